This design comes from an exercise in tuning for small area and a short achievable clock period on the open sky130 flow, not from production work.
In this exercise RTL edits were held to simulation tests only and were not proved equivalent to the original.
Order is by start time. A run may have started before the one above it ended, and the first run may already hold edits.
Some runs may be left out. An edit can pass the tests and still lose a function that they never use.
Power figures rest on the tool's default switching activity, not on a simulated workload.

File: flow/design.v
package cep_define;
typedef enum logic [11:0] {
    CSR_PMPCFG0   = 12'h3A0,
    CSR_PMPCFG1   = 12'h3A1,
    CSR_PMPCFG2   = 12'h3A2,
    CSR_PMPCFG3   = 12'h3A3,
    CSR_PMPADDR0  = 12'h3B0,
    CSR_PMPADDR1  = 12'h3B1,
    CSR_PMPADDR2  = 12'h3B2,
    CSR_PMPADDR3  = 12'h3B3,
    CSR_PMPADDR4  = 12'h3B4,
    CSR_PMPADDR5  = 12'h3B5,
    CSR_PMPADDR6  = 12'h3B6,
    CSR_PMPADDR7  = 12'h3B7,
    CSR_PMPADDR8  = 12'h3B8,
    CSR_PMPADDR9  = 12'h3B9,
    CSR_PMPADDR10 = 12'h3BA,
    CSR_PMPADDR11 = 12'h3BB,
    CSR_PMPADDR12 = 12'h3BC,
    CSR_PMPADDR13 = 12'h3BD,
    CSR_PMPADDR14 = 12'h3BE,
    CSR_PMPADDR15 = 12'h3BF
} pmp_csr_e;
typedef enum logic[1:0] { 
    OFF,
    TOR,
    NA4,
    NAPOT
 } mode;
typedef struct packed {
    logic        L;       
    logic [1:0]  reserved;  
    mode         A;       
    logic        X;       
    logic        W;       
    logic        R;       
} pmpcfg;
typedef enum logic[1:0] { 
   READ,
   WRITE,
   EXECUTE,
   NOTHING
} operations;
endpackage
module tor (
    input logic unsigned [31:0] addr,addr_n_1,addr_n,
    input logic [1:0]size,
    output logic tor_out
    );
always_comb begin
    if ((addr + size) < addr) begin
        tor_out = 1'b0;
    end 
    else begin
        tor_out = (addr>=addr_n_1) && ((addr+size)< (addr_n));
    end
end
endmodule
module na4 (
    input logic unsigned [31:0] addr,addr_n,
    input logic [1:0]size,
    output logic na4_out
    );
always_comb begin
    if ((addr + size) < addr) begin
        na4_out = 1'b0;
    end 
    else begin
        na4_out=(addr>=(addr_n))  && ((addr+size) <= (addr_n+3));
    end
end
endmodule
module napot (
    input logic unsigned [31:0] addr,addr_n,
    input logic [1:0]size,
    output logic napot_out
);
logic [5:0]position;
logic [31:0]ones,base,offset;
assign ones=(~(32'b0) << position+1);
assign base=(addr_n & (ones));
assign offset=(32'h8<<position);
always_comb begin
    if ((addr + size) < addr) begin
        napot_out = 1'b0;
    end 
    else begin
        napot_out = ((((base) + offset-1) >= (addr+size)) && (addr >= (base)));
    end
end
always_comb begin :priority_circuit
    casez (addr_n)   
        32'b???????????????????????????????0: position = 6'd0;
        32'b??????????????????????????????01: position = 6'd1;
        32'b?????????????????????????????011: position = 6'd2;
        32'b????????????????????????????0111: position = 6'd3;
        32'b???????????????????????????01111: position = 6'd4;
        32'b??????????????????????????011111: position = 6'd5;
        32'b?????????????????????????0111111: position = 6'd6;
        32'b????????????????????????01111111: position = 6'd7;
        32'b???????????????????????011111111: position = 6'd8;
        32'b??????????????????????0111111111: position = 6'd9;
        32'b?????????????????????01111111111: position = 6'd10;
        32'b????????????????????011111111111: position = 6'd11;
        32'b???????????????????0111111111111: position = 6'd12;
        32'b??????????????????01111111111111: position = 6'd13;
        32'b?????????????????011111111111111: position = 6'd14;
        32'b????????????????0111111111111111: position = 6'd15;
        32'b???????????????01111111111111111: position = 6'd16;
        32'b??????????????011111111111111111: position = 6'd17;
        32'b?????????????0111111111111111111: position = 6'd18;
        32'b????????????01111111111111111111: position = 6'd19;
        32'b???????????011111111111111111111: position = 6'd20;
        32'b??????????0111111111111111111111: position = 6'd21;
        32'b?????????01111111111111111111111: position = 6'd22;
        32'b????????011111111111111111111111: position = 6'd23;
        32'b???????0111111111111111111111111: position = 6'd24;
        32'b??????01111111111111111111111111: position = 6'd25;
        32'b?????011111111111111111111111111: position = 6'd26;
        32'b????0111111111111111111111111111: position = 6'd27;
        32'b???01111111111111111111111111111: position = 6'd28;
        32'b??011111111111111111111111111111: position = 6'd29;
        32'b?0111111111111111111111111111111: position = 6'd30;
        32'b01111111111111111111111111111111: position = 6'd31;
        32'b11111111111111111111111111111111: position = 6'd32;
        default: position = 6'd0;   
    endcase
end
endmodule
import cep_define ::*;
module addr_check_n (
    input logic unsigned [31:0]addr,addr_n,addr_n_1,
    input logic [1:0]size,
    input logic [1:0]a_n,
    output logic out
);
logic na4_out,napot_out,tor_out;
tor TOR(.*);
na4 NA4(.*);
napot NAPOT(.*);
always_comb begin
    case (a_n)
       2'b00:out = 1'b0;
       2'b01:out = tor_out;
       2'b10:out = na4_out;
       2'b11:out = napot_out;
       default: out= 1'b0;
    endcase
end
endmodule
module pmp_check (
    input logic unsigned [31:0] pmpaddr0_data,  pmpaddr1_data,   pmpaddr2_data,  pmpaddr3_data,  pmpaddr4_data,  pmpaddr5_data,
                                pmpaddr6_data,  pmpaddr7_data,   pmpaddr8_data,  pmpaddr9_data,  pmpaddr10_data, pmpaddr11_data,
                                pmpaddr12_data, pmpaddr13_data,  pmpaddr14_data, pmpaddr15_data,
    input logic          [31:0] pmpcfg0_data, pmpcfg1_data, pmpcfg2_data, pmpcfg3_data,
    input logic          [1:0]  size,
    input logic          [1:0]  priv_mode,oper,
    input logic unsigned [31:0] addr,
    output logic         [1:0]  permission
);
    logic        out0, out1, out2, out3, out4, out5, out6, out7, out8, out9, out10, out11, out12, out13, out14, out15; 
    logic [1:0]  pre_permission;
    logic [15:0] pri;
    logic [4:0]  entry_num;
    logic [31:0] pmpcfg_reg_selected;
    logic        oper_permission, pre_lock;
    cep_define::pmpcfg       pmp0cfg, pmp1cfg,  pmp2cfg,  pmp3cfg,  pmp4cfg,  pmp5cfg,  pmp6cfg,  pmp7cfg, 
                 pmp8cfg, pmp9cfg,  pmp10cfg, pmp11cfg, pmp12cfg, pmp13cfg, pmp14cfg, pmp15cfg;
    cep_define::pmpcfg       pmpcfg_selected;
    assign {pmp3cfg,  pmp2cfg,  pmp1cfg,  pmp0cfg}   = pmpcfg0_data;
    assign {pmp7cfg,  pmp6cfg,  pmp5cfg,  pmp4cfg}   = pmpcfg1_data;
    assign {pmp11cfg, pmp10cfg, pmp9cfg,  pmp8cfg}   = pmpcfg2_data;
    assign {pmp15cfg, pmp14cfg, pmp13cfg, pmp12cfg}  = pmpcfg3_data;
    addr_check_n Addr_Check_0 (.addr, .a_n(pmp0cfg.A),  .addr_n_1(32'b0),          .addr_n(pmpaddr0_data),  .size, .out(out0));
    addr_check_n Addr_Check_1 (.addr, .a_n(pmp1cfg.A),  .addr_n_1(pmpaddr0_data),  .addr_n(pmpaddr1_data),  .size, .out(out1));
    addr_check_n Addr_Check_2 (.addr, .a_n(pmp2cfg.A),  .addr_n_1(pmpaddr1_data),  .addr_n(pmpaddr2_data),  .size, .out(out2));
    addr_check_n Addr_Check_3 (.addr, .a_n(pmp3cfg.A),  .addr_n_1(pmpaddr2_data),  .addr_n(pmpaddr3_data),  .size, .out(out3));
    addr_check_n Addr_Check_4 (.addr, .a_n(pmp4cfg.A),  .addr_n_1(pmpaddr3_data),  .addr_n(pmpaddr4_data),  .size, .out(out4));
    addr_check_n Addr_Check_5 (.addr, .a_n(pmp5cfg.A),  .addr_n_1(pmpaddr4_data),  .addr_n(pmpaddr5_data),  .size, .out(out5));
    addr_check_n Addr_Check_6 (.addr, .a_n(pmp6cfg.A),  .addr_n_1(pmpaddr5_data),  .addr_n(pmpaddr6_data),  .size, .out(out6));
    addr_check_n Addr_Check_7 (.addr, .a_n(pmp7cfg.A),  .addr_n_1(pmpaddr6_data),  .addr_n(pmpaddr7_data),  .size, .out(out7));
    addr_check_n Addr_Check_8 (.addr, .a_n(pmp8cfg.A),  .addr_n_1(pmpaddr7_data),  .addr_n(pmpaddr8_data),  .size, .out(out8));
    addr_check_n Addr_Check_9 (.addr, .a_n(pmp9cfg.A),  .addr_n_1(pmpaddr8_data),  .addr_n(pmpaddr9_data),  .size, .out(out9));
    addr_check_n Addr_Check_10(.addr, .a_n(pmp10cfg.A), .addr_n_1(pmpaddr9_data),  .addr_n(pmpaddr10_data), .size, .out(out10));
    addr_check_n Addr_Check_11(.addr, .a_n(pmp11cfg.A), .addr_n_1(pmpaddr10_data), .addr_n(pmpaddr11_data), .size, .out(out11));
    addr_check_n Addr_Check_12(.addr, .a_n(pmp12cfg.A), .addr_n_1(pmpaddr11_data), .addr_n(pmpaddr12_data), .size, .out(out12));
    addr_check_n Addr_Check_13(.addr, .a_n(pmp13cfg.A), .addr_n_1(pmpaddr12_data), .addr_n(pmpaddr13_data), .size, .out(out13));
    addr_check_n Addr_Check_14(.addr, .a_n(pmp14cfg.A), .addr_n_1(pmpaddr13_data), .addr_n(pmpaddr14_data), .size, .out(out14));
    addr_check_n Addr_Check_15(.addr, .a_n(pmp15cfg.A), .addr_n_1(pmpaddr14_data), .addr_n(pmpaddr15_data), .size, .out(out15));
always_comb begin : priority_circuit
    pri = {out15, out14, out13, out12, out11, out10, out9, out8,
           out7,  out6,  out5,  out4,  out3,  out2,  out1, out0};
    casez (pri)   
        16'b???????????????1: entry_num = 5'd0;
        16'b??????????????10: entry_num = 5'd1;
        16'b?????????????100: entry_num = 5'd2;
        16'b????????????1000: entry_num = 5'd3;
        16'b???????????10000: entry_num = 5'd4;
        16'b??????????100000: entry_num = 5'd5;
        16'b?????????1000000: entry_num = 5'd6;
        16'b????????10000000: entry_num = 5'd7;
        16'b???????100000000: entry_num = 5'd8;
        16'b??????1000000000: entry_num = 5'd9;
        16'b?????10000000000: entry_num = 5'd10;
        16'b????100000000000: entry_num = 5'd11;
        16'b???1000000000000: entry_num = 5'd12;
        16'b??10000000000000: entry_num = 5'd13;
        16'b?100000000000000: entry_num = 5'd14;
        16'b1000000000000000: entry_num = 5'd15;
        default:entry_num=5'd16;
    endcase
end
always_comb begin : selction_of_pmpcfg_reg_and_entry
    case (entry_num[3:2])
        4'd0: pmpcfg_reg_selected = pmpcfg0_data;
        4'd1: pmpcfg_reg_selected = pmpcfg1_data;
        4'd2: pmpcfg_reg_selected = pmpcfg2_data;
        4'd3: pmpcfg_reg_selected = pmpcfg3_data;
        default: pmpcfg_reg_selected = 32'b0;
    endcase
    case (entry_num[1:0])
        4'd0: pmpcfg_selected = pmpcfg_reg_selected[7:0];
        4'd1: pmpcfg_selected = pmpcfg_reg_selected[15:8];
        4'd2: pmpcfg_selected = pmpcfg_reg_selected[23:16];
        4'd3: pmpcfg_selected = pmpcfg_reg_selected[31:24];
        default: pmpcfg_selected = 8'b0;
    endcase
    if (entry_num != 5'd16) begin
    case (oper)
        2'b00: oper_permission = pmpcfg_selected.R;
        2'b01: oper_permission = pmpcfg_selected.W;
        2'b10: oper_permission = pmpcfg_selected.X;
        default: oper_permission = 1'b0; 
    endcase
    end
    else 
        oper_permission = 1'b1;
    end
assign pre_permission = (oper_permission) ? 2'b11 : oper; 
assign pre_lock = (~pmpcfg_selected.L) && (priv_mode==2'b0);
assign permission = (pre_lock) ? {1'b1, pre_lock} : pre_permission;
endmodule
module pmp_registers (
    input  logic                 clock, reset, wr_en,
    input  logic          [1:0]  priv_mode,
    input  logic          [31:0] wdata,
    input  logic unsigned [31:0] rw_addr,
    output logic          [31:0] rdata,
    output logic unsigned [31:0] pmpaddr0_data,  pmpaddr1_data,  pmpaddr2_data,  pmpaddr3_data,  pmpaddr4_data,   pmpaddr5_data,
                                 pmpaddr6_data,  pmpaddr7_data,  pmpaddr8_data,  pmpaddr9_data,  pmpaddr10_data,  pmpaddr11_data,
                                 pmpaddr12_data, pmpaddr13_data, pmpaddr14_data, pmpaddr15_data,
    output logic          [31:0] pmpcfg0_data,   pmpcfg1_data,   pmpcfg2_data,   pmpcfg3_data
);
    logic unsigned [31:0] pmpaddr0, pmpaddr1, pmpaddr2,  pmpaddr3,  pmpaddr4,  pmpaddr5,  pmpaddr6,  pmpaddr7,
                          pmpaddr8, pmpaddr9, pmpaddr10, pmpaddr11, pmpaddr12, pmpaddr13, pmpaddr14, pmpaddr15;
    logic          [31:0] pmpcfg0, pmpcfg1, pmpcfg2, pmpcfg3;
    always_ff @(posedge clock) begin
        if (reset)begin
            pmpcfg0   <= 32'b0;
            pmpcfg1   <= 32'b0;
            pmpcfg2   <= 32'b0;
            pmpcfg3   <= 32'b0;
            pmpaddr0  <= 32'b0;
            pmpaddr1  <= 32'b0;
            pmpaddr2  <= 32'b0;
            pmpaddr3  <= 32'b0;
            pmpaddr4  <= 32'b0;
            pmpaddr5  <= 32'b0;
            pmpaddr6  <= 32'b0;
            pmpaddr7  <= 32'b0;
            pmpaddr8  <= 32'b0;
            pmpaddr9  <= 32'b0;
            pmpaddr10 <= 32'b0;
            pmpaddr11 <= 32'b0;
            pmpaddr12 <= 32'b0;
            pmpaddr13 <= 32'b0;
            pmpaddr14 <= 32'b0;
            pmpaddr15 <= 32'b0;
        end
        else if (wr_en && (priv_mode == 2'b0)) begin
            case (rw_addr)
                cep_define::CSR_PMPCFG0:
                    if (~(pmpcfg0[7]  || pmpcfg0[15] || pmpcfg0[23] || pmpcfg0[31]))
                        pmpcfg0 <= wdata;
                cep_define::CSR_PMPCFG1:
                    if (~(pmpcfg1[7]  || pmpcfg1[15] || pmpcfg1[23] || pmpcfg1[31]))
                        pmpcfg1 <= wdata;
                cep_define::CSR_PMPCFG2:
                    if (~(pmpcfg2[7]  || pmpcfg2[15] || pmpcfg2[23] || pmpcfg2[31]))
                        pmpcfg2 <= wdata;
                cep_define::CSR_PMPCFG3:
                    if (~(pmpcfg3[7]  || pmpcfg3[15] || pmpcfg3[23] || pmpcfg3[31]))
                        pmpcfg3 <= wdata;
                cep_define::CSR_PMPADDR0:
                    if (~pmpcfg0[7])        
                        pmpaddr0  <= wdata;
                cep_define::CSR_PMPADDR1:
                    if (~pmpcfg0[15])       
                        pmpaddr1  <= wdata;
                cep_define::CSR_PMPADDR2:
                    if (~pmpcfg0[23])       
                        pmpaddr2  <= wdata;
                cep_define::CSR_PMPADDR3:
                    if (~pmpcfg0[31])       
                        pmpaddr3  <= wdata;
                cep_define::CSR_PMPADDR4:
                    if (~pmpcfg1[7])        
                        pmpaddr4  <= wdata;
                cep_define::CSR_PMPADDR5:
                    if (~pmpcfg1[15])       
                        pmpaddr5  <= wdata;
                cep_define::CSR_PMPADDR6:
                    if (~pmpcfg1[23])       
                        pmpaddr6  <= wdata;
                cep_define::CSR_PMPADDR7:
                    if (~pmpcfg1[31])       
                        pmpaddr7  <= wdata;
                cep_define::CSR_PMPADDR8:
                    if (~pmpcfg2[7])        
                        pmpaddr8  <= wdata;
                cep_define::CSR_PMPADDR9:
                    if (~pmpcfg2[15])       
                        pmpaddr9  <= wdata;
                cep_define::CSR_PMPADDR10:
                    if (~pmpcfg2[23])       
                        pmpaddr10 <= wdata;
                cep_define::CSR_PMPADDR11:
                    if (~pmpcfg2[31])       
                        pmpaddr11 <= wdata;
                cep_define::CSR_PMPADDR12:
                    if (~pmpcfg3[7])        
                        pmpaddr12 <= wdata;
                cep_define::CSR_PMPADDR13:
                    if (~pmpcfg3[15])       
                        pmpaddr13 <= wdata;
                cep_define::CSR_PMPADDR14:
                    if (~pmpcfg3[23])       
                        pmpaddr14 <= wdata;
                cep_define::CSR_PMPADDR15:
                    if (~pmpcfg3[31])       
                        pmpaddr15 <= wdata;
                default:  ;
            endcase
        end
    end
    always_comb begin
        if (priv_mode==2'b0 && !(wr_en)) begin
            case (rw_addr)
                cep_define::CSR_PMPCFG0:   rdata = pmpcfg0;
                cep_define::CSR_PMPCFG1:   rdata = pmpcfg1;
                cep_define::CSR_PMPCFG2:   rdata = pmpcfg2;
                cep_define::CSR_PMPCFG3:   rdata = pmpcfg3;
                cep_define::CSR_PMPADDR0:  rdata = pmpaddr0;
                cep_define::CSR_PMPADDR1:  rdata = pmpaddr1;
                cep_define::CSR_PMPADDR2:  rdata = pmpaddr2;
                cep_define::CSR_PMPADDR3:  rdata = pmpaddr3;
                cep_define::CSR_PMPADDR4:  rdata = pmpaddr4;
                cep_define::CSR_PMPADDR5:  rdata = pmpaddr5;
                cep_define::CSR_PMPADDR6:  rdata = pmpaddr6;
                cep_define::CSR_PMPADDR7:  rdata = pmpaddr7;
                cep_define::CSR_PMPADDR8:  rdata = pmpaddr8;
                cep_define::CSR_PMPADDR9:  rdata = pmpaddr9;
                cep_define::CSR_PMPADDR10: rdata = pmpaddr10;
                cep_define::CSR_PMPADDR11: rdata = pmpaddr11;
                cep_define::CSR_PMPADDR12: rdata = pmpaddr12;
                cep_define::CSR_PMPADDR13: rdata = pmpaddr13;
                cep_define::CSR_PMPADDR14: rdata = pmpaddr14;
                cep_define::CSR_PMPADDR15: rdata = pmpaddr15;
                default:       rdata = 32'b0;
            endcase
        end 
        else rdata = 32'b0;
    end
    assign pmpcfg0_data   = pmpcfg0;
    assign pmpcfg1_data   = pmpcfg1;
    assign pmpcfg2_data   = pmpcfg2;
    assign pmpcfg3_data   = pmpcfg3;
    assign pmpaddr0_data  = pmpaddr0;
    assign pmpaddr1_data  = pmpaddr1;
    assign pmpaddr2_data  = pmpaddr2;
    assign pmpaddr3_data  = pmpaddr3;
    assign pmpaddr4_data  = pmpaddr4;
    assign pmpaddr5_data  = pmpaddr5;
    assign pmpaddr6_data  = pmpaddr6;
    assign pmpaddr7_data  = pmpaddr7;
    assign pmpaddr8_data  = pmpaddr8;
    assign pmpaddr9_data  = pmpaddr9;
    assign pmpaddr10_data = pmpaddr10;
    assign pmpaddr11_data = pmpaddr11;
    assign pmpaddr12_data = pmpaddr12;
    assign pmpaddr13_data = pmpaddr13;
    assign pmpaddr14_data = pmpaddr14;
    assign pmpaddr15_data = pmpaddr15;
endmodule
module pmp (
    input  logic                 clock, reset, wr_en,
    input  logic          [1:0]  oper, size, priv_mode,
    input  logic unsigned [31:0] addr, rw_addr,
    input  logic          [31:0] wdata,
    output logic          [31:0] rdata,
    output logic          [1:0]  permission
);
    logic unsigned [31:0] pmpaddr0_data,  pmpaddr1_data,  pmpaddr2_data,  pmpaddr3_data,  pmpaddr4_data,   pmpaddr5_data,
                          pmpaddr6_data,  pmpaddr7_data,  pmpaddr8_data,  pmpaddr9_data,  pmpaddr10_data,  pmpaddr11_data,
                          pmpaddr12_data, pmpaddr13_data, pmpaddr14_data, pmpaddr15_data;
    logic          [31:0] pmpcfg0_data, pmpcfg1_data, pmpcfg2_data, pmpcfg3_data;
    pmp_registers PMP_REG(.*);
    pmp_check PMP_CHECK(.*);
endmodule
File: flow/constraint.sdc
create_clock -name core_clock -period 18.0 [get_ports {clock}]
set_input_delay 3.6000 -clock core_clock [delete_from_list [all_inputs] [get_ports {clock}]]
set_output_delay 3.6000 -clock core_clock [all_outputs]
set_load 0.01 [all_outputs]
File: flow/run.sh
#!/bin/bash
# synth_recipe.tcl (not shown) runs the flow's synth.tcl, then flattens the netlist and writes it again
# the make line also repeats each setting of config.mk as NAME=value (left out here)
make -C /OpenROAD-flow-scripts/flow DESIGN_CONFIG=/design/flow/config.mk WORK_HOME=/design/flow/orfs CLKGATE_MAP_FILE= SYNTH_SCRIPT=/design/flow/synth_recipe.tcl finish
File: flow/config.mk
export PLATFORM = sky130hd
export DESIGN_NAME = pmp
export DESIGN_NICKNAME = pmp
export VERILOG_FILES = /design/flow/design.v
export SDC_FILE = /design/flow/constraint.sdc
export NUM_CORES = 4
export LEC_CHECK = 0
export CAP_MARGIN = 20
export CORE_MARGIN = 2
export CORE_UTILIZATION = 25
export PLACE_DENSITY = 0.35
export SLEW_MARGIN = 20
==> metrics.yaml, run 1 <==
synth_top_area_cell: "ha_1"
p_per_area_nw_per_um2: 32.7
cp_max_fo: 8
firstDrtPassIters: 8
place.gp.congestion: 1.01
synth_nets: 23000
async_reset_ff_frac: 0
setup_tns_ns: 0
rsz0062_at_grt: "false"
ant_nets: 0
hp-class: "reg -> reg"
finalHoldViolations: 0
routedWlPerCell_um: 35.0
synth-seq-cells: 640
drive_gt1_frac: 0.0628
numCtsBuffers: 97
synth_warnings: 6
synth_ff_type: "dfxtp_1"
p_leak_nw: 63.3
p_total_mw: 5.10
cp.arrival_ns: 13.83
post-route-period-util: 0.968
initial_core_util: 0.251
grt_pass1_wl_um: 1250000
startpoint_type: "register"
grt_pass1_vias: 143000
final-setup-viol-count: 0
cp-end-kind: "output port"
cts_buffer_depth: 4
cts_tree: "yes"
synth_area_per_cell_um2: 7.20
io_pins: 139
via_per_inst: 5.72
use_met1: 0.429
finClkSkew_ns: 0.0972
ctsHoldBuffers: 0
dr_total_vias: 153000
wl_um: 937000
status: "timing/DRC/antenna clean"
crit_type: "reg -> out"
synth_top_area_share: 0.330
fin_crit_ns: 17.43
dp_worst_setup_slack_ns: 0.202
finalNetCount: 23100
synth_area_um2: 138000
area_growth_pct: 12.7
slew_headroom: 0.0281
layout_setup_ws_ns: 0.568
grt_max_degree: 169
n_fill_cell: 60700
vdd.ir_drop.worst_v: 0.0000745
die_w_um: 748
drc: 0
required_ns: 14.40
clkSlewWorstSetupHoldPaths_ns: 0.06
place_inst: 26500
drt-initial-drc-count: 17900
ys_top_cells_by_area: "ha_1 (33%), dfxtp_1 (9.3%), nand2_1 (7.8%)"
worst_path_max_delay_cell: "a311oi_1"
die-area_um2: 559000
met3_usage: 0.0561
root_buffer: "clkbuf_16"
yosysSeqAreaShare: 0.0927
slowest_delay_ns: 0.86
yosysMostFrequentCell: "ha_1"
gr-total-overflow: 0
fin_util: 0.282
drv_slew: 0
fin_cells: 26800
num_rows: 273
synth_edf_count: 0
synth.distinct_cells: 104
grt_antenna_before_repair: 155
clock_latency_ns: 0.91
max_cap_viol_count: 0
dieHeight_um: 748
busiest_layer: "met2"
clock.fmax_mhz: 57.4
synth_cells: 19200
grt_util_met2: 0.486
clock_sinks: 640
netlist_top_cells_count: "ha_1 (3649), nand2_1 (2870), inv_1 (1747)"
portBuffers: 138
core_um2: 552000
grt_usage: 0.321
h-tree-depth: 3
tightest_slew_ns: 1.44
dp_hpwl_um: 732000
-- routing by layer --
metal  up-vias  share of wire
met5         -        0.00019
met4        26          0.065
met3      1593          0.080
met2      7245           0.42
met1     74700           0.43
li1      69800              -
-- repair_timing --
| action | CTS | global route |
|---|---|---|
| setup endpoints to repair | 2 | 2 |
| buffers inserted | 1 | 5 |
| hold endpoints to repair | 0 | 0 |
| cloned | 0 | 0 |
| pin swaps | 1 | 8 |
| gates resized for setup | 11 | 117 |
-- final cells by class --
type / instances / area (um2) / area share
Tap cell: 7287 / 9120 / 0.0585
Antenna cell: 67 / 168 / 0.00108
Clock buffer: 124 / 2730 / 0.0175
Timing Repair Buffer: 802 / 6450 / 0.0414
Clock inverter: 49 / 588 / 0.00378
Sequential cell: 640 / 12800 / 0.0825
Inverter: 1748 / 6630 / 0.0426
Multi-Input combinational cell: 16100 / 117000 / 0.753
-- flip-flops by register name (all words and copies together), names as in the netlist --
| name | flops |
|---|---|
| PMP_REG.pmpaddr0 | 32 |
| PMP_REG.pmpaddr1 | 32 |
| PMP_REG.pmpaddr10 | 32 |
| PMP_REG.pmpaddr11 | 32 |
| PMP_REG.pmpaddr12 | 32 |
| PMP_REG.pmpaddr13 | 32 |
| PMP_REG.pmpaddr14 | 32 |
| PMP_REG.pmpaddr15 | 32 |
| PMP_REG.pmpaddr2 | 32 |
| PMP_REG.pmpaddr3 | 32 |
| PMP_REG.pmpaddr4 | 32 |
| PMP_REG.pmpaddr5 | 32 |
| PMP_REG.pmpaddr6 | 32 |
| PMP_REG.pmpaddr7 | 32 |
| PMP_REG.pmpaddr8 | 32 |
| PMP_REG.pmpaddr9 | 32 |
| PMP_REG.pmpcfg0 | 32 |
| PMP_REG.pmpcfg1 | 32 |
| PMP_REG.pmpcfg2 | 32 |
| PMP_REG.pmpcfg3 | 32 |
-- stage by stage --
| stage | hold WS [ns] | instance area (um2) |
|---|---|---|
| global placement | 0.443 | 152000 |
| CTS | 0.455 | 155000 |
| detailed placement | 0.447 | 152000 |
| global route | 0.472 | 156000 |
| floorplan | 0.436 | 138000 |
| finish | 0.455 | 156000 |
-- power by group --
part           total (mW)   switching, mW  internal (mW)
registers            1.42  0.000000000165           1.42
logic                1.55            1.14          0.417
clock network        2.13           0.905           1.23
-- placed cells by master, fill, tap and decap left out, drive strengths merged, types with 101 or more instances in the layout --
| cell type | instances |
|---|---|
| nand3 | 833 |
| o211ai | 322 |
| nor3 | 387 |
| o21a | 113 |
| and2 | 101 |
| xor2 | 130 |
| a221oi | 125 |
| nor2 | 958 |
| clkbuf | 124 |
| inv | 1739 |
| nand4 | 497 |
| xnor2 | 829 |
| buf | 730 |
| nor4 | 123 |
| o21ai | 797 |
| nand2 | 2870 |
| a31oi | 160 |
| a22oi | 135 |
| a21o | 507 |
| nor2b | 215 |
| ha | 3649 |
| nand2b | 128 |
| a211oi | 215 |
| and3 | 161 |
| a21oi | 1727 |
| dfxtp | 640 |
-- critical path: cells and delay by family (launching register included) --
kind                     cells  cell delay [ns]
AO/OA/AOI/OAI               22             6.18
adder cells (fa/ha/maj)      5             1.58
XOR/XNOR                     1             0.12
AND/OR/NAND/NOR             12             3.24
buffers and inverters        4             1.10
flip-flops                   1             0.71
-- worst paths after layout --
check                        endpoint  cells past startpoint                  from  slack [ns]
setup / recovery        permission[0]                     44  PMP_REG.pmpaddr14[5]        0.57
setup reg to reg  PMP_REG.pmpcfg1[19]                      5    PMP_REG.pmpcfg1[7]       15.37
hold / removal    PMP_REG.pmpcfg1[28]                      2   PMP_REG.pmpcfg1[28]        0.46
hold reg to reg   PMP_REG.pmpcfg1[28]                      2   PMP_REG.pmpcfg1[28]        0.46
-- kinds of logic (layout without fill, tap and decap cells) --
family,Yosys count,in the layout,share of synthesized area
AND/OR/NAND/NOR,6571,6571,0.220
XOR/XNOR,959,959,0.0608
multiplexers,27,27,0.00196
AO/OA/AOI/OAI,4852,4852,0.224
adder cells (fa/ha/maj),3666,3666,0.333
flip-flops,640,640,0.0927
buffers and inverters,2486,2723,0.0677
other,0,67,0
==> inputs of run 2 (changes only) <==
==> flow/design.v (replaced) <==
package cep_define;
typedef enum logic [11:0] {
    CSR_PMPCFG0   = 12'h3A0,
    CSR_PMPCFG1   = 12'h3A1,
    CSR_PMPCFG2   = 12'h3A2,
    CSR_PMPCFG3   = 12'h3A3,
    CSR_PMPADDR0  = 12'h3B0,
    CSR_PMPADDR1  = 12'h3B1,
    CSR_PMPADDR2  = 12'h3B2,
    CSR_PMPADDR3  = 12'h3B3,
    CSR_PMPADDR4  = 12'h3B4,
    CSR_PMPADDR5  = 12'h3B5,
    CSR_PMPADDR6  = 12'h3B6,
    CSR_PMPADDR7  = 12'h3B7,
    CSR_PMPADDR8  = 12'h3B8,
    CSR_PMPADDR9  = 12'h3B9,
    CSR_PMPADDR10 = 12'h3BA,
    CSR_PMPADDR11 = 12'h3BB,
    CSR_PMPADDR12 = 12'h3BC,
    CSR_PMPADDR13 = 12'h3BD,
    CSR_PMPADDR14 = 12'h3BE,
    CSR_PMPADDR15 = 12'h3BF
} pmp_csr_e;
typedef enum logic[1:0] { 
    OFF,
    TOR,
    NA4,
    NAPOT
 } mode;
typedef struct packed {
    logic        L;       
    logic [1:0]  reserved;  
    mode         A;       
    logic        X;       
    logic        W;       
    logic        R;       
} pmpcfg;
typedef enum logic[1:0] { 
   READ,
   WRITE,
   EXECUTE,
   NOTHING
} operations;
endpackage
module lt32 (
    input  logic [31:0] x, y,
    output logic        lt
);
    logic [31:0] g, p;
    logic [15:0] g1, p1;
    logic [7:0]  g2, p2;
    logic [3:0]  g3, p3;
    logic [1:0]  g4, p4;
    always_comb begin
        g = y & ~x;
        p = y | ~x;
        for (int b = 0; b < 16; b++) begin
            g1[b] = g[2*b+1] | (p[2*b+1] & g[2*b]);
            p1[b] = p[2*b+1] & p[2*b];
        end
        for (int b = 0; b < 8; b++) begin
            g2[b] = g1[2*b+1] | (p1[2*b+1] & g1[2*b]);
            p2[b] = p1[2*b+1] & p1[2*b];
        end
        for (int b = 0; b < 4; b++) begin
            g3[b] = g2[2*b+1] | (p2[2*b+1] & g2[2*b]);
            p3[b] = p2[2*b+1] & p2[2*b];
        end
        for (int b = 0; b < 2; b++) begin
            g4[b] = g3[2*b+1] | (p3[2*b+1] & g3[2*b]);
            p4[b] = p3[2*b+1] & p3[2*b];
        end
        lt = g4[1] | (p4[1] & g4[0]);
    end
endmodule
module entry_cmp (
    input  logic [31:0] addr, e,
    input  logic [31:0] lob,         
    input  logic [31:0] u,           
    output logic        lower, below
);
    logic lt_lo;
    lt32 c_lo (.x(addr), .y(lob), .lt(lt_lo));
    lt32 c_hi (.x(e),    .y(u),   .lt(below));
    assign lower = ~lt_lo;
endmodule
module entry_reg (
    input  logic [31:0] a,
    input  logic [1:0]  mode,
    output logic [31:0] lob, u,
    output logic        valid,       
    output logic        up_all       
);
    logic [31:0] am;
    logic [32:0] pre, c;
    logic        na4, napot, big, cout, base_zero;
    assign na4   = (mode == 2'd2);
    assign napot = (mode == 2'd3);
    assign pre[0] = 1'b1;
    for (genvar b = 0; b < 32; b++) begin : g_pre
        assign pre[b+1] = pre[b] & a[b];
        assign am[b] = a[b] & ~(napot & pre[b]);
    end
    assign c[0] = 1'b0;
    for (genvar b = 1; b <= 32; b++) begin : g_inc
        logic st;
        if (b == 2) begin : g_s2
            assign st = na4;
        end else if (b >= 3 && b < 32) begin : g_sn
            assign st = napot & pre[b-3] & ~a[b-3];
        end else begin : g_s0
            assign st = 1'b0;
        end
        assign c[b] = st | (c[b-1] & a[b-1]);
    end
    for (genvar b = 0; b < 32; b++) begin : g_u
        assign u[b] = am[b] ^ c[b];
    end
    assign cout      = c[32];
    assign big       = napot & pre[29];             
    assign base_zero = ~(am[31] | am[30]);
    assign valid     = big ? base_zero : (~cout | (u == 32'b0));
    assign up_all    = cout | big;
    for (genvar b = 0; b < 32; b++) begin : g_lob
        assign lob[b] = a[b] & ~(napot & valid & pre[b]);
    end
endmodule
module pmp_match (
    input  logic [511:0] pmpaddr,      
    input  logic [127:0] pmpcfg,       
    input  logic [31:0]  addr,
    input  logic [1:0]   size, oper, priv_mode,
    output logic [1:0]   permission
);
    logic [31:0] e;
    logic        wrap;
    pmp_end u_end (.addr, .size, .e, .wrap);
    logic [15:0] match, grant, lower, below, valid, up_all;
    genvar i;
    generate
        for (i = 0; i < 16; i++) begin : g_entry
            logic [31:0] lob, u;
            logic [7:0]  cfg;
            logic        tor, lsel;
            assign cfg = pmpcfg[8*i +: 8];
            entry_reg u_reg (.a(pmpaddr[32*i +: 32]), .mode(cfg[4:3]), .lob, .u,
                             .valid(valid[i]), .up_all(up_all[i]));
            entry_cmp u_cmp (.addr, .e, .lob, .u, .lower(lower[i]), .below(below[i]));
            assign tor = (cfg[4:3] == 2'd1);
            if (i == 0) begin : g_l0
                assign lsel = tor | lower[0];
            end else begin : g_ln
                assign lsel = tor ? lower[i-1] : lower[i];
            end
            assign match[i] = (cfg[4:3] != 2'd0) && !wrap && valid[i] && lsel &&
                              (up_all[i] || below[i]);
            assign grant[i] = ((priv_mode == 2'b00) && !cfg[7]) ||
                              (oper == 2'd0 && cfg[0]) ||
                              (oper == 2'd1 && cfg[1]) ||
                              (oper == 2'd2 && cfg[2]);
        end
    endgenerate
    logic granted;
    always_comb begin
        granted = 1'b1;       
        for (int k = 15; k >= 0; k--)
            if (match[k]) granted = grant[k];
    end
    assign permission = granted ? 2'b11 : oper;
endmodule
module pmp_end (
    input  logic [31:0] addr,
    input  logic [1:0]  size,
    output logic [31:0] e,
    output logic        wrap
);
    logic [32:2] cy;           
    assign e[0]  = addr[0] ^ size[0];
    assign e[1]  = addr[1] ^ size[1] ^ (addr[0] & size[0]);
    assign cy[2] = (addr[1] & size[1]) | ((addr[1] | size[1]) & addr[0] & size[0]);
    for (genvar b = 3; b <= 32; b++) begin : g_cy
        assign cy[b] = cy[2] & (&addr[b-1:2]);
    end
    for (genvar b = 2; b < 32; b++) begin : g_e
        assign e[b] = addr[b] ^ cy[b];
    end
    assign wrap = cy[32];
endmodule
module pmp (
    input  logic                 clock, reset, wr_en,
    input  logic          [1:0]  oper, size, priv_mode,
    input  logic unsigned [31:0] addr, rw_addr,
    input  logic          [31:0] wdata,
    output logic          [31:0] rdata,
    output logic          [1:0]  permission
);
    logic [3:0][31:0]  pmpcfg;
    logic [15:0][31:0] pmpaddr;
    logic        csr_hi, is_cfg, is_addr, m0, wr_ok, rd_ok;
    logic [31:0] wd;
    assign csr_hi  = (rw_addr[31:6] == 26'hE);                                
    assign is_addr = csr_hi && (rw_addr[5:4] == 2'b11);                       
    assign is_cfg  = csr_hi && (rw_addr[5:4] == 2'b10) && (rw_addr[3:2] == 2'b00);  
    assign m0      = (priv_mode == 2'b00);
    assign wr_ok   = wr_en && m0;
    assign rd_ok   = !wr_en && m0;
    assign wd      = reset ? 32'b0 : wdata;
    always_ff @(posedge clock) begin
        for (int k = 0; k < 4; k++)
            if (reset || (wr_ok && is_cfg && rw_addr[1:0] == k &&
                          !(pmpcfg[k][7] || pmpcfg[k][15] || pmpcfg[k][23] || pmpcfg[k][31])))
                pmpcfg[k] <= wd;
        for (int k = 0; k < 16; k++)
            if (reset || (wr_ok && is_addr && rw_addr[3:0] == k && !pmpcfg[k/4][8*(k%4)+7]))
                pmpaddr[k] <= wd;
    end
    logic [31:0] ra, rc;
    assign ra    = pmpaddr[rw_addr[3:0]];
    assign rc    = pmpcfg[rw_addr[1:0]];
    assign rdata = (rd_ok && is_addr) ? ra : (rd_ok && is_cfg) ? rc : 32'b0;
    pmp_match u_match (.pmpaddr(pmpaddr), .pmpcfg(pmpcfg), .addr, .size, .oper, .priv_mode,
                       .permission);
endmodule
--- a/flow/config.mk
+++ b/flow/config.mk
@@ -5,8 +5,11 @@
 export SDC_FILE = /design/flow/constraint.sdc
 export NUM_CORES = 4
 export LEC_CHECK = 0
+export ABC_AREA = 1
 export CAP_MARGIN = 20
 export CORE_MARGIN = 2
 export CORE_UTILIZATION = 25
 export PLACE_DENSITY = 0.35
 export SLEW_MARGIN = 20
+export SYNTH_HIERARCHICAL = 1
+export SYNTH_MINIMUM_KEEP_SIZE = 0
==> run 2 against run 1 <==
Effect of this change:
- cell area decreased by 40%
- fmax is 16% higher
- power increased by 21%
- critical endpoint is now permission[1]
- largest cell class unchanged
- largest power group unchanged
- highest routed layer unchanged
==> metrics.yaml, run 2 <==
required_ns: 14.40  # about the same
final_common_cell: "nand2_1"
whs_path_depth: 3  # +1
setup_tns_ns: 0  # unchanged
cp_max_fo: 29  # +21
reg2reg_slack_ns: 15.39  # +0.02 ns
cts_buffer_depth: 4  # unchanged
hp-class: "reg -> reg"
rsz0062_at_grt: "false"
finalNetCount: 14900  # -36%
cpLargestDelayFamily: "simple AND/OR/NAND/NOR gates"
synth_warnings: 9  # +3
num_rows: 211  # -23%
worst_path_max_delay_cell: "nand3_2"
slew_headroom: 0.202  # +0.174
dp_hpwl_um: 391000  # -47%
yosysMostFrequentCell: "nand2_1"
worst-path-buf-inv: 5  # +1
worstReg2RegStart: "pmpcfg[127]"
netlist_top_cells_count: "nand2_1 (5435), inv_1 (2222), nor2_1 (1749)"
synth_area_um2: 82600  # -40%
regMostFlops: "pmpaddr"
clock_latency_ns: 0.89  # -0.02 ns
numCtsBuffers: 100  # +3.1%
io_pins: 139  # unchanged
dr_total_vias: 93700  # -39%
crit_type: "reg -> out"
synth_top_area_cell: "nand2_1"
drt-initial-drc-count: 9023  # -50%
portBuffers: 138  # unchanged
synth_top_area_share: 0.247  # -0.0835
finClkSkew_ns: 0.0687  # -0.0284 ns
final_cell_mix: "nand2_1 (5402), inv_1 (2222), nor2_1 (1710)"
cts.repair.resized: 0  # -11
synth_nets: 14700  # -36%
die-area_um2: 335000  # -40%
p_leak_nw: 46.6  # -26%
h-tree-depth: 3  # unchanged
r2r_end: "pmpaddr[509]"
place.gp.congestion: 1.01  # +0.13%
ys_top_cells_by_area: "nand2_1 (25%), edfxtp_1 (23%), inv_1 (10%)"
grt_antenna_before_repair: 61  # -61%
initial_core_util: 0.251  # about the same
core_um2: 330000  # -40%
hold_path.startpoint: "pmpcfg[7]"
dieHeight_um: 579  # -23%
clock_sinks: 640  # unchanged
tightest_slew_ns: 1.19  # -0.250 ns
fin_crit_ns: 14.99  # -2.44 ns
startpoint_type: "register"
grt_usage: 0.305  # -0.0161
reg_top3: "pmpaddr (512), pmpcfg (128)"
dp_worst_setup_slack_ns: 3.94  # +3.73 ns
root_buffer: "clkbuf_16"
drv_slew: 0  # unchanged
ff2ff_path_depth: 4  # -1
area_growth_pct: 12.8  # about the same
cts_setup_buffers: 0  # -1
wl_um: 524000  # -44%
synth_ff_type: "edfxtp_1"
firstDrtPassIters: 6  # -2
synth_edf_count: 640  # +640
synth_area_per_cell_um2: 5.68  # -21%
p_per_area_nw_per_um2: 66.2  # +100%
cp.arrival_ns: 11.39  # -2.44 ns
cpMostUsedCell: "nand2_1"
slowest_delay_ns: 0.77  # -0.09 ns
max_cap_viol_count: 0  # unchanged
grt_max_degree: 108  # -36%
cp-end-kind: "output port"
ant_nets: 0  # unchanged
final-setup-viol-count: 0  # unchanged
synth_cells: 14600  # -24%
yosysSeqAreaShare: 0.233  # +0.140
clock.fmax_mhz: 66.7  # +16%
drc: 0  # unchanged
via_per_inst: 4.86  # -15%
ctsHoldBuffers: 0  # unchanged
post-route-period-util: 0.833  # -0.136
layout_setup_ws_ns: 3.01  # +2.44 ns
hold_end: "pmpcfg[4]"
status: "timing/DRC/antenna clean"
synth-seq-cells: 640  # unchanged
largest_reg_flops: 512
routedWlPerCell_um: 27.2  # -22%
cts_tree: "yes"
gr-total-overflow: 0  # unchanged
synth.distinct_cells: 61  # -41%
drive_gt1_frac: 0.116  # +0.0532
grt_pass1_wl_um: 708000  # -43%
vdd.ir_drop.worst_v: 0.0000675  # -9.4%
grt_pass1_vias: 87500  # -39%
clkSlewWorstSetupHoldPaths_ns: 0.06  # about the same
finalHoldViolations: 0  # unchanged
async_reset_ff_frac: 0  # unchanged
die_w_um: 579  # -23%
==> run 2: cell types whose count changed in the layout (fill, tap and decap cells not counted), moves of 340 or more <==
cell,before,now
ha_1,3633,2
nand2_1,2865,5402
a21oi_1,1718,777
nor2_1,937,1710
xnor2_1,818,80
nand2_2,5,653
edfxtp_1,0,640
dfxtp_1,617,0
inv_1,1714,2222
a21o_1,506,1
buf_4,660,215
o21ai_0,775,418
nand4_1,494,154
==> run 2: worst max-delay path by stage <==
stage                           start            end  depth (start not counted)
final                     pmpcfg[108]  permission[1]                         97
after global routing      pmpcfg[108]  permission[1]                         97
after floorplan               size[1]  permission[0]                         36
after detailed placement  pmpcfg[108]  permission[1]                         91
after CTS                 pmpcfg[108]  permission[1]                         93
after global placement    pmpcfg[108]  permission[1]                         91
==> run 2: layout make-up <==
cell class,count,area (um2)
timing repair buffer,330,2800
sequential,640,19200
inverter,2394,9000
multi-input combinational,11300,53200
tap,4366,5460
clock inverter,68,763
fill,38300,237000
clock buffer,115,2560
antenna,55,138
==> run 2: per-module statistics from Yosys (local to each module, per instance) <==
module,flops+latches,cell area (um2)
pmp,640,27100
entry_reg,0,1970
pmp_match,0,1030
pmp_end,0,946
lt32,0,688
entry_cmp,0,3.75
==> run 2: stage by stage <==
step	power [mW]	hold WS (ns)	cell area (um2)	cells	util
2_1_floorplan	3.07	1.33	82600	14600	-
3_3_place_gp	4.07	1.09	89700	19000	0.272
3_5_place_dp	4.04	1.08	89700	19000	0.272
4_1_cts	6.19	1.08	93000	19200	0.282
5_1_grt	6.42	1.13	93000	19200	0.282
6_report	6.16	1.06	93200	19300	0.283
==> run 2: routing by layer <==
| metal | track usage | share of wire |
|---|---|---|
| met5 | 0 | 0.000063 |
| met4 | 0.203 | 0.072 |
| met3 | 0.0318 | 0.053 |
| met2 | 0.509 | 0.47 |
| met1 | 0.370 | 0.41 |
==> run 2: cells by family after synthesis <==
kind of cell             Yosys count  share of synthesized area
flip-flops                       640                      0.233
AND/OR/NAND/NOR                 9382                      0.489
adder cells (fa/ha/maj)            4                   0.000606
AO/OA/AOI/OAI                   1746                      0.131
XOR/XNOR                         167                     0.0177
buffers and inverters           2620                      0.130
==> run 2: report_power, final <==
| part | internal, mW | switching (mW) |
|---|---|---|
| logic | 0.510 | 1.52 |
| clock network | 1.22 | 0.902 |
| registers | 1.78 | 0.223 |
==> run 2: worst register-to-register path: stages (launching register included) <==
cell      delay [ns]
edfxtp_1        0.42
or2_2           0.34
nor2_1          0.18
nand2_1         0.27
nand2_2         0.89
==> inputs of run 3 (changes only) <==
--- a/flow/design.v
+++ b/flow/design.v
@@ -73,6 +73,23 @@
         lt = g4[1] | (p4[1] & g4[0]);
     end
 endmodule
+module pre_and32 (
+    input  logic [31:0] x,
+    output logic [32:0] pre
+);
+    logic [7:0] blk;
+    logic [8:0] bp;
+    assign bp[0] = 1'b1;
+    for (genvar m = 0; m < 8; m++) begin : g_blk
+        assign blk[m]  = &x[4*m +: 4];
+        assign bp[m+1] = bp[m] & blk[m];
+        assign pre[4*m]     = bp[m];
+        assign pre[4*m + 1] = bp[m] & x[4*m];
+        assign pre[4*m + 2] = bp[m] & x[4*m] & x[4*m+1];
+        assign pre[4*m + 3] = bp[m] & x[4*m] & x[4*m+1] & x[4*m+2];
+    end
+    assign pre[32] = bp[8];
+endmodule
 module entry_cmp (
     input  logic [31:0] addr, e,
     input  logic [31:0] lob,         
@@ -91,36 +108,37 @@
     output logic        valid,       
     output logic        up_all       
 );
-    logic [31:0] am;
-    logic [32:0] pre, c;
-    logic        na4, napot, big, cout, base_zero;
+    logic [32:0] pre, pres;
+    logic [31:0] am, as, ms, v2;
+    logic        tor, na4, napot, inc, big, base_zero, cout;
+    assign tor   = (mode == 2'd1);
     assign na4   = (mode == 2'd2);
     assign napot = (mode == 2'd3);
-    assign pre[0] = 1'b1;
-    for (genvar b = 0; b < 32; b++) begin : g_pre
-        assign pre[b+1] = pre[b] & a[b];
+    assign inc   = na4 | napot;
+    pre_and32 u_pre (.x(a), .pre);
+    assign ms[0] = 1'b1;
+    assign ms[1] = 1'b1;
+    for (genvar b = 2; b < 32; b++) begin : g_ms
+        assign ms[b] = napot & pre[b-2];
+    end
+    for (genvar b = 0; b < 32; b++) begin : g_am
         assign am[b] = a[b] & ~(napot & pre[b]);
     end
-    assign c[0] = 1'b0;
-    for (genvar b = 1; b <= 32; b++) begin : g_inc
-        logic st;
-        if (b == 2) begin : g_s2
-            assign st = na4;
-        end else if (b >= 3 && b < 32) begin : g_sn
-            assign st = napot & pre[b-3] & ~a[b-3];
-        end else begin : g_s0
-            assign st = 1'b0;
-        end
-        assign c[b] = st | (c[b-1] & a[b-1]);
-    end
+    assign as = a | ms;
+    pre_and32 u_pres (.x(as), .pre(pres));
     for (genvar b = 0; b < 32; b++) begin : g_u
-        assign u[b] = am[b] ^ c[b];
-    end
-    assign cout      = c[32];
+        assign u[b] = am[b] ^ (inc & ~ms[b] & pres[b]);
+    end
+    assign cout = inc & pres[32];
+    assign v2[0] = a[0] & ~napot;
+    assign v2[1] = a[1] & (~napot | ~pre[1]);
+    for (genvar b = 2; b < 32; b++) begin : g_v2
+        assign v2[b] = a[b] & napot & pre[b-2] & ~pre[b];
+    end
     assign big       = napot & pre[29];             
-    assign base_zero = ~(am[31] | am[30]);
-    assign valid     = big ? base_zero : (~cout | (u == 32'b0));
-    assign up_all    = cout | big;
+    assign base_zero = ~(a[31] & ~pre[31]) & ~(a[30] & ~pre[30]);
+    assign valid     = tor | (big ? base_zero : ~(cout & (|v2)));
+    assign up_all    = big | cout;
     for (genvar b = 0; b < 32; b++) begin : g_lob
         assign lob[b] = a[b] & ~(napot & valid & pre[b]);
     end
@@ -160,12 +178,30 @@
                               (oper == 2'd2 && cfg[2]);
         end
     endgenerate
+    logic [15:0] m1, g1;
+    logic [7:0]  m2, g2;
+    logic [3:0]  m3, g3;
+    logic [1:0]  m4, g4;
+    always_comb begin
+        for (int k = 0; k < 16; k++) begin
+            m1[k] = match[k];
+            g1[k] = grant[k];
+        end
+        for (int k = 0; k < 8; k++) begin
+            m2[k] = m1[2*k] | m1[2*k+1];
+            g2[k] = m1[2*k] ? g1[2*k] : g1[2*k+1];
+        end
+        for (int k = 0; k < 4; k++) begin
+            m3[k] = m2[2*k] | m2[2*k+1];
+            g3[k] = m2[2*k] ? g2[2*k] : g2[2*k+1];
+        end
+        for (int k = 0; k < 2; k++) begin
+            m4[k] = m3[2*k] | m3[2*k+1];
+            g4[k] = m3[2*k] ? g3[2*k] : g3[2*k+1];
+        end
+    end
     logic granted;
-    always_comb begin
-        granted = 1'b1;       
-        for (int k = 15; k >= 0; k--)
-            if (match[k]) granted = grant[k];
-    end
+    assign granted    = m4[0] ? g4[0] : (m4[1] ? g4[1] : 1'b1);
     assign permission = granted ? 2'b11 : oper;
 endmodule
 module pmp_end (
@@ -174,17 +210,16 @@
     output logic [31:0] e,
     output logic        wrap
 );
-    logic [32:2] cy;           
-    assign e[0]  = addr[0] ^ size[0];
-    assign e[1]  = addr[1] ^ size[1] ^ (addr[0] & size[0]);
-    assign cy[2] = (addr[1] & size[1]) | ((addr[1] | size[1]) & addr[0] & size[0]);
-    for (genvar b = 3; b <= 32; b++) begin : g_cy
-        assign cy[b] = cy[2] & (&addr[b-1:2]);
-    end
+    logic [32:0] pre;          
+    logic        c2;           
+    pre_and32 u_pre (.x({2'b11, addr[31:2]}), .pre);
+    assign e[0] = addr[0] ^ size[0];
+    assign e[1] = addr[1] ^ size[1] ^ (addr[0] & size[0]);
+    assign c2   = (addr[1] & size[1]) | ((addr[1] | size[1]) & addr[0] & size[0]);
     for (genvar b = 2; b < 32; b++) begin : g_e
-        assign e[b] = addr[b] ^ cy[b];
-    end
-    assign wrap = cy[32];
+        assign e[b] = addr[b] ^ (c2 & pre[b-2]);
+    end
+    assign wrap = c2 & pre[30];
 endmodule
 module pmp (
     input  logic                 clock, reset, wr_en,
==> flow/flow/run.sh (new file) <==
#!/bin/bash
# Own flow: the standard layout (standard.sh), with one change to synthesis:
# ABC maps for area ("map -a", keeping the balanced structure the RTL describes) instead of
# the delay script, and adders are left to ABC instead of being extracted into
# half/full-adder cells. Everything else (floorplan, power grid, placement,
# CTS, routing) is the standard flow.
set -euo pipefail
W=$PWD
S=$W/scripts_area
rm -rf "$S"
cp -r "$FLOW_HOME/scripts" "$S"
cp "$W/flow/abc_area_map.script" "$S/abc_speed.script"
sed -i 's/^  extract_fa {\*}\[dont_use_extract_fa_args\]$/  # extract_fa skipped by this flow/' "$S/synth.tcl"
grep -q "extract_fa skipped by this flow" "$S/synth.tcl"
bash standard.sh finish SCRIPTS_DIR="$S" > "$W/standard_flow.log" 2>&1
==> flow/flow/abc_area_map.script (new file) <==
strash
map -a
topo
==> flow/standard.sh (new file) <==
#!/bin/bash
# synth_recipe.tcl (not shown) runs the flow's synth.tcl, then flattens the netlist and writes it again
# the make line also repeats each setting of config.mk as NAME=value (left out here)
make -C /OpenROAD-flow-scripts/flow DESIGN_CONFIG=/design/flow/config.mk WORK_HOME=/design/flow/orfs CLKGATE_MAP_FILE= SYNTH_SCRIPT=/design/flow/synth_recipe.tcl "${@:-finish}"
==> flow/config.mk (replaced) <==
export PLATFORM = sky130hd
export DESIGN_NAME = pmp
export DESIGN_NICKNAME = pmp
export VERILOG_FILES = /design/flow/design.v
export SDC_FILE = /design/flow/constraint.sdc
export NUM_CORES = 4
export LEC_CHECK = 0
export CAP_MARGIN = 20
export CORE_MARGIN = 2
export CORE_UTILIZATION = 40
export PLACE_DENSITY = 0.55
export SETUP_SLACK_MARGIN = 5
export SLEW_MARGIN = 20
removed: flow/run.sh
==> run 3 against run 2 <==
Effect of this change:
- still clean on timing, DRC and antenna
- global-route usage is 17 points higher
- core utilization grew 19 points
- critical path depth shrank 76
- count of clock-buffer cells in the layout is 11 lower
- via count fell by 2.8%
- worst setup slack improved by 2.2 ns
- wire length is 15% lower
- cell count decreased by 29%
- largest power group is now combinational cells
==> metrics.yaml, run 3 <==
status: "timing/DRC/antenna clean"
p_leak_nw: 27.8  # -40%
slowest_delay_ns: 0.64  # -0.13 ns
netlist_top_cells_count: "nor2_1 (2040), clkinv_1 (1502), nand2_1 (1482)"
synth_ff_type: "edfxtp_1"
slew_headroom: 0.110  # -0.0916
layout_setup_ws_ns: 5.21  # +2.20 ns
synth_area_um2: 69900  # -15%
synth.distinct_cells: 41  # -33%
grt_antenna_before_repair: 53  # -13%
core_um2: 174000  # -47%
final_common_cell: "nor2_1"
cts_tree: "yes"
h-tree-depth: 3  # unchanged
synth_top_area_share: 0.275  # +0.0280
root_buffer: "clkbuf_16"
synthXorXnorAreaFrac: 0.0638  # +0.0461
cp-end-kind: "output port"
synth_simple_gate_area_share: 0.325  # -0.164
synth_top_area_cell: "edfxtp_1"
final_cell_mix: "nor2_1 (1895), nand2_1 (1470), clkinv_1 (1462)"
dp_hpwl_um: 325000  # -17%
die_w_um: 422  # -27%
initial_core_util: 0.402  # +0.152
grt_max_degree: 131  # +21%
wl_um: 447000  # -15%
busiest_layer: "met2"
post-route-period-util: 0.710  # -0.122
num_rows: 153  # -27%
reg_top3: "pmpaddr (512), pmpcfg (128)"
routedWlPerCell_um: 32.9  # +21%
p_total_mw: 5.94  # -3.7%
synth_nets: 10700  # -27%
crit_type: "in -> out"
muxShareOfSynthArea: 0.0332  # +0.0332
portBuffers: 138  # unchanged
numCtsBuffers: 88  # -12%
ant_nets: 0  # unchanged
worst_path_max_delay_cell: "buf_2"
multi_input_area_um2: 47500  # -11%
whs_path_depth: 2  # -1
met3_usage: 0.178  # +0.147
cts_buffer_depth: 3  # -1
setup_tns_ns: 0  # unchanged
cp.arrival_ns: 9.19  # -2.20 ns
synth-seq-cells: 640  # unchanged
reg2reg_slack_ns: 15.38  # about the same
startpoint_type: "primary input"
drive_gt1_frac: 0.0869  # -0.0291
area_growth_pct: 18.2
placed_area_um2: 76700  # -14%
yosysSeqAreaShare: 0.275  # +0.0423
fin_crit_ns: 12.79  # -2.20 ns
synth_top_family_by_area: "simple AND/OR/NAND/NOR gates"
clock.fmax_mhz: 78.2  # +17%
die-area_um2: 178000  # -47%
cp_max_fo: 20  # -31%
place_inst: 13300  # -30%
dp_worst_setup_slack_ns: 2.47  # -1.47 ns
synth_adder_area_share: 0.00172  # +0.00111
synth-compound-area-share: 0.221  # +0.0903
required_ns: 14.40  # about the same
hold_path.startpoint: "pmpcfg[15]"
hp-class: "reg -> reg"
gr-total-overflow: 0  # unchanged
drc: 0  # unchanged
clock_sinks: 640  # unchanged
grt_pass1_vias: 79500  # -9.1%
synth_cells: 10600  # -27%
async_reset_ff_frac: 0  # unchanged
clock_latency_ns: 0.78  # -0.11 ns
pwr-share-seq: 0.324  # -0.002
finalNetCount: 11300  # -24%
grt_pass1_wl_um: 604000  # -15%
switchingPower_mw: 2.53  # -4.5%
fin_cells: 13600  # -29%
grt_util_met2: 0.658  # +0.149
grt_usage: 0.477  # +0.173
dieHeight_um: 422  # -27%
final-setup-viol-count: 0  # unchanged
drt-initial-drc-count: 14400  # +60%
synth_area_per_cell_um2: 6.60  # +16%
ff2ff_path_depth: 4  # unchanged
io_pins: 139  # unchanged
r2r_end: "pmpcfg[75]"
dr_total_vias: 91000  # -2.8%
finClkSkew_ns: 0.0343  # -0.0345 ns
hold_end: "pmpcfg[30]"
regMostFlops: "pmpaddr"
place.gp.congestion: 1.11  # +10%
fin_area_um2: 82600  # -11%
largest_reg_flops: 512  # unchanged
drv_slew: 0  # unchanged
p_per_area_nw_per_um2: 71.9  # +8.6%
max_cap_viol_count: 0  # unchanged
ys_top_cells_by_area: "edfxtp_1 (27%), nor2_1 (11%), clkinv_1 (8.1%)"
use_met1: 0.593  # +0.222
synth_warnings: 3  # -6
firstDrtPassIters: 9  # +3
via_per_inst: 6.69  # +38%
synth_edf_count: 640  # unchanged
worstReg2RegStart: "pmpcfg[71]"
combPwrFrac: 0.353  # +0.023
rsz0062_at_grt: "false"
ctsHoldBuffers: 0  # unchanged
yosysMostFrequentCell: "nor2_1"
finalHoldViolations: 0  # unchanged
path_cells: "buf_2 > buf_4 > clkinv_1 > nor4_1 > a31oi_1 > nor2_4 > clkinv_2 > a21oi_1 > o211a_1 > nor3b_2 > o21ai_0 > nand3_1 > a31oi_1 > a311o_2 > nand2_1 > nor2_1 > o22ai_2 > nand3_4 > a21oi_4 > nand2_1 > dlymetal6s2s_1"
tightest_slew_ns: 1.33  # +0.142 ns
netSwitchingFraction: 0.426  # -0.00353
p_int_mw: 3.41  # -3.1%
clkSlewWorstSetupHoldPaths_ns: 0.06  # about the same
n_fill_cell: 18000  # -53%
vdd.ir_drop.worst_v: 0.0000825  # +22%
area.sequential_um2: 19200  # unchanged
clockPowerShare: 0.322  # -0.022
[run 3: cell types whose count changed after synthesis, moves of 291 or more]
cell	before	now
nand2_2	634	0
inv_1	2222	0
o21ai_0	420	773
nand2_1	5435	1482
nand4_1	154	464
clkinv_1	16	1502
nor2_1	1749	2040
[run 3: worst max path at each step]
| stage | startpoint | end | slack (ns) | cells past startpoint |
|---|---|---|---|---|
| detailed placement | addr[0] | permission[1] | 2.47 | 23 |
| global route | pmpaddr[480] | permission[0] | 5.06 | 42 |
| floorplan | addr[4] | permission[0] | 5.27 | 25 |
| finish | addr[28] | permission[0] | 5.21 | 21 |
| CTS | addr[2] | permission[1] | 5.00 | 32 |
| global placement | addr[0] | permission[1] | 2.48 | 23 |
[run 3: power by group through the flow]
stage / registers [mW] / logic, mW / clock network (mW)
final: 1.93 / 2.10 / 1.91
after CTS: 1.91 / 1.92 / 1.91
after global placement: 1.95 / 1.86 / 0
after detailed placement: 1.94 / 1.87 / 0
after global routing: 1.93 / 2.16 / 1.96
after floorplan: 1.89 / 1.00 / 0
[run 3: kinds of logic after synthesis]
logic type,count (synthesis)
and+or+nand+nor,5179
AOI/OAI and AO/OA,2520
buffers and inverters,1502
DFF,640
xor gates and xnor gates,509
muxes,232
adders and majority gates,12
[run 3: timing repair]
action	4_1_cts	5_1_grt
pin swaps	26	49
resized for setup	168	264
endpoints found under the setup margin	2	2
gates cloned	8	4
setup buffers	49	62
hold endpoints to repair	0	0
[run 3: stage by stage]
| step | utilization | hold slack, ns |
|---|---|---|
| 3_5_place_dp | 0.441 | 0.830 |
| 3_3_place_gp | 0.441 | 0.824 |
| 4_1_cts | 0.466 | 0.838 |
| 6_report | 0.475 | 0.870 |
| 5_1_grt | 0.474 | 0.871 |
| 2_1_floorplan | - | 1.35 |
[run 3: area by class of cell]
type | instances | area share
multi-input combinational | 8458 | 0.575
inverter | 1502 | 0.0697
antenna | 56 | 0.00170
sequential | 640 | 0.233
tap | 2325 | 0.0352
timing repair inverter | 3 | 0.000227
clock inverter | 58 | 0.00828
clock buffer | 104 | 0.0276
timing repair buffer | 463 | 0.0495
[run 3: critical path: cells and delay by family]
family | cells | cell delay (ns)
and+or+nand+nor | 8 | 1.62
AOI/OAI and AO/OA | 8 | 1.95
buffers and inverters | 5 | 1.96
[run 3: layer usage]
metal  wire, um  part of all wire
met1     164000              0.37
met2     175000              0.39
met3      64800              0.14
met4      43200             0.097
met5        270           0.00060
==> inputs of run 4 (changes only) <==
--- a/flow/design.v
+++ b/flow/design.v
@@ -109,7 +109,7 @@
     output logic        up_all       
 );
     logic [32:0] pre, pres;
-    logic [31:0] am, as, ms, v2;
+    logic [31:0] as, ms, v2;
     logic        tor, na4, napot, inc, big, base_zero, cout;
     assign tor   = (mode == 2'd1);
     assign na4   = (mode == 2'd2);
@@ -121,13 +121,10 @@
     for (genvar b = 2; b < 32; b++) begin : g_ms
         assign ms[b] = napot & pre[b-2];
     end
-    for (genvar b = 0; b < 32; b++) begin : g_am
-        assign am[b] = a[b] & ~(napot & pre[b]);
-    end
     assign as = a | ms;
     pre_and32 u_pres (.x(as), .pre(pres));
     for (genvar b = 0; b < 32; b++) begin : g_u
-        assign u[b] = am[b] ^ (inc & ~ms[b] & pres[b]);
+        assign u[b] = lob[b] ^ (inc & ~ms[b] & pres[b]);
     end
     assign cout = inc & pres[32];
     assign v2[0] = a[0] & ~napot;
==> flow/flow/run.sh (replaced) <==
#!/bin/bash
# Own flow: the standard layout (standard.sh), with one change to synthesis:
# ABC maps for area ("map -a", keeping the balanced structure the RTL describes) instead of
# the delay script, and adders are left to ABC instead of being extracted into
# half/full-adder cells. Everything else (floorplan, power grid, placement,
# CTS, routing) is the standard flow, with repair_timing asked for more slack.
set -euo pipefail
W=$PWD
S=$W/scripts_area
rm -rf "$S"
cp -r "$FLOW_HOME/scripts" "$S"
cp "$W/flow/abc_area_map.script" "$S/abc_speed.script"
sed -i 's/^  extract_fa {\*}\[dont_use_extract_fa_args\]$/  # extract_fa skipped by this flow/' "$S/synth.tcl"
grep -q "extract_fa skipped by this flow" "$S/synth.tcl"
# repair_timing aims for 7 ns of setup slack (the 18 ns clock and the SDC are unchanged)
bash standard.sh finish SCRIPTS_DIR="$S" SETUP_SLACK_MARGIN=7 > "$W/standard_flow.log" 2>&1
--- a/flow/config.mk
+++ b/flow/config.mk
@@ -9,5 +9,4 @@
 export CORE_MARGIN = 2
 export CORE_UTILIZATION = 40
 export PLACE_DENSITY = 0.55
-export SETUP_SLACK_MARGIN = 5
 export SLEW_MARGIN = 20
==> run 4 against run 3 <==
Effect of this change:
- the layout now fails its checks (capacitance limit, slew limit)
- clock power about the same
- global-route usage up 2.4 points
- first-iteration DRC count is 16% higher
- sequential share of layout area decreased by 1.9 points
- core utilization up 6.3 points
- synthesized area decreased by 3.7%
- critical path depth grew 2
- largest cell class unchanged
- highest routed layer unchanged
==> metrics.yaml, run 4 <==
p_leak_nw: 29.1  # +4.4%
synth-seq-cells: 640  # unchanged
dieHeight_um: 414  # -1.9%
async_reset_ff_frac: 0  # unchanged
cts_tree: "yes"
fin_crit_ns: 11.69  # -1.09 ns
root_buffer: "clkbuf_16"
p_total_mw: 6.16  # +3.8%
startpoint_type: "primary input"
reg_top3: "pmpaddr (512), pmpcfg (128)"
synth_top_area_share: 0.286  # +0.0106
ys_top_cells_by_area: "edfxtp_1 (29%), nand2_1 (8.4%), clkinv_1 (7.3%)"
wl_um: 460000  # +2.9%
final-setup-viol-count: 0  # unchanged
status: "finished with violations"
die_w_um: 414  # -1.9%
drv_slew: 1  # +1
required_ns: 14.40  # about the same
ant_nets: 0  # unchanged
final_cell_mix: "nand2_1 (1428), clkinv_1 (1080), o21ai_0 (757)"
firstDrtPassIters: 8  # -1
core_um2: 167000  # -3.8%
crit_type: "in -> out"
grt_max_degree: 152  # +16%
synth_nets: 9824  # -8.2%
finalNetCount: 10800  # -4.4%
h-tree-depth: 3  # unchanged
portBuffers: 138  # unchanged
clock.fmax_mhz: 85.5  # +9.4%
drt-initial-drc-count: 16700  # +16%
yosysMostFrequentCell: "nand2_1"
so_faults: "capacitance limit, slew limit"
regMostFlops: "pmpaddr"
gr-total-overflow: 0  # unchanged
tightest_slew_ns: 1.50  # +0.163 ns
cp_max_fo: 11  # -45%
die-area_um2: 172000  # -3.7%
layout_setup_ws_ns: 6.31  # +1.09 ns
netlist_top_cells_count: "nand2_1 (1510), clkinv_1 (1310), nor2_1 (1095)"
synth_top_area_cell: "edfxtp_1"
drc: 0  # unchanged
ctsHoldBuffers: 0  # unchanged
numCtsBuffers: 84  # -4.5%
setup_tns_ns: 0  # unchanged
synth.distinct_cells: 41  # unchanged
grt_usage: 0.501  # +0.0238
via_per_inst: 7.08  # +5.9%
finClkSkew_ns: 0.0297  # -0.00451 ns
clkSlewWorstSetupHoldPaths_ns: 0.06  # about the same
synth_warnings: 3  # unchanged
finalHoldViolations: 0  # unchanged
max_cap_viol_count: 2  # +2
yosysSeqAreaShare: 0.286  # +0.0106
p_per_area_nw_per_um2: 68.5  # -4.7%
dp_hpwl_um: 311000  # -4.1%
synth_ff_type: "edfxtp_1"
place.gp.congestion: 1.11  # -0.37%
cp.arrival_ns: 8.09  # -1.10 ns
clock_latency_ns: 0.79  # about the same
grt_antenna_before_repair: 66  # +25%
cp-end-kind: "output port"
vdd.ir_drop.worst_v: 0.0000818  # -0.86%
post-route-period-util: 0.650  # -0.0608
dr_total_vias: 92400  # +1.5%
clock_sinks: 640  # unchanged
drive_gt1_frac: 0.219  # +0.132
cts_buffer_depth: 3  # unchanged
synth_area_um2: 67300  # -3.7%
slew_headroom: -0.00891  # -0.119
grt_pass1_vias: 80000  # +0.55%
num_rows: 150  # -2.0%
routedWlPerCell_um: 35.3  # +7.4%
hp-class: "reg -> reg"
synth_cells: 9719  # -8.3%
rsz0062_at_grt: "true"
largest_reg_flops: 512  # unchanged
whs_ns: 0.916  # +0.0468 ns
grt_pass1_wl_um: 613000  # +1.5%
final_common_cell: "nand2_1"
synth_area_per_cell_um2: 6.93  # +5.0%
area_growth_pct: 33.7
initial_core_util: 0.403  # about the same
synth_edf_count: 640  # unchanged
io_pins: 139  # unchanged
dp_worst_setup_slack_ns: 3.01  # +0.546 ns
## run 4: cell types whose count changed in the layout (fill, tap and decap cells not counted), sizes merged, moves of 55 or more
cell	previous run	this run
a21oi	791	914
buf	336	700
clkinv	1490	1210
diode	56	115
inv	46	145
nand4	464	380
nor2	2043	1097
nor3	358	225
o211ai	110	167
o21ai	773	929
o22ai	86	26
xor2	339	284
## run 4: layout make-up
type                       instances  area, um2
multi-input combinational       7776      51100
fill                           16000      77200
tap                             2204       2760
sequential                       640      19200
clock buffer                      93       2140
timing repair inverter            22        255
timing repair buffer             823       7920
inverter                        1310       5510
clock inverter                    62        833
antenna                          115        288
## run 4: path summary, 6_finish.rpt
kind                                  from       endpoint  slack [ns]  cells past startpoint
worst max-delay path              addr[24]  permission[0]        6.31                     23
worst min-delay path            pmpcfg[55]     pmpcfg[38]        0.92                      2
worst max register to register  pmpcfg[47]     pmpcfg[60]       15.32                      3
worst min register to register  pmpcfg[55]     pmpcfg[38]        0.92                      2
## run 4: what timing repair did
action,in CTS,in global routing
setup buffers,266,178
resized for setup,1470,783
cloned,27,13
pin swaps,199,252
endpoints found under the setup margin,23,25
## run 4: critical path, stage by stage
cell and delay, ns:
buf_4 0.38, nand4_1 0.41, nor2_4 0.31, clkinv_4 0.10, nor2_4 0.18, buf_6 0.13
a21boi_4 0.06, nor2_4 0.25, clkinv_4 0.22, a21oi_4 0.22, o221ai_4 0.16, nor4_4 0.46
o21ai_2 0.17, a41oi_2 0.32, nor2_1 0.09, a21oi_1 0.15, or2_4 0.15, a21oi_2 0.04
nor2_1 0.13, nor2_2 0.06, a21oi_4 0.21, nand2_1 0.08, buf_2 0.14
## run 4: cells by family (layout without fill, tap and decap cells)
kind of cell / Yosys count / after routing / synth area share
AO/OA/AOI/OAI: 2937 / 2937 / 0.268
XOR/XNOR: 510 / 510 / 0.0664
adder cells (fa/ha/maj): 8 / 8 / 0.00119
buffers and inverters: 1310 / 2310 / 0.0730
flip-flops: 640 / 640 / 0.286
multiplexers: 236 / 236 / 0.0351
other: 0 / 115 / 0
AND/OR/NAND/NOR: 4078 / 4085 / 0.270
## run 4: per-layer routing
metal	global-route usage	wire (um)	share of wire
met5	0.0128	577	0.0013
met4	0.365	41400	0.090
met3	0.231	80100	0.17
met1	0.638	166000	0.36
met2	0.655	172000	0.37
## run 4: where the power goes
group | internal (mW) | switching, mW
Combinational | 0.634 | 1.73
Clock | 1.11 | 0.800
Sequential | 1.78 | 0.116
Total | 3.52 | 2.64
## run 4: through the flow
stage               utilization  instance area, um2  cells
finish                    0.538               90000  13000
global route              0.537               89700  12900
CTS                       0.509               85100  12700
detailed placement        0.444               74200  12300
global placement          0.443               74200  12300
floorplan                     -               67700   9719
==> inputs of run 5 (changes only) <==
--- a/flow/design.v
+++ b/flow/design.v
@@ -90,6 +90,24 @@
     end
     assign pre[32] = bp[8];
 endmodule
+module pre_and32_fast (
+    input  logic [31:0] x,
+    output logic [32:0] pre
+);
+    logic [31:0] l [0:5];
+    always_comb begin
+        l[0] = x;
+        for (int k = 0; k < 5; k++)
+            for (int b = 0; b < 32; b++)
+                if ((b >> k) & 1)
+                    l[k+1][b] = l[k][b] & l[k][((b >> k) << k) - 1];
+                else
+                    l[k+1][b] = l[k][b];
+        pre[0] = 1'b1;
+        for (int b = 0; b < 32; b++)
+            pre[b+1] = l[5][b];
+    end
+endmodule
 module entry_cmp (
     input  logic [31:0] addr, e,
     input  logic [31:0] lob,         
@@ -209,7 +227,7 @@
 );
     logic [32:0] pre;          
     logic        c2;           
-    pre_and32 u_pre (.x({2'b11, addr[31:2]}), .pre);
+    pre_and32_fast u_pre (.x({2'b11, addr[31:2]}), .pre);
     assign e[0] = addr[0] ^ size[0];
     assign e[1] = addr[1] ^ size[1] ^ (addr[0] & size[0]);
     assign c2   = (addr[1] & size[1]) | ((addr[1] | size[1]) & addr[0] & size[0]);
--- a/flow/flow/run.sh
+++ b/flow/flow/run.sh
@@ -12,5 +12,7 @@
 cp "$W/flow/abc_area_map.script" "$S/abc_speed.script"
 sed -i 's/^  extract_fa {\*}\[dont_use_extract_fa_args\]$/  # extract_fa skipped by this flow/' "$S/synth.tcl"
 grep -q "extract_fa skipped by this flow" "$S/synth.tcl"
-# repair_timing aims for 7 ns of setup slack (the 18 ns clock and the SDC are unchanged)
-bash standard.sh finish SCRIPTS_DIR="$S" SETUP_SLACK_MARGIN=7 > "$W/standard_flow.log" 2>&1
+# repair_timing aims for 7 ns of setup slack (the 18 ns clock and the SDC are unchanged);
+# every port still gets its own buffer, a buf_2 instead of the default delay buffer
+bash standard.sh finish SCRIPTS_DIR="$S" SETUP_SLACK_MARGIN=7 \
+    BUFFER_PORTS_ARGS="-buffer_cell sky130_fd_sc_hd__buf_2" > "$W/standard_flow.log" 2>&1
==> run 5 against run 4 <==
Effect of this change:
- critical path depth up 1
- non-clock buffer count fell by 26
- clock skew about the same
- the run now finishes clean
- cell count fell by 0.52%
- cell area shrank 2.2%
- sequential power is essentially flat
- first-iteration DRC count shrank 8.9%
- synthesized area hardly changed
- register-to-register slack worse by 0.05 ns
- largest cell class unchanged
- combinational power is 3% lower
- sequential cell count is the same
- worst setup slack lost 0.064 ns
==> metrics.yaml, run 5 <==
numCtsBuffers: 86  # +2.4%
rsz0062_at_grt: "true"
firstDrtPassIters: 10  # +2
cp.arrival_ns: 8.16  # +0.07 ns
area_growth_pct: 30.6
core_um2: 167000  # unchanged
async_reset_ff_frac: 0  # unchanged
fin_crit_ns: 11.76  # +0.0637 ns
multi_input_area_um2: 50300  # -1.4%
startpoint_type: "primary input"
vdd.ir_drop.worst_v: 0.000102  # +25%
tightest_slew_ns: 1.25  # -0.252 ns
cts_buffer_depth: 3  # unchanged
drive_gt1_frac: 0.218  # -0.000703
clock.fmax_mhz: 85.1  # -0.54%
netlist_top_cells_count: "nand2_1 (1499), clkinv_1 (1320), nor2_1 (1101)"
clock_sinks: 640  # unchanged
p_total_mw: 6.00  # -2.7%
synth_edf_count: 640  # unchanged
synth_area_um2: 67400  # about the same
post-route-period-util: 0.653  # +0.00354
drv_slew: 0  # -1
cpLargestDelayFamily: "buffers and inverters"
via_per_inst: 6.98  # -1.5%
root_buffer: "clkbuf_16"
largest_reg_flops: 512  # unchanged
whs_path_depth: 2  # unchanged
synth_warnings: 5  # +2
dp_hpwl_um: 311000  # about the same
final_common_cell: "nand2_1"
die_w_um: 414  # about the same
grt_pass1_wl_um: 598000  # -2.4%
p_per_area_nw_per_um2: 68.2  # -0.49%
setup_tns_ns: 0  # unchanged
fin_cells: 13000  # -0.52%
io_pins: 139  # unchanged
synth_simple_gate_area_share: 0.270  # about the same
synth.distinct_cells: 41  # unchanged
initial_core_util: 0.403  # about the same
synth_top_area_cell: "edfxtp_1"
synthXorXnorAreaFrac: 0.0663  # about the same
n_fill_cell: 16100  # +0.087%
die-area_um2: 172000  # about the same
place.gp.congestion: 1.09  # -1.7%
grt_antenna_before_repair: 65  # -1.5%
yosysMostFrequentCell: "nand2_1"
reg_top3: "pmpaddr (512), pmpcfg (128)"
finClkSkew_ns: 0.0302  # +0.000453 ns
finalNetCount: 10700  # -0.20%
portBuffers: 138  # unchanged
muxShareOfSynthArea: 0.0352  # +0.000117
clkSlewWorstSetupHoldPaths_ns: 0.06  # about the same
synth-seq-cells: 640  # unchanged
p_leak_nw: 28.6  # -1.4%
synth_top_family_by_area: "simple AND/OR/NAND/NOR gates"
cp_max_fo: 22  # +11
dr_total_vias: 90600  # -2.0%
finalHoldViolations: 0  # unchanged
synth_nets: 9836  # +0.12%
crit_type: "in -> out"
area.sequential_um2: 19200  # unchanged
drc: 0  # unchanged
slew_headroom: 0.146  # +0.155
critical_path_depth: 24  # +4.3%
final_cell_mix: "nand2_1 (1414), clkinv_1 (1107), o21ai_0 (790)"
grt_usage: 0.489  # -0.0125
synth_top_area_share: 0.285  # about the same
clock_latency_ns: 0.75  # -0.04 ns
synth_cells: 9731  # +0.12%
place_inst: 12300  # +0.19%
regMostFlops: "pmpaddr"
synth_ff_type: "edfxtp_1"
drt-initial-drc-count: 15200  # -8.9%
required_ns: 14.40  # about the same
slowest_delay_ns: 0.62  # +0.16 ns
fin_util: 0.526  # -0.0118
synth_area_per_cell_um2: 6.92  # about the same
synth_adder_area_share: 0.00119  # about the same
cts_tree: "yes"
wl_um: 449000  # -2.4%
ctsHoldBuffers: 0  # unchanged
worst-path-buf-inv: 9  # +4
fin_area_um2: 88000  # -2.2%
dieHeight_um: 414  # about the same
cp-end-kind: "output port"
placed_area_um2: 73700  # -0.63%
num_rows: 150  # unchanged
grt_pass1_vias: 79400  # -0.69%
ff2ff_path_depth: 3  # unchanged
path_cells: "buf_2 > buf_6 > inv_2 > buf_4 > xor2_4 > buf_12 > nand2_1 > nand3_1 > o21ai_0 > a21oi_1 > o21ai_0 > a21oi_2 > nand4_1 > nand4_1 > nand2_2 > inv_4 > nand3_4 > buf_4 > nor2_4 > nor2_2 > a21oi_4 > buf_12 > nand2_4 > buf_6"
ant_nets: 0  # unchanged
routedWlPerCell_um: 34.6  # -1.9%
synth-compound-area-share: 0.268  # -0.000295
grt_max_degree: 106  # -30%
yosysSeqAreaShare: 0.285  # about the same
max_cap_viol_count: 0  # -2
worst_path_max_delay_cell: "buf_4"
hp-class: "reg -> reg"
status: "timing/DRC/antenna clean"
gr-total-overflow: 0  # unchanged
final-setup-viol-count: 0  # unchanged
h-tree-depth: 3  # unchanged
ys_top_cells_by_area: "edfxtp_1 (29%), nand2_1 (8.4%), clkinv_1 (7.4%)"
-- run 5: layout make-up --
type / instances / area share
multi-input combinational: 7774 / 0.572
inverter: 1320 / 0.0623
timing repair inverter: 17 / 0.00183
clock inverter: 53 / 0.00630
tap: 2204 / 0.0313
timing repair buffer: 797 / 0.0803
clock buffer: 100 / 0.0255
antenna: 72 / 0.00205
sequential: 640 / 0.218
-- run 5: power by group --
group / total [mW] / internal [mW] / switching (mW)
combinational: 2.30 / 0.622 / 1.68
sequential: 1.90 / 1.78 / 0.118
clock: 1.80 / 1.01 / 0.792
total: 6.00 / 3.41 / 2.59
-- run 5: worst register-to-register path, delay by kind of cell (launching register included) --
| family | cells | cell delay, ns |
|---|---|---|
| buffers and inverters | 1 | 0.63 |
| and+or+nand+nor | 1 | 0.73 |
| DFF | 1 | 0.47 |
| AOI/OAI and AO/OA | 1 | 0.38 |
-- run 5: timing repair --
| item | 4_1_cts | 5_1_grt |
|---|---|---|
| resized for setup | 1060 | 942 |
| gates cloned | 14 | 18 |
| pin swaps | 138 | 232 |
| setup buffers | 194 | 212 |
| endpoints found under the setup margin | 26 | 15 |
-- run 5: layer usage --
layer / wire length, um / vias up / global-route usage
li1: - / 38100 / -
met1: 159000 / 42700 / 0.604
met2: 176000 / 7917 / 0.674
met3: 68200 / 1908 / 0.174
met4: 46100 / 9 / 0.412
met5: 100 / - / 0
-- run 5: final timing paths --
path                    from             to  slack, ns
setup / recovery    addr[21]  permission[1]       6.24
hold reg to reg    pmpcfg[7]      pmpcfg[7]       0.89
setup reg to reg  pmpcfg[31]     pmpcfg[27]      15.27
hold / removal     pmpcfg[7]      pmpcfg[7]       0.89
-- run 5: logic make-up (layout without fill, tap and decap cells) --
family          count (synthesis)  after routing
simple gates                 4080           4083
compound gates               2936           2936
buf+inv                      1320           2287
flops                         640            640
xor+xnor                      510            510
mux                           237            237
fa+ha+maj                       8              8
other cells                     0             72
-- run 5: metrics by stage --
stage | setup WS, ns | hold slack [ns]
2_1_floorplan | 7.01 | 1.35
3_3_place_gp | 2.85 | 0.844
3_5_place_dp | 2.87 | 0.866
4_1_cts | 6.37 | 0.884
5_1_grt | 6.13 | 0.930
6_report | 6.24 | 0.894
==> inputs of run 6 (changes only) <==
--- a/flow/flow/run.sh
+++ b/flow/flow/run.sh
@@ -12,7 +12,7 @@
 cp "$W/flow/abc_area_map.script" "$S/abc_speed.script"
 sed -i 's/^  extract_fa {\*}\[dont_use_extract_fa_args\]$/  # extract_fa skipped by this flow/' "$S/synth.tcl"
 grep -q "extract_fa skipped by this flow" "$S/synth.tcl"
-# repair_timing aims for 7 ns of setup slack (the 18 ns clock and the SDC are unchanged);
+# repair_timing aims for 6 ns of setup slack (the 18 ns clock and the SDC are unchanged);
 # every port still gets its own buffer, a buf_2 instead of the default delay buffer
-bash standard.sh finish SCRIPTS_DIR="$S" SETUP_SLACK_MARGIN=7 \
+bash standard.sh finish SCRIPTS_DIR="$S" SETUP_SLACK_MARGIN=6 \
     BUFFER_PORTS_ARGS="-buffer_cell sky130_fd_sc_hd__buf_2" > "$W/standard_flow.log" 2>&1
--- a/flow/config.mk
+++ b/flow/config.mk
@@ -5,8 +5,8 @@
 export SDC_FILE = /design/flow/constraint.sdc
 export NUM_CORES = 4
 export LEC_CHECK = 0
-export CAP_MARGIN = 20
+export CAP_MARGIN = 40
 export CORE_MARGIN = 2
 export CORE_UTILIZATION = 40
 export PLACE_DENSITY = 0.55
-export SLEW_MARGIN = 20
+export SLEW_MARGIN = 40
==> run 6 against run 5 <==
Effect of this change:
- critical path depth is 2 lower
- clock power rose by 3%
- sequential cell count is the same
- synthesized area unchanged
- clock skew increased by 0.022 ns
- cell area down 3.9%
- critical path type unchanged
- critical endpoint is now permission[0]
- largest cell class unchanged
- largest power group unchanged
==> metrics.yaml, run 6 <==
yosysSeqAreaShare: 0.285  # unchanged
synth_nets: 9836  # unchanged
tightest_slew_ns: 1.12  # -0.126 ns
reg_top3: "pmpaddr (512), pmpcfg (128)"
grt_pass1_wl_um: 621000  # +3.8%
dieHeight_um: 414  # unchanged
clock_latency_ns: 0.80  # +0.05 ns
core_um2: 167000  # unchanged
clock_sinks: 640  # unchanged
cpLargestDelayFamily: "simple AND/OR/NAND/NOR gates"
p_int_mw: 3.37  # -1.3%
io_pins: 139  # unchanged
slowest_delay_ns: 0.53  # -0.09 ns
hold_end: "pmpcfg[120]"
synth_area_per_cell_um2: 6.92  # unchanged
wl_um: 473000  # +5.3%
status: "timing/DRC/antenna clean"
startpoint_type: "primary input"
final_cell_mix: "nand2_1 (1457), clkinv_1 (1179), nor2_1 (784)"
h-tree-depth: 3  # unchanged
finalNetCount: 10600  # -1.4%
slew_headroom: 0.245  # +0.0997
ys_top_cells_by_area: "edfxtp_1 (29%), nand2_1 (8.4%), clkinv_1 (7.4%)"
largest_reg_flops: 512  # unchanged
firstDrtPassIters: 12  # +2
grt_max_degree: 111  # +4.7%
initial_core_util: 0.403  # unchanged
synth.distinct_cells: 41  # unchanged
hp-class: "reg -> reg"
cpMostUsedCell: "nand2_1"
hold_path.startpoint: "pmpcfg[127]"
grt_pass1_vias: 78400  # -1.3%
routedWlPerCell_um: 36.7  # +6.1%
place.gp.congestion: 1.10  # +0.82%
ff2ff_path_depth: 3  # unchanged
drv_slew: 0  # unchanged
combPwrFrac: 0.374  # -0.009
cp_max_fo: 19  # -14%
root_buffer: "clkbuf_16"
numCtsBuffers: 84  # -2.3%
ant_nets: 0  # unchanged
synth_top_area_cell: "edfxtp_1"
finalHoldViolations: 0  # unchanged
netSwitchingFraction: 0.439  # +0.00781
via_per_inst: 7.17  # +2.7%
finClkSkew_ns: 0.0520  # +0.0218 ns
worst_path_max_delay_cell: "nand4_1"
worstReg2RegStart: "pmpcfg[23]"
synth_cells: 9731  # unchanged
synth_warnings: 5  # unchanged
netlist_top_cells_count: "nand2_1 (1499), clkinv_1 (1320), nor2_1 (1101)"
path_cells: "buf_2 > buf_4 > clkinv_2 > nor3_1 > nand2_1 > nor2_2 > xor2_4 > buf_12 > a31oi_2 > o221ai_1 > nand2_1 > o211ai_1 > a221oi_2 > o2111ai_1 > nand4_1 > nand2_1 > clkinv_1 > nand4_1 > nand3_4 > a21oi_4 > nand2_1 > buf_2"
rsz0062_at_grt: "false"
required_ns: 14.40  # about the same
worst-path-buf-inv: 6  # -3
final_common_cell: "nand2_1"
area_growth_pct: 25.5
cp-end-kind: "output port"
async_reset_ff_frac: 0  # unchanged
dp_hpwl_um: 332000  # +6.8%
cp.arrival_ns: 8.57  # +0.41 ns
grt_antenna_before_repair: 79  # +22%
cts_tree: "yes"
die_w_um: 414  # unchanged
portBuffers: 138  # unchanged
cts_buffer_depth: 3  # unchanged
crit_type: "in -> out"
regMostFlops: "pmpaddr"
max_cap_viol_count: 0  # unchanged
synth-seq-cells: 640  # unchanged
synth_ff_type: "edfxtp_1"
drive_gt1_frac: 0.178  # -0.0410
clock.fmax_mhz: 82.2  # -3.4%
r2r_end: "pmpcfg[1]"
grt_usage: 0.515  # +0.0261
switchingPower_mw: 2.63  # +1.9%
p_per_area_nw_per_um2: 71.0  # +4.1%
final-setup-viol-count: 0  # unchanged
synth_edf_count: 640  # unchanged
yosysMostFrequentCell: "nand2_1"
die-area_um2: 172000  # unchanged
synth_area_um2: 67400  # unchanged
fin_area_um2: 84600  # -3.9%
placed_area_um2: 73900  # +0.32%
setup_tns_ns: 0  # unchanged
gr-total-overflow: 0  # unchanged
synth_top_area_share: 0.285  # unchanged
drc: 0  # unchanged
whs_path_depth: 1  # -1
pwr-share-seq: 0.318  # about the same
post-route-period-util: 0.676  # +0.0231
n_fill_cell: 16400  # +2.3%
drt-initial-drc-count: 18600  # +22%
clkSlewWorstSetupHoldPaths_ns: 0.06  # about the same
reg2reg_slack_ns: 15.27  # about the same
dr_total_vias: 92400  # +2.0%
vdd.ir_drop.worst_v: 0.0000883  # -13%
p_leak_nw: 27.3  # -4.6%
num_rows: 150  # unchanged
clockPowerShare: 0.309  # +0.008
fin_crit_ns: 12.17  # +0.415 ns
[run 6: cell families (layout without fill, tap and decap cells)]
kind of cell / Yosys count / count (layout) / share of synthesized area
fa+ha+maj: 8 / 8 / 0.00119
flops: 640 / 640 / 0.285
compound gates: 2936 / 2936 / 0.268
buf+inv: 1320 / 2138 / 0.0735
simple gates: 4080 / 4082 / 0.270
xor+xnor: 510 / 510 / 0.0663
other cells: 0 / 131 / 0
mux: 237 / 237 / 0.0352
[run 6: worst register-to-register path: stages (launching register included)]
cell	delay, ns
edfxtp_1	0.50
or4_2	0.72
o31ai_4	0.60
buf_4	0.53
[run 6: metal layers]
| layer | share of wire | GRT usage | vias up | wire length [um] |
|---|---|---|---|---|
| met4 | 0.10 | 0.436 | 34 | 49100 |
| met2 | 0.38 | 0.685 | 9187 | 180000 |
| met1 | 0.35 | 0.638 | 43100 | 164000 |
| li1 | - | - | 37800 | - |
| met3 | 0.17 | 0.212 | 2259 | 79800 |
| met5 | 0.00089 | 0 | - | 421 |
[run 6: final cells by class]
cell class | instances | area (um2) | share of cell area
well taps | 2204 | 2760 | 0.0326
multi-input cells | 7773 | 48600 | 0.574
clock buffers | 97 | 2150 | 0.0254
flip-flops and latches | 640 | 19200 | 0.227
clock inverters | 59 | 721 | 0.00852
diodes | 131 | 328 | 0.00388
inverters | 1320 | 5320 | 0.0629
repair buffers | 652 | 5420 | 0.0640
repair inverters | 10 | 90.1 | 0.00107
[run 6: worst max-delay path by stage]
stage	from	end	slack, ns	depth (start not counted)
detailed placement	addr[6]	permission[0]	3.46	21
global placement	addr[6]	permission[0]	3.52	24
finish	addr[14]	permission[0]	5.83	22
floorplan	addr[2]	permission[0]	6.03	18
global route	pmpaddr[324]	permission[1]	5.80	39
CTS	addr[1]	permission[0]	6.00	24
[run 6: what timing repair did]
item                                    in CTS  in global routing
gates resized for setup                    480                895
hold buffers                                 0                  0
gates cloned                                 4                 12
endpoints found under the setup margin       2                  2
buffers inserted                            93                167
pin swaps                                   58                147
[run 6: power groups by stage]
| stage | Combinational (mW) | Clock, mW | Sequential (mW) |
|---|---|---|---|
| global placement | 1.84 | 0 | 1.93 |
| CTS | 1.95 | 1.85 | 1.90 |
| floorplan | 0.956 | 0 | 1.89 |
| global route | 2.26 | 1.90 | 1.91 |
| finish | 2.24 | 1.85 | 1.91 |
| detailed placement | 1.86 | 0 | 1.93 |
[run 6: per-stage QoR]
stage                     setup slack, ns  hold WS [ns]  utilization  power, mW  std cells
after floorplan                      6.03          1.35            -       2.84       9731
after global placement               3.52         0.859        0.440       3.78      12300
after detailed placement             3.46         0.847        0.442       3.79      12300
after CTS                            6.00         0.837        0.475       5.69      12600
after global routing                 5.80         0.846        0.504       6.07      12800
final                                5.83         0.836        0.506       6.00      12900
==> inputs of run 7 (changes only) <==
--- a/flow/flow/run.sh
+++ b/flow/flow/run.sh
@@ -1,6 +1,6 @@
 #!/bin/bash
 # Own flow: the standard layout (standard.sh), with one change to synthesis:
-# ABC maps for area ("map -a", keeping the balanced structure the RTL describes) instead of
+# ABC maps for area ("&nf -R 1000", keeping the balanced structure the RTL describes) instead of
 # the delay script, and adders are left to ABC instead of being extracted into
 # half/full-adder cells. Everything else (floorplan, power grid, placement,
 # CTS, routing) is the standard flow, with repair_timing asked for more slack.
==> flow/flow/abc_area_map.script (replaced) <==
strash
&get -n
&nf -R 1000
&put
topo
==> run 7 against run 6 <==
Effect of this change:
- still clean on timing, DRC and antenna
- wire length is 12% lower
- register-to-register slack better by 0.30 ns
- clock power hardly changed
- first-iteration DRC count is 17% lower
- sequential share of layout area stayed put
- clock skew is 0.0097 ns lower
- non-clock buffer count is 117 higher
- synthesized cell count is 18% lower
- sequential power is 6% higher
- synthesized area is 1.8% lower
- largest power group unchanged
==> metrics.yaml, run 7 <==
status: "timing/DRC/antenna clean"
place_inst: 10600  # -14%
dr_total_vias: 83700  # -9.4%
ant_nets: 0  # unchanged
netlist_top_cells_count: "nand2_1 (1106), nor2_1 (847), o21ai_0 (643)"
n_fill_cell: 15400  # -6.2%
regMostFlops: "pmpaddr"
p_per_area_nw_per_um2: 70.5  # -0.65%
root_buffer: "clkbuf_16"
grt_antenna_before_repair: 48  # -39%
cp_max_fo: 12  # -7
multi_input_area_um2: 51800  # +6.6%
synth_nets: 8112  # -18%
slew_headroom: 0.328  # +0.0824
synth_top_area_share: 0.290  # +0.00521
cts_buffer_depth: 3  # unchanged
rsz0062_at_grt: "true"
final_common_cell: "nand2_1"
synth_warnings: 5  # unchanged
placed_area_um2: 72900  # -1.5%
drc: 0  # unchanged
setup_tns_ns: 0  # unchanged
finalNetCount: 8968  # -15%
routedWlPerCell_um: 37.3  # +1.5%
num_rows: 149  # -0.67%
fin_cells: 11200  # -13%
clkSlewWorstSetupHoldPaths_ns: 0.07  # about the same
area_growth_pct: 27.8
clock_latency_ns: 0.75  # -0.05 ns
cpMostUsedCell: "buf_4"
drv_slew: 0  # unchanged
async_reset_ff_frac: 0  # unchanged
finalHoldViolations: 0  # unchanged
core_um2: 165000  # -1.6%
firstDrtPassIters: 12  # unchanged
tightest_slew_ns: 0.999  # -0.121 ns
ys_top_cells_by_area: "edfxtp_1 (29%), mux4_2 (6.5%), nand2_1 (6.3%)"
max_cap_viol_count: 0  # unchanged
synth_area_per_cell_um2: 8.26  # +19%
yosysSeqAreaShare: 0.290  # +0.00521
io_pins: 139  # unchanged
yosysMostFrequentCell: "nand2_1"
synth_area_um2: 66200  # -1.8%
fin_crit_ns: 12.19  # +0.0178 ns
dp_worst_setup_slack_ns: 3.10  # -0.364 ns
hp-class: "reg -> reg"
cp-end-kind: "output port"
dieHeight_um: 411  # -0.89%
final-setup-viol-count: 0  # unchanged
ctsHoldBuffers: 0  # unchanged
synth.distinct_cells: 59  # +44%
final_cell_mix: "nand2_1 (1063), nor2_1 (770), edfxtp_1 (640)"
synth_ff_type: "edfxtp_1"
die-area_um2: 169000  # -1.8%
reg_top3: "pmpaddr (512), pmpcfg (128)"
synth_cells: 8007  # -18%
portBuffers: 138  # unchanged
crit_type: "in -> out"
synth-seq-cells: 640  # unchanged
via_per_inst: 7.49  # +4.5%
cts_tree: "yes"
grt_pass1_vias: 72300  # -7.7%
worst-path-buf-inv: 7  # +1
drt-initial-drc-count: 15500  # -17%
gr-total-overflow: 0  # unchanged
grt_pass1_wl_um: 556000  # -10%
layout_setup_ws_ns: 5.81  # -0.0178 ns
dp_hpwl_um: 299000  # -10%
slowest_delay_ns: 0.71  # +0.18 ns
p_leak_nw: 27.2  # -0.53%
initial_core_util: 0.402  # -0.000956
path_cells: "clkbuf_4 > or2_4 > nand3_2 > buf_12 > and2_2 > nor4b_4 > buf_4 > xnor2_2 > buf_6 > o211ai_1 > a21boi_0 > a2111oi_4 > nor4_4 > nor4_4 > o41ai_4 > buf_4 > nor3_4 > buf_4 > nand2_1 > o21ai_2 > a21oi_4 > o21ai_4 > or2_0 > buf_2"
post-route-period-util: 0.677  # +0.000990
vdd.ir_drop.worst_v: 0.0000905  # +2.5%
fin_area_um2: 84600  # unchanged
h-tree-depth: 3  # unchanged
required_ns: 14.40  # about the same
largest_reg_flops: 512  # unchanged
synth_edf_count: 640  # unchanged
place.gp.congestion: 1.08  # -1.9%
drive_gt1_frac: 0.199  # +0.0217
clock.fmax_mhz: 82.0  # -0.15%
grt_max_degree: 65  # -41%
p_total_mw: 5.96  # -0.65%
wl_um: 416000  # -12%
startpoint_type: "primary input"
finClkSkew_ns: 0.0423  # -0.00967 ns
worst_path_max_delay_cell: "xnor2_2"
grt_usage: 0.462  # -0.0528
area.sequential_um2: 19200  # unchanged
cp.arrival_ns: 8.59  # +0.02 ns
synth_top_area_cell: "edfxtp_1"
numCtsBuffers: 83  # -1.2%
die_w_um: 411  # -0.89%
clock_sinks: 640  # unchanged
cpLargestDelayFamily: "simple AND/OR/NAND/NOR gates"
## run 7: cell types whose count changed in the layout (fill, tap and decap cells not counted), sizes merged, moves of 139 or more
| cell | previous run | this run |
|---|---|---|
| clkinv | 1241 | 105 |
| a21oi | 913 | 485 |
| nand2 | 1500 | 1106 |
| o21ai | 929 | 643 |
| nor2 | 1102 | 847 |
| mux2i | 237 | 12 |
| mux4 | 0 | 192 |
| and2 | 12 | 187 |
| nor4 | 336 | 166 |
| a211o | 1 | 154 |
| nand3b | 9 | 148 |
## run 7: worst reg2reg max path, cell delays in order, from the launching register on
cell and delay, ns:
edfxtp_1 0.50, nor4_1 0.37, a41o_2 0.63, buf_4 0.52
## run 7: timing repair
action	4_1_cts	5_1_grt
gates cloned	10	17
resized for setup	743	572
setup buffers	156	180
pin swaps	98	154
endpoints found under the setup margin	2	2
## run 7: worst paths after layout
kind | start | to | slack, ns | depth (start not counted)
setup / recovery | size[1] | permission[0] | 5.81 | 24
hold / removal | pmpcfg[127] | pmpaddr[481] | 1.04 | 2
setup reg to reg | pmpcfg[63] | pmpcfg[36] | 15.57 | 3
hold reg to reg | pmpcfg[127] | pmpaddr[481] | 1.04 | 2
## run 7: through the flow
| step | util | hold slack [ns] |
|---|---|---|
| after global routing | 0.513 | 1.08 |
| final | 0.514 | 1.04 |
| after floorplan | - | 1.28 |
| after CTS | 0.488 | 1.04 |
| after detailed placement | 0.443 | 1.02 |
| after global placement | 0.440 | 1.02 |
## run 7: logic make-up after synthesis
| kind of cell | count (synthesis) | synth area share |
|---|---|---|
| AO/OA/AOI/OAI | 2659 | 0.276 |
| XOR/XNOR | 526 | 0.0696 |
| adder cells (fa/ha/maj) | 40 | 0.00605 |
| buffers and inverters | 82 | 0.00465 |
| flip-flops | 640 | 0.290 |
| multiplexers | 205 | 0.0673 |
| AND/OR/NAND/NOR | 3855 | 0.286 |
## run 7: area by class of cell
class                   instances  area share
inverters                      82     0.00459
clock buffers                  89      0.0251
diodes                         48     0.00142
flip-flops and latches        640       0.227
repair buffers                769      0.0883
clock inverters                64     0.00858
multi-input cells            7287       0.612
well taps                    2189      0.0324
## run 7: power by group
group | leakage, nW | internal (mW) | total, mW | switching (mW)
Combinational | 19.6 | 0.694 | 2.12 | 1.43
Clock | 1.36 | 1.04 | 1.82 | 0.787
Sequential | 6.17 | 1.78 | 2.02 | 0.236
Total | 27.2 | 3.51 | 5.96 | 2.45
## run 7: routing by layer
metal	GRT usage	part of all wire	vias to the layer above
met5	0	0.00074	-
met4	0.263	0.073	24
met3	0.216	0.18	1265
met2	0.605	0.38	7425
met1	0.615	0.37	40600
li1	-	-	34400

[afterwards: timing with drivers on the ports]
Ports are ideal in the flow. The routed layouts listed here were re-timed in OpenROAD. Step 1 (the two cells are an assumption about what drives the block):
set clk [get_ports {clock}]
set_driving_cell -lib_cell sky130_fd_sc_hd__clkbuf_16 $clk
set_driving_cell -lib_cell sky130_fd_sc_hd__buf_2 [delete_from_list [all_inputs] $clk]
Step 2 moves the port delays by t, midway between the first and last clock arrival at a register: inputs arrive t later, outputs are due t later. That takes back most of the time a late clock gives input paths. Three values: ideal, step 1, step 2; two values: the first two.
run | shift t [ns] | slack for setup (ns) | hold WS [ns] | worst register clock-pin slew, ns
run 1 | 0.948 | 0.568 / 0.469 / 1.189 | 0.455 / 0.455 / 0.455 | 0.07 / 0.07
run 2 | 0.971 | 3.010 / 2.897 / 3.868 | 1.059 / 1.059 / 1.059 | 0.07 / 0.07
run 3 | 0.855 | 5.214 / 5.192 / 5.192 | 0.870 / 0.870 / 0.870 | 0.07 / 0.07
run 4 | 0.869 | 6.308 / 6.266 / 6.266 | 0.916 / 0.916 / 0.916 | 0.08 / 0.08
run 5 | 0.845 | 6.244 / 6.166 / 6.166 | 0.894 / 0.894 / 0.894 | 0.07 / 0.07
run 6 | 0.877 | 5.829 / 5.804 / 5.804 | 0.836 / 0.836 / 0.836 | 0.07 / 0.07
run 7 | 0.818 | 5.811 / 5.627 / 5.627 | 1.040 / 1.040 / 1.040 | 0.08 / 0.08
The setup slack of run 7, which loses most, moves by -0.184 ns with the drivers and by -0.184 ns with both steps.
